Source: an optimization exercise on an open RTL-to-GDS flow (aim: small area and a short achievable clock period). Production flows keep margins and buffers that such runs may drop. The RTL was checked by simulation tests, not by an equivalence proof against the original design. Order is by start time. A run may have started before the one above it ended, and the first run may already hold edits. Not every run is shown, and edits may drop behaviour that the tests do not exercise. Power figures rest on the tool's default switching activity, not on a simulated workload.

==> constraint.sdc <==
create_clock -name core_clock -period 7.0 [get_ports {PCLK}]
set_input_delay 1.4000 -clock core_clock [delete_from_list [all_inputs] [get_ports {PCLK}]]
set_output_delay 1.4000 -clock core_clock [all_outputs]
set_load 0.01 [all_outputs]
==> design.v <==
module apb_mux_top #(
    parameter NUM_APB_MASTERS = 16,
    parameter APB_ADDR_WIDTH  = 32,
    parameter APB_DATA_WIDTH  = 32,
    parameter APB_STRB_WIDTH  = APB_DATA_WIDTH/4
)(
    input                       PRESETn,
    input                       PCLK,
    input      [NUM_APB_MASTERS-1:0]                  PSEL_s,
    input      [NUM_APB_MASTERS*APB_ADDR_WIDTH-1:0]   PADDR_s,
    input      [NUM_APB_MASTERS-1:0]                  PWRITE_s,
    input      [NUM_APB_MASTERS*APB_DATA_WIDTH-1:0]   PWDATA_s,
    input      [NUM_APB_MASTERS-1:0]                  PENABLE_s,
    input      [NUM_APB_MASTERS*APB_STRB_WIDTH-1:0]   PSTRB_s,
    input      [NUM_APB_MASTERS*3-1:0]                PPROT_s,
    output reg [NUM_APB_MASTERS*APB_DATA_WIDTH-1:0]   PRDATA_s,
    output reg [NUM_APB_MASTERS-1:0]                  PREADY_s,
    output reg [NUM_APB_MASTERS-1:0]                  PSLVERR_s,
    output reg                      PSEL_m,
    output reg [APB_ADDR_WIDTH-1:0] PADDR_m,
    output reg                      PWRITE_m,
    output reg [APB_DATA_WIDTH-1:0] PWDATA_m,
    output reg                      PENABLE_m,
    output reg [APB_STRB_WIDTH-1:0] PSTRB_m,      
    output reg [2:0]                PPROT_m,      
    input      [APB_DATA_WIDTH-1:0] PRDATA_m,
    input                           PREADY_m,
    input                           PSLVERR_m
);
    localparam PTR_WIDTH = $clog2(NUM_APB_MASTERS);
    logic [PTR_WIDTH-1:0]              ptr;             
    logic [NUM_APB_MASTERS-1:0]        current_master; 
    logic [NUM_APB_MASTERS-1:0]        gnt;            
    logic [NUM_APB_MASTERS-1:0]        shift_req;
    logic [NUM_APB_MASTERS-1:0]        shift_gnt;
    logic [2*NUM_APB_MASTERS-1:0]      double_req, double_gnt;
    logic found;
    logic [NUM_APB_MASTERS-1:0] PSEL_packed;
    always_comb begin
        for (int i = 0; i < NUM_APB_MASTERS; i++) begin
            PSEL_packed[i] = PSEL_s[i];
        end
        double_req = {PSEL_packed, PSEL_packed} >> ptr;
        shift_req  = double_req[NUM_APB_MASTERS-1:0];
        shift_gnt = '0;
        found = 1'b0;
        for (int i = 0; i < NUM_APB_MASTERS; i++) begin
            if (shift_req[i] && !found) begin
                shift_gnt[i] = 1'b1;
                found = 1'b1;
            end else begin
                shift_gnt[i] = 1'b0;
            end
        end
        double_gnt = {shift_gnt, shift_gnt} << ptr;
        gnt        = double_gnt[2*NUM_APB_MASTERS-1:NUM_APB_MASTERS];
    end
    always_ff @(posedge PCLK or negedge PRESETn) begin
        if (!PRESETn)
            ptr <= '0;
        else if (|gnt) begin
            for (int i = 0; i < NUM_APB_MASTERS; i++) begin
                if (gnt[i]) begin
                    ptr <= (i == NUM_APB_MASTERS-1) ? '0 : i + 1;
                end
            end
        end
    end
    typedef enum logic [1:0] {
        IDLE   = 2'b00,
        SETUP  = 2'b01,
        ACCESS = 2'b10
    } state_t;
    state_t current_state, next_state;
    always_comb begin
        next_state = current_state;
        case (current_state)
            IDLE: begin
                if (|gnt)
                    next_state = SETUP;
            end
            SETUP: begin
                next_state = ACCESS;
            end
            ACCESS: begin
                if (PREADY_m)
                    next_state = IDLE;
            end
        endcase
    end
    always_ff @(posedge PCLK or negedge PRESETn) begin
        if (!PRESETn) begin
            current_state  <= IDLE;
            current_master <= '0;
        end else begin
            current_state <= next_state;
            if (current_state == IDLE && next_state == SETUP)
                current_master <= gnt;
            else if (current_state == ACCESS && PREADY_m)
                current_master <= '0;
        end
    end
    always_comb begin
        PSEL_m    = 1'b0;
        PADDR_m   = '0;
        PWRITE_m  = 1'b0;
        PWDATA_m  = '0;
        PENABLE_m = 1'b0;
        PSTRB_m   = 1'b0;
        PPROT_m   = 1'b0;
        if (current_state != IDLE) begin
            for (int i = 0; i < NUM_APB_MASTERS; i++) begin
                if (current_master[i]) begin
                    PSEL_m    = PSEL_s[i];
                    PADDR_m   = PADDR_s[i*APB_ADDR_WIDTH +: APB_ADDR_WIDTH];
                    PWRITE_m  = PWRITE_s[i];
                    PWDATA_m  = PWDATA_s[i*APB_DATA_WIDTH +: APB_DATA_WIDTH];
                    PENABLE_m = (current_state == ACCESS) ? PENABLE_s[i] : 1'b0;
                    PSTRB_m   = PSTRB_s[i*APB_STRB_WIDTH +: APB_STRB_WIDTH];
                    PPROT_m   = PPROT_s[i*3 +: 3];
                end
            end
        end
    end
    generate
        for (genvar i = 0; i < NUM_APB_MASTERS; i++) begin : master_resp_gen
            always_comb begin
                PRDATA_s[i*APB_DATA_WIDTH +: APB_DATA_WIDTH] = '0;
                PREADY_s[i]  = 1'b0;
                PSLVERR_s[i] = 1'b0;
                if (current_master[i] && current_state == ACCESS) begin
                    PRDATA_s[i*APB_DATA_WIDTH +: APB_DATA_WIDTH] = PRDATA_m;
                    PREADY_s[i]  = PREADY_m;
                    PSLVERR_s[i] = PSLVERR_m;
                end
            end
        end
    endgenerate
endmodule
==> run.sh <==
#!/bin/bash
# synth_recipe.tcl (not shown) runs the flow's synth.tcl, then flattens the netlist and writes it again
# the make line also repeats each setting of config.mk as NAME=value (left out here)
make -C /OpenROAD-flow-scripts/flow DESIGN_CONFIG=/design/flow/config.mk WORK_HOME=/design/flow/orfs CLKGATE_MAP_FILE= SYNTH_SCRIPT=/design/flow/synth_recipe.tcl finish
==> config.mk <==
export PLATFORM = sky130hd
export DESIGN_NAME = apb_mux_top
export DESIGN_NICKNAME = apb_mux_top
export VERILOG_FILES = /design/flow/design.v
export SDC_FILE = /design/flow/constraint.sdc
export NUM_CORES = 4
export LEC_CHECK = 0
export CAP_MARGIN = 20
export CORE_AREA = 10 10 550 550
export DIE_AREA = 0 0 560 560
export SLEW_MARGIN = 20
==> results.txt, run 1 <==
- Status: finished clean
- Maxcap violations: 0
- Fin Setup TNS: 0 ns
- Portion of netlist area occupied by mux cells: 5.98%
- Die ar.: 0.314 mm²
- CP required: 5.60 ns
- Post-route ant nets: 0
- RSZ-0062 raised after global routing: false
- CP Class: in -> out
- Post-Synth Adder-Cell Area: 0%
- Leading cell type in the layout, fill and taps excluded: clkdlybuf4s50_1
- Startpoint Class: input port
- Most frequent cells in the layout: 1882 x clkdlybuf4s50_1, 546 x and3_1, 264 x nor2_1
- #FFs+latches synth: 22
- Layout cells sized above 1: 8.56%
- Slew HR: 24.9%
- Sw Pwr: 0.0115 W
- Worst-Margin Slew: 1.11 ns
- Synth Net Count: 4340
- Largest fanout on the critical path: 1
- Syn Area/Cell: 6.26 µm²
- Largest family of logic cells by synthesized area: compound AO/OA/AOI/OAI gates
- Comb pwr share: 95.5%
- Gp weighted congestion: 0.992
- Crit path DAT: 5.38 ns
- Routed len/inst: 35.7 µm
- Reg2Reg Setup Slack: 1.60 ns
- Die W: 560 µm
- Hold wc startpoint: current_state[1]$_DFF_PN0_
- Kind of end point of the critical path: primary output
- Final min period: 6.78 ns
- Max stage delay on crit path: 0.83 ns
- Number of global-route vias before repair: 34900
- Worst reg2reg path endpoint: current_master[1]$_DFFE_PN0P_
- Hold buffer count at cts: 0
- FF-to-FF Start: ptr[1]$_DFFE_PN0P_
- Syn Inst Count: 3056
- Reg power frac: 3.7%
- Vias per std cell: 4.09
- Port buffer count: 1905
- # IOs: 1906
- Clk root buf: clkbuf_16
- DRC violation count after routing: 0
- Via count: 35500
- Warnings from Yosys: 1
- Total CTS buffers: 3
- Tcrit/Tclk final: 96.9%
- Dominant synthesized flop cell: dfrtp_1
- Pwr dens: 428 mW/mm²
- Hold Path Class: reg -> reg
- CTS tree: built
- Max-slew violation count: 0
- HPWL after detailed placement: 264 mm
- Syn Std Cell Area: 0.0191 mm²
- Number of DRC markers in iteration 0: 4099
- Clock Latency Late Sink: 0.26 ns
- Clock power frac: 0.8%
- Layout Skew: 0.00603 ns
- Final Util: 15.2%
- Fillers: 33400
- Final setup fails: 0
- Synth cell types: 75
- Synth Area in XOR/XNOR: 0%
- Initial core utilization: 6.58%
- Synth Area in Compound Gates: 44.2%
- Pin count of the biggest net entering global routing: 229
- Nets: 6017
- First-pass GRT wire length: 387 mm
- Sequence of cells on the critical path: clkdlybuf4s50_1 > a221oi_1 > o311ai_0 > o211a_1 > a211oi_1 > nor3_1 > a211oi_1 > o31ai_1 > buf_4 > a221oi_1 > o31a_1 > nor3_1 > clkdlybuf4s50_1
- H-tree lvl count: 1
- Router iterations before antenna repair: 6
- Worst VDD drop: 452 µV
- Total track usage: 18.4%
- Die Y: 560 µm
- Rows: 198
- Hold Path Sink: current_state[1]$_DFF_PN0_
- Sw Ratio: 60.9%
- Reg2reg path depth: 12
- CTS clk-pin slew, worst paths: 0.06 ns
- CTS Sinks: 22
- Remaining Overflow, GRT: 0
- Final Hold Vio Count: 0
- CTS Buffer Depth: 2
- Hold path depth: 1
- P&R area growth vs syn: 131%
- Initial antenna violation count: 117
- Fraction of registers with async set/reset: 100%
- Pint: 0.00740 W
- Fmax: 147 MHz
- Simple-gate share of the synthesized area: 35.7%
- Post-synth EDFFs: 0
- Critical path's slowest cell: nor3_1
- Final wirelength: 310 mm
- Core region area: 0.291 mm²
- Total power: 0.0189 W
- Sequential share of the synthesized area: 2.88%
- Lkg Pwr: 16.6 nW
## logic make-up (layout without fill, tap and decap cells)
logic type	Yosys count	in the layout
DFF	22	22
AOI/OAI and AO/OA	1108	1108
muxes	82	82
buffers and inverters	559	2235
other	0	52
and+or+nand+nor	1285	1285
## cell type report
| type | instances | area, µm² | area share [%] |
|---|---|---|---|
| Sequential cell | 22 | 607 | 1.37 |
| Clock buffer | 3 | 75.1 | 0.170 |
| Timing Repair Buffer | 2139 | 21200 | 48.1 |
| Antenna cell | 52 | 130 | 0.295 |
| Multi-Input combinational cell | 2475 | 16800 | 38.1 |
| Clock inverter | 1 | 30.0 | 0.0680 |
| Inverter | 92 | 368 | 0.833 |
| Tap cell | 3900 | 4880 | 11.0 |
## synthesized netlist by cell type, types with 4 or more instances
library cell	number	share of area, %
a22o_1	4	0.18
and4_1	4	0.18
mux2i_1	35	1.8
or2_2	7	0.23
o21ai_0	35	0.92
buf_1	7	0.14
o21ai_1	10	0.26
o311ai_0	82	3.8
a21oi_1	169	4.4
nor2_1	266	5.2
nand2_1	155	3.0
o22a_1	6	0.27
buf_2	7	0.18
nand2b_1	12	0.39
nor4_1	7	0.23
o31a_1	80	3.7
o211ai_1	16	0.63
o21a_1	7	0.27
o211a_1	75	3.9
o22ai_1	87	2.8
inv_1	86	1.7
and2_1	9	0.29
o31ai_1	79	3.1
mux2_2	22	1.3
mux4_2	23	2.7
dfrtp_1	22	2.9
a211oi_1	155	6.1
a221oi_1	234	11
a22oi_1	5	0.20
nand3_1	16	0.42
and3_1	546	18
a31oi_1	13	0.43
a21o_1	7	0.27
nor3_1	161	4.2
buf_6	6	0.35
nor2b_1	84	2.7
o2111ai_1	6	0.27
clkbuf_1	444	8.7
o32ai_1	4	0.18
## power groups by stage
| stage | sequential (W) | clock, W | combinational (W) |
|---|---|---|---|
| 2_1_floorplan | 0.000198 | 0 | 0.00772 |
| 3_3_place_gp | 0.000727 | 0 | 0.0188 |
| 3_5_place_dp | 0.000725 | 0 | 0.0187 |
| 4_1_cts | 0.000722 | 0.000161 | 0.0188 |
| 5_1_grt | 0.000725 | 0.000168 | 0.0193 |
| 6_report | 0.000694 | 0.000160 | 0.0180 |
## metrics by stage
step | area, µm² | hold WS (ns) | instances | setup slack [ns]
6_report | 44200 | 0.618 | 8684 | 0.220
5_1_grt | 44100 | 0.645 | 8663 | 0.102
4_1_cts | 44000 | 0.616 | 8632 | 0.0976
3_5_place_dp | 43900 | 0.601 | 8628 | -0.251
3_3_place_gp | 43900 | 0.582 | 8627 | -0.286
2_1_floorplan | 19100 | 0.484 | 3056 | 2.06
## sequential cells by signal (all words and copies together) (netlist names)
register,count
current_master,16
current_state,2
ptr,4
## metal layers
layer	global-route usage [%]	vias to the layer above	wire length, µm
met5	0	-	227
met4	7.31	36	14000
met3	4.52	422	25100
met2	33.0	2443	156000
met1	20.6	17300	115000
li1	-	15300	-
## how the worst max path moves through the flow
stage	from	to	cells past startpoint	slack [ns]
after floorplan	PSEL_s[2]	ptr[0]$_DFFE_PN0P_	12	2.06
after global placement	PWDATA_s[31]	PWDATA_m[31]	14	-0.29
after detailed placement	PWDATA_s[63]	PWDATA_m[31]	14	-0.25
after CTS	PWDATA_s[63]	PWDATA_m[31]	14	0.1
after global routing	PWDATA_s[31]	PWDATA_m[31]	14	0.10
final	PADDR_s[32]	PADDR_m[0]	13	0.22
## what timing repair did
action,4_1_cts,5_1_grt
gates resized for setup,2,0
endpoints found under the setup margin,2,0
setup buffers,0,0
## critical path: cells and delay by family
kind / cells / cell delay (ns)
AND/OR/NAND/NOR: 2 / 0.95
AO/OA/AOI/OAI: 8 / 1.69
buffers and inverters: 3 / 1.35
==> inputs of run 2 (changes only) <==
==> design.v (replaced) <==
module apb_mux_top #(
    parameter NUM_APB_MASTERS = 16,
    parameter APB_ADDR_WIDTH  = 32,
    parameter APB_DATA_WIDTH  = 32,
    parameter APB_STRB_WIDTH  = APB_DATA_WIDTH/4
)(
    input                       PRESETn,
    input                       PCLK,
    input      [NUM_APB_MASTERS-1:0]                  PSEL_s,
    input      [NUM_APB_MASTERS*APB_ADDR_WIDTH-1:0]   PADDR_s,
    input      [NUM_APB_MASTERS-1:0]                  PWRITE_s,
    input      [NUM_APB_MASTERS*APB_DATA_WIDTH-1:0]   PWDATA_s,
    input      [NUM_APB_MASTERS-1:0]                  PENABLE_s,
    input      [NUM_APB_MASTERS*APB_STRB_WIDTH-1:0]   PSTRB_s,
    input      [NUM_APB_MASTERS*3-1:0]                PPROT_s,
    output reg [NUM_APB_MASTERS*APB_DATA_WIDTH-1:0]   PRDATA_s,
    output reg [NUM_APB_MASTERS-1:0]                  PREADY_s,
    output reg [NUM_APB_MASTERS-1:0]                  PSLVERR_s,
    output reg                      PSEL_m,
    output reg [APB_ADDR_WIDTH-1:0] PADDR_m,
    output reg                      PWRITE_m,
    output reg [APB_DATA_WIDTH-1:0] PWDATA_m,
    output reg                      PENABLE_m,
    output reg [APB_STRB_WIDTH-1:0] PSTRB_m,
    output reg [2:0]                PPROT_m,
    input      [APB_DATA_WIDTH-1:0] PRDATA_m,
    input                           PREADY_m,
    input                           PSLVERR_m
);
    localparam N  = NUM_APB_MASTERS;
    localparam PW = $clog2(N);
    localparam BW = 1 + APB_ADDR_WIDTH + 1 + APB_DATA_WIDTH + APB_STRB_WIDTH + 3 + 1;
    logic [PW-1:0] ptr;
    logic          busy, acc;
    logic [N-1:0]  sel;
    logic [N-1:0]   mask, hi;
    logic [2*N-1:0] cat, pre;
    logic [N-1:0]   gnt, nxt;
    logic           any;
    always_comb begin
        for (int i = 0; i < N; i++)
            mask[i] = (i >= ptr);
        hi  = PSEL_s & mask;
        cat = {PSEL_s, hi};
        pre[0] = 1'b0;
        for (int i = 1; i < 2*N; i++)
            pre[i] = pre[i-1] | cat[i-1];
        for (int i = 0; i < N; i++)
            gnt[i] = (cat[i] & ~pre[i]) | (cat[N+i] & ~pre[N+i]);
        any = |PSEL_s;
        nxt = {gnt[N-2:0], gnt[N-1]};
    end
    logic [PW-1:0] ptr_n;
    always_comb begin
        ptr_n = '0;
        for (int i = 0; i < N; i++)
            if (nxt[i]) ptr_n = ptr_n | i[PW-1:0];
    end
    always_ff @(posedge PCLK or negedge PRESETn) begin
        if (!PRESETn)
            ptr <= '0;
        else if (any)
            ptr <= ptr_n;
    end
    wire done = acc & PREADY_m;
    always_ff @(posedge PCLK or negedge PRESETn) begin
        if (!PRESETn) begin
            busy <= 1'b0;
            acc  <= 1'b0;
            sel  <= '0;
        end else begin
            if (!busy) begin
                busy <= any;
                sel  <= gnt;
            end else if (!acc) begin
                acc  <= 1'b1;
            end else if (PREADY_m) begin
                busy <= 1'b0;
                acc  <= 1'b0;
                sel  <= '0;
            end
        end
    end
    logic [BW-1:0] bundle [N];
    logic [BW-1:0] req_m;
    always_comb begin
        for (int i = 0; i < N; i++)
            bundle[i] = {PSEL_s[i],
                         PADDR_s[i*APB_ADDR_WIDTH +: APB_ADDR_WIDTH],
                         PWRITE_s[i],
                         PWDATA_s[i*APB_DATA_WIDTH +: APB_DATA_WIDTH],
                         PSTRB_s[i*APB_STRB_WIDTH +: APB_STRB_WIDTH],
                         PPROT_s[i*3 +: 3],
                         PENABLE_s[i]};
        req_m = '0;
        for (int i = 0; i < N; i++)
            req_m = req_m | (bundle[i] & {BW{sel[i]}});
        {PSEL_m, PADDR_m, PWRITE_m, PWDATA_m, PSTRB_m, PPROT_m} = req_m[BW-1:1];
        PENABLE_m = req_m[0] & acc;
    end
    always_comb begin
        for (int i = 0; i < N; i++) begin
            PRDATA_s[i*APB_DATA_WIDTH +: APB_DATA_WIDTH] = PRDATA_m & {APB_DATA_WIDTH{sel[i] & acc}};
            PREADY_s[i]  = PREADY_m  & sel[i] & acc;
            PSLVERR_s[i] = PSLVERR_m & sel[i] & acc;
        end
    end
endmodule
==> flow/run.sh (new file) <==
#!/bin/bash
# Standard ORFS layout, with plain buf_1 cells as the input/output port buffers.
set -euo pipefail
export BUFFER_PORTS_ARGS="-buffer_cell sky130_fd_sc_hd__buf_1"
bash standard.sh finish > standard_flow.log 2>&1
==> standard.sh (new file) <==
#!/bin/bash
# synth_recipe.tcl (not shown) runs the flow's synth.tcl, then flattens the netlist and writes it again
# the make line also repeats each setting of config.mk as NAME=value (left out here)
make -C /OpenROAD-flow-scripts/flow DESIGN_CONFIG=/design/flow/config.mk WORK_HOME=/design/flow/orfs CLKGATE_MAP_FILE= SYNTH_SCRIPT=/design/flow/synth_recipe.tcl "${@:-finish}"
removed: run.sh
==> run 2 against run 1 <==
Against the previous run:
- setup slack better by 1.2 ns
- maximum frequency is 23% higher
- clock skew shrank 0.0029 ns
- non-clock buffer count down 122
- critical path depth fell by 7
- the layout now fails its checks (antenna rules)
- total power down 63%
- critical endpoint is now PWDATA_m[6]
- cell count down 12%
- sequential share of layout area increased by 1.1 points
- routed wire length is 16% higher
- register-to-register slack better by 2.6 ns
- die area did not move
==> results.txt, run 2 <==
- Syn Area/Cell: 6.97 µm² (was 6.26 µm²)
- Max-slew violation count: 0 (unchanged)
- Post-place setup slack: 1.94 ns (was -0.251 ns)
- Met1 track demand over resource: 21.8% (was 20.6%)
- #FFs+latches synth: 22 (unchanged)
- Area of the multi-input gates: 0.0104 mm² (was 0.0168 mm²)
- Number of DRC markers in iteration 0: 4714 (was 4099)
- Hold Path Sink: sel[8]$_DFFE_PN0P_ (was current_state[1]$_DFF_PN0_)
- P&R area growth vs syn: 108% (was 131%)
- Hold wc startpoint: busy$_DFF_PN0_ (was current_state[1]$_DFF_PN0_)
- Kind of end point of the critical path: primary output (unchanged)
- Biggest regs: sel: 16 flops, ptr: 4 flops (was current_master: 16 flops, ptr: 4 flops, current_state: 2 flops)
- WP buf/inv: 3 (unchanged)
- Final Hold Vio Count: 0 (unchanged)
- Post-synth top area cell: and3_1 (unchanged)
- Register area: 614 µm² (was 607 µm²)
- Sequential share of the synthesized area: 4.55% (was 2.88%)
- Startpoint Class: flip-flop (was input port)
- CP required: 5.60 ns (about the same)
- Most frequent cells in the layout: 1881 x buf_1, 546 x and3_1, 312 x a22o_1 (was 1882 x clkdlybuf4s50_1, 546 x and3_1, 264 x nor2_1)
- FF-to-FF Start: ptr[3]$_DFFE_PN0P_ (was ptr[1]$_DFFE_PN0P_)
- Post-route ant nets: 1 (was 0)
- Core region area: 0.291 mm² (unchanged)
- Failed Checks: antenna rules
- Gp weighted congestion: 1.07 (was 0.992)
- Remaining Overflow, GRT: 0 (unchanged)
- Die Y: 560 µm (unchanged)
- Worst reg2reg path endpoint: ptr[0]$_DFFE_PN0P_ (was current_master[1]$_DFFE_PN0P_)
- Fraction of registers with async set/reset: 100% (unchanged)
- CTS resizes: 0 (was 2)
- Dominant synthesized flop cell: dfrtp_1 (unchanged)
- Reg2reg path depth: 7 (was 12)
- Leading cell type in the layout, fill and taps excluded: buf_1 (was clkdlybuf4s50_1)
- Nets: 4730 (was 6017)
- Die W: 560 µm (unchanged)
- Pin count of the biggest net entering global routing: 244 (was 229)
- Ranking of synthesized cells by area: and3_1 28%, a22o_1 23%, a221oi_1 22%, clkbuf_1 8.7%, dfrtp_1 4.6% (was and3_1 18%, a221oi_1 11%, clkbuf_1 8.7%, a211oi_1 6.1%, nor2_1 5.2%)
- Largest register FFs: 16 (unchanged)
- Tcrit/Tclk final: 79.0% (was 96.9%)
- Top post-synthesis cells by count: 546 x and3_1, 312 x a22o_1, 309 x a221oi_1 (was 546 x and3_1, 444 x clkbuf_1, 266 x nor2_1)
- Final min period: 5.53 ns (was 6.78 ns)
- Fillers: 34600 (was 33400)
- Hold buffer count at cts: 0 (unchanged)
- First-pass GRT wire length: 416 mm (was 387 mm)
- CTS clk-pin slew, worst paths: 0.06 ns (about the same)
- Met3 layer usage reported by global route: 9.98% (was 4.52%)
- HPWL after detailed placement: 322 mm (was 264 mm)
- Die ar.: 0.314 mm² (unchanged)
- Status: finished with violations (was finished clean)
- Final setup fails: 0 (unchanged)
- Total CTS buffers: 3 (unchanged)
- Pwr dens: 277 mW/mm² (was 428 mW/mm²)
- Warnings from Yosys: 2 (was 1)
- Total track usage: 21.4% (was 18.4%)
- Maxcap violations: 0 (unchanged)
- Fin Setup TNS: 0 ns (unchanged)
- Largest Register: sel (was current_master)
- Crit path DAT: 4.13 ns (was 5.38 ns)
- Post-CTS setup buffers: 0 (unchanged)
- Worst VDD drop: 349 µV (was 452 µV)
- Critical path's top delay family: compound AO/OA/AOI/OAI gates (unchanged)
- Rows: 198 (unchanged)
- Max stage delay on crit path: 0.97 ns (was 0.83 ns)
- CP Class: reg -> out (was in -> out)
- # IOs: 1906 (unchanged)
- Met2 Resource Use GR: 38.2% (was 33.0%)
- Gr busiest metal: met2 (unchanged)
- Setup ws final: 1.47 ns (was 0.220 ns)
- Syn Std Cell Area: 0.0121 mm² (was 0.0191 mm²)
- Crit path top cell by count: buf_4
- Largest fanout on the critical path: 26 (was 1)
- Synth cell types: 61 (was 75)
- Slew HR: 14.3% (was 24.9%)
- CTS Sinks: 22 (unchanged)
- Cell with the most instances after synthesis: and3_1 (unchanged)
- Clock Latency Late Sink: 0.27 ns (was 0.26 ns)
- Hold path depth: 1 (unchanged)
- Number of global-route vias before repair: 26400 (was 34900)
- Clk root buf: clkbuf_16 (unchanged)
- Critical path's slowest cell: a221oi_1 (was nor3_1)
- CTS tree: built (unchanged)
- Initial core utilization: 4.16% (was 6.58%)
- Final wirelength: 361 mm (was 310 mm)
- Fmax: 181 MHz (was 147 MHz)
- Routed len/inst: 47.1 µm (was 35.7 µm)
- Syn Inst Count: 1736 (was 3056)
- Via count: 29700 (was 35500)
- Port buffer count: 1905 (unchanged)
- Post-synth EDFFs: 0 (unchanged)
- DRC violation count after routing: 0 (unchanged)
- Layout Skew: 0.00318 ns (was 0.00603 ns)
- Synth Net Count: 3020 (was 4340)
- Sequence of cells on the critical path: buf_4 > buf_4 > a22o_1 > a221oi_1 > nand4_1 > buf_1 (was clkdlybuf4s50_1 > a221oi_1 > o311ai_0 > o211a_1 > a211oi_1 > nor3_1 > a211oi_1 > o31ai_1 > buf_4 > a221oi_1 > o31a_1 > nor3_1 > clkdlybuf4s50_1)
- Reg2Reg Setup Slack: 4.19 ns (was 1.60 ns)
- Worst-Margin Slew: 1.29 ns (was 1.11 ns)
- Initial antenna violation count: 468 (was 117)
- CTS Buffer Depth: 2 (unchanged)
- RSZ-0062 raised after global routing: false (unchanged)
- Hold Path Class: reg -> reg (unchanged)
- Lkg Pwr: 8.55 nW (was 16.6 nW)
- H-tree lvl count: 1 (unchanged)
- Layout cells sized above 1: 5.46% (was 8.56%)
- Top-area cell type share of the netlist area: 28.2% (was 17.9%)
- Vias per std cell: 3.87 (was 4.09)
- Router iterations before antenna repair: 6 (unchanged)
## run 2: metal layers
metal	routed length [µm]	share of wire, %
met5	699	0.19
met4	17100	4.7
met3	43700	12
met2	178000	49
met1	122000	34
## run 2: worst max path at each step
stage | startpoint | endpoint | slack [ns] | depth (start not counted)
2_1_floorplan | PENABLE_s[1] | PENABLE_m | 3.49 | 4
3_3_place_gp | PWDATA_s[369] | PWDATA_m[17] | 1.77 | 5
3_5_place_dp | PWDATA_s[166] | PWDATA_m[6] | 1.94 | 5
4_1_cts | sel[9]$_DFFE_PN0P_ | PWDATA_m[6] | 1.75 | 6
5_1_grt | sel[9]$_DFFE_PN0P_ | PWDATA_m[6] | 1.71 | 6
6_report | sel[9]$_DFFE_PN0P_ | PWDATA_m[6] | 1.47 | 6
## run 2: cell type report
type,count,share of cell area (%)
timing repair buffer,2017,32.9
clock inverter,1,0.120
sequential,22,2.45
tap,3900,19.4
multi-input combinational,1398,41.5
clock buffer,3,0.299
inverter,4,0.0598
antenna,329,3.28
## run 2: logic make-up after synthesis
family,synth area share (%)
simple gates,36.4
mux,0.0828
compound gates,49.0
buf+inv,9.97
flops,4.55
## run 2: worst reg2reg max path: stages, from the launching register on
cell and delay [ns]:
dfrtp_1 0.78, nor3_1 0.19, o21ai_1 0.31, nand4_4 0.26, nor4_1 0.54, a21boi_0 0.25, and4_4 0.25, a31oi_1 0.15
## run 2: per-stage QoR
step,utilization [%],instances,cell area (µm²),hold slack (ns),total power [W]
after global placement,8.32,7338,24200,0.751,0.00678
after CTS,8.36,7345,24300,0.780,0.00695
after detailed placement,8.33,7341,24200,0.765,0.00677
final,8.65,7674,25100,0.769,0.00695
after floorplan,-,1736,12100,0.573,0.00283
after global routing,8.51,7512,24700,0.824,0.00722
## run 2: power breakdown
group	switching, W	total (W)	internal (W)
registers	0.000435	0.000604	0.000169
clock network	0.0000528	0.000167	0.000114
logic	0.00445	0.00618	0.00173
total	0.00494	0.00695	0.00201
==> inputs of run 3 (changes only) <==
--- a/config.mk
+++ b/config.mk
@@ -7,5 +7,5 @@
 export LEC_CHECK = 0
 export CAP_MARGIN = 20
-export CORE_AREA = 10 10 550 550
-export DIE_AREA = 0 0 560 560
+export CORE_AREA = 10 10 370 370
+export DIE_AREA = 0 0 380 380
 export SLEW_MARGIN = 20
==> run 3 against run 2 <==
Against the previous run:
- the flow now stops in 3_2_place_iop
- area after synthesis is the same
- synthesized cell count did not move
==> results.txt, run 3 <==
- Rows: 132 (was 198)
- Synth Net Count: 3020 (unchanged)
- Error Message: [ERROR PPL-0024] Number of IO pins (1906) exceeds maximum number of available positions (1374). Increase the die perimeter from 1520.00um to 2592.16um.
- Warnings from Yosys: 2 (unchanged)
- Initial core utilization: 9.37% (was 4.16%)
- Post-synth top area cell: and3_1 (unchanged)
- Syn Inst Count: 1736 (unchanged)
- Dominant synthesized flop cell: dfrtp_1 (unchanged)
- Status: aborted with a tool error (was finished with violations)
- Die W: 380 µm (was 560 µm)
- Sequential share of the synthesized area: 4.55% (unchanged)
- Synth cell types: 61 (unchanged)
- Fraction of registers with async set/reset: 100% (unchanged)
- Post-synth EDFFs: 0 (unchanged)
- Halt Stage: 3_2_place_iop
- Syn Std Cell Area: 0.0121 mm² (unchanged)
- #FFs+latches synth: 22 (unchanged)
- Syn Area/Cell: 6.97 µm² (unchanged)
- Cell with the most instances after synthesis: and3_1 (unchanged)
- Die Y: 380 µm (was 560 µm)
- Top post-synthesis cells by count: 546 x and3_1, 312 x a22o_1, 309 x a221oi_1 (unchanged)
- Top-area cell type share of the netlist area: 28.2% (unchanged)
- Ranking of synthesized cells by area: and3_1 28%, a22o_1 23%, a221oi_1 22%, clkbuf_1 8.7%, dfrtp_1 4.6% (unchanged)
[run 3: cell counts after synthesis]
No cell type changed its count.
[run 3: cell families after synthesis]
family	after synthesis	synth area share (%)
compound gates	687	49.0
flops	22	4.55
buf+inv	316	9.97
simple gates	710	36.4
mux	1	0.0828
==> inputs of run 4 (changes only) <==
==> flow/run.sh (replaced) <==
#!/bin/bash
# Standard ORFS layout, with plain buf_1 cells as the input/output port buffers
# and I/O pins packed one routing track apart so the die can be small.
set -euo pipefail
export BUFFER_PORTS_ARGS="-buffer_cell sky130_fd_sc_hd__buf_1"
export PLACE_PINS_ARGS="-min_distance 1 -min_distance_in_tracks"
bash standard.sh finish > standard_flow.log 2>&1
--- a/config.mk
+++ b/config.mk
@@ -7,5 +7,6 @@
 export LEC_CHECK = 0
 export CAP_MARGIN = 20
-export CORE_AREA = 10 10 370 370
-export DIE_AREA = 0 0 380 380
+export CORE_AREA = 10 10 320 320
+export DIE_AREA = 0 0 330 330
+export SETUP_SLACK_MARGIN = 2.5
 export SLEW_MARGIN = 20
==> run 4 against run 3 <==
Against the previous run:
- the flow stops in 5_1_grt
- area after synthesis did not move
- synthesized cell count did not move
==> results.txt, run 4 <==
- Error Message: [ERROR GRT-0116] Global routing finished with congestion. Check the congestion regions in the DRC Viewer. (was [ERROR PPL-0024] Number of IO pins (1906) exceeds maximum number of available positions (1374). Increase the die perimeter from 1520.00um to 2592.16um.)
- Post-place setup slack: 2.43 ns
- Synth Net Count: 3020 (unchanged)
- Dominant synthesized flop cell: dfrtp_1 (unchanged)
- Number of global-route vias before repair: 28100
- Status: aborted with a tool error (unchanged)
- Remaining Overflow, GRT: 5
- Syn Area/Cell: 6.97 µm² (unchanged)
- HPWL after detailed placement: 173 mm
- # IOs: 1906
- Top-area cell type share of the netlist area: 28.2% (unchanged)
- Synth cell types: 61 (unchanged)
- Sequential share of the synthesized area: 4.55% (unchanged)
- Port buffer count: 1905
- Post-synth top area cell: and3_1 (unchanged)
- H-tree lvl count: 1
- Fraction of registers with async set/reset: 100% (unchanged)
- CTS Sinks: 22
- Die W: 330 µm (was 380 µm)
- Gp weighted congestion: 1.24
- Syn Std Cell Area: 0.0121 mm² (unchanged)
- Cell with the most instances after synthesis: and3_1 (unchanged)
- Initial core utilization: 12.7% (was 9.37%)
- CTS Buffer Depth: 2
- Halt Stage: 5_1_grt (was 3_2_place_iop)
- Top post-synthesis cells by count: 546 x and3_1, 312 x a22o_1, 309 x a221oi_1 (unchanged)
- #FFs+latches synth: 22 (unchanged)
- Syn Inst Count: 1736 (unchanged)
- Area post-placement: 0.0201 mm²
- Post-synth EDFFs: 0 (unchanged)
- Total CTS buffers: 3
- Rows: 113 (was 132)
- Total track usage: 39.5%
- First-pass GRT wire length: 287 mm
- Die Y: 330 µm (was 380 µm)
- Warnings from Yosys: 2 (unchanged)
- Placed insts: 4639
- Ranking of synthesized cells by area: and3_1 28%, a22o_1 23%, a221oi_1 22%, clkbuf_1 8.7%, dfrtp_1 4.6% (unchanged)
- Clk root buf: clkbuf_16
- Pin count of the biggest net entering global routing: 293
- Post-CTS setup buffers: 0
[run 4: cell counts after synthesis]
No cell type changed its count.
[run 4: cell families after synthesis]
group                  share of synthesized area [%]
AO/OA/AOI/OAI                                   49.0
buffers and inverters                           9.97
flip-flops                                      4.55
multiplexers                                  0.0828
AND/OR/NAND/NOR                                 36.4
[run 4: worst max path at each step]
stage	from	endpoint	slack (ns)	cells after the start
2_1_floorplan	PENABLE_s[1]	PENABLE_m	3.49	4
3_3_place_gp	PADDR_s[100]	PADDR_m[4]	2.45	5
3_5_place_dp	PADDR_s[31]	PADDR_m[31]	2.43	6
4_1_cts	PADDR_s[100]	PADDR_m[4]	2.52	5
[run 4: per-stage QoR]
stage | hold slack (ns) | utilization [%]
2_1_floorplan | 0.573 | -
3_3_place_gp | 0.747 | 21.2
3_5_place_dp | 0.756 | 21.2
4_1_cts | 0.771 | 21.3
[run 4: layer usage]
| metal | overflow | GRT usage (%) |
|---|---|---|
| met4 | 1 | 34.3 |
| met1 | 0 | 41.1 |
| met5 | 0 | 7.54 |
| met3 | 0 | 25.2 |
| met2 | 4 | 53.9 |
[run 4: repair_timing]
item,CTS
hold buffers,0
setup endpoints to repair,3
resized for setup,3
cloned,0
[run 4: power groups by stage]
stage / sequential (W) / clock, W / combinational [W]
after global placement: 0.000569 / 0 / 0.00468
after CTS: 0.000565 / 0.000159 / 0.00470
after detailed placement: 0.000569 / 0 / 0.00468
after floorplan: 0.000182 / 0 / 0.00265
==> inputs of run 5 (changes only) <==
==> flow/run.sh (replaced) <==
#!/bin/bash
# Standard ORFS layout, with plain buf_1 cells as the input/output port buffers.
set -euo pipefail
export BUFFER_PORTS_ARGS="-buffer_cell sky130_fd_sc_hd__buf_1"
bash standard.sh finish > standard_flow.log 2>&1
--- a/config.mk
+++ b/config.mk
@@ -7,6 +7,6 @@
 export LEC_CHECK = 0
 export CAP_MARGIN = 20
-export CORE_AREA = 10 10 320 320
-export DIE_AREA = 0 0 330 330
+export CORE_AREA = 10 10 550 550
+export DIE_AREA = 0 0 560 560
 export SETUP_SLACK_MARGIN = 2.5
 export SLEW_MARGIN = 20
==> run 5 against run 4 <==
Against the previous run:
- the run now finishes clean
- area after synthesis unchanged
- synthesized cell count unchanged
==> results.txt, run 5 <==
- Worst hold margin: 0.770 ns
- CTS Buffer Depth: 2 (unchanged)
- Fraction of registers with async set/reset: 100% (unchanged)
- Clock Latency Late Sink: 0.26 ns
- Die ar.: 0.314 mm²
- Final Hold Vio Count: 0
- DRC violation count after routing: 0
- Clk root buf: clkbuf_16 (unchanged)
- Layout cells sized above 1: 6.11%
- #FFs+latches synth: 22 (unchanged)
- CTS clk-pin slew, worst paths: 0.06 ns
- Finished layout cell area: 0.0253 mm²
- CTS tree: built
- Number of DRC markers in iteration 0: 4668
- Syn Area/Cell: 6.97 µm² (unchanged)
- Fmax: 216 MHz
- Largest Register: sel
- Hold Path Class: reg -> reg
- Total CTS buffers: 3 (unchanged)
- H-tree lvl count: 1 (unchanged)
- Final min period: 4.63 ns
- Register area: 614 µm²
- Sequence of cells on the critical path: buf_1 > a22o_1 > a221oi_4 > nand4_1 > buf_2
- Post-synth EDFFs: 0 (unchanged)
- First-pass GRT wire length: 417 mm
- Largest fanout on the critical path: 1
- Port buffer count: 1905 (unchanged)
- Rows: 198 (was 113)
- Initial antenna violation count: 462
- Warnings from Yosys: 2 (unchanged)
- Remaining Overflow, GRT: 0
- Cell with the most instances after synthesis: and3_1 (unchanged)
- Area of the multi-input gates: 0.0105 mm²
- Worst-Margin Slew: 1.30 ns
- Synth Net Count: 3020 (unchanged)
- Tcrit/Tclk final: 66.1%
- Post-route ant nets: 0
- Max stage delay on crit path: 0.66 ns
- Fillers: 34600
- Biggest regs: sel: 16 flops, ptr: 4 flops
- Final Instance Count excl. Fillers: 7685
- Router iterations before antenna repair: 6
- Top-area cell type share of the netlist area: 28.2% (unchanged)
- Final setup fails: 0
- Via count: 30000
- Most frequent cells in the layout: 1875 x buf_1, 546 x and3_1, 311 x a22o_1
- Crit path DAT: 3.23 ns
- # IOs: 1906 (unchanged)
- Status: finished clean (was aborted with a tool error)
- Final Util: 8.72%
- Critical path's top delay family: compound AO/OA/AOI/OAI gates
- Total track usage: 21.5%
- Vias per std cell: 3.91
- Core region area: 0.291 mm²
- Largest register FFs: 16
- CTS Sinks: 22 (unchanged)
- Dominant synthesized flop cell: dfrtp_1 (unchanged)
- Top post-synthesis cells by count: 546 x and3_1, 312 x a22o_1, 309 x a221oi_1 (unchanged)
- CP required: 5.60 ns
- CP Class: in -> out
- Die Y: 560 µm (was 330 µm)
- HPWL after detailed placement: 322 mm (was 173 mm)
- Synth cell types: 61 (unchanged)
- Placed insts: 7341 (was 4639)
- Max-slew violation count: 0
- Die W: 560 µm (was 330 µm)
- Post-synth top area cell: and3_1 (unchanged)
- Startpoint Class: input port
- Layout Skew: 0.00223 ns
- Number of global-route vias before repair: 26400
- Syn Inst Count: 1736 (unchanged)
- Kind of end point of the critical path: primary output
- Pin count of the biggest net entering global routing: 244
- Routed len/inst: 47.2 µm
- Critical path's slowest cell: a221oi_4
- Area post-placement: 0.0242 mm² (was 0.0201 mm²)
- Ranking of synthesized cells by area: and3_1 28%, a22o_1 23%, a221oi_1 22%, clkbuf_1 8.7%, dfrtp_1 4.6% (unchanged)
- Maxcap violations: 0
- Hold buffer count at cts: 0 (unchanged)
- Slew HR: 13.6%
- Fin Setup TNS: 0 ns
- Gp weighted congestion: 1.07 (was 1.24)
- Syn Std Cell Area: 0.0121 mm² (unchanged)
- Pwr dens: 277 mW/mm²
- Leading cell type in the layout, fill and taps excluded: buf_1
- Sequential share of the synthesized area: 4.55% (unchanged)
- RSZ-0062 raised after global routing: true
- Initial core utilization: 4.16% (was 12.7%)
- Final wirelength: 363 mm
- Lkg Pwr: 8.65 nW
- Worst VDD drop: 350 µV
- WP buf/inv: 2
- P&R area growth vs syn: 110%
- Nets: 4737
run 5: cell counts after synthesis:
Identical to the previous run, type by type.
run 5: area by class of cell:
cell class / instances / area share, %
multi-input cells: 1398 / 41.6
flip-flops and latches: 22 / 2.42
inverters: 4 / 0.0592
well taps: 3900 / 19.3
clock buffers: 3 / 0.296
diodes: 333 / 3.29
repair buffers: 2024 / 32.9
clock inverters: 1 / 0.118
run 5: worst paths after layout:
| check | start | endpoint | cells after the start | slack [ns] |
|---|---|---|---|---|
| max | PSTRB_s[25] | PSTRB_m[1] | 5 | 2.37 |
| min | busy$_DFF_PN0_ | sel[8]$_DFFE_PN0P_ | 1 | 0.77 |
| max reg2reg | ptr[3]$_DFFE_PN0P_ | ptr[2]$_DFFE_PN0P_ | 7 | 4.20 |
| min in group asynchronous | PRESETn | sel[3]$_DFFE_PN0P_ | 2 | 1.11 |
| min reg2reg | busy$_DFF_PN0_ | sel[8]$_DFFE_PN0P_ | 1 | 0.77 |
| max in group asynchronous | PRESETn | sel[13]$_DFFE_PN0P_ | 2 | 5.60 |
run 5: through the flow:
step                      total power [W]  setup slack, ns
after floorplan                   0.00283             3.49
final                             0.00702             2.37
after CTS                         0.00704             2.38
after global placement            0.00678             1.77
after global routing              0.00732             2.41
after detailed placement          0.00677             1.94
run 5: where the power goes:
group          total (W)  switching [W]  internal [W]
Clock           0.000167      0.0000527      0.000114
Combinational    0.00632        0.00454       0.00178
Sequential      0.000528       0.000358      0.000170
Total            0.00702        0.00495       0.00206
run 5: layer usage:
layer | track usage, % | up-vias | share of wire (%)
met1 | 21.9 | 14300 | 33
li1 | - | 11200 | -
met4 | 7.87 | 124 | 4.2
met3 | 9.99 | 950 | 12
met2 | 38.2 | 3445 | 50
met5 | 0 | - | 0.22
run 5: repair_timing:
item                                    CTS  global route
resized for setup                        23             6
endpoints found under the setup margin   13             5
buffers inserted                          7             0
cloned                                    0             0
pin swaps                                 4             1
run 5: cells by family after synthesis:
logic type | synth area share (%)
DFF | 4.55
AOI/OAI and AO/OA | 49.0
muxes | 0.0828
and+or+nand+nor | 36.4
buffers and inverters | 9.97
==> inputs of run 6 (changes only) <==
--- a/design.v
+++ b/design.v
@@ -33,5 +33,5 @@
     logic [PW-1:0] ptr;
     logic          busy, acc;
-    logic [N-1:0]  sel;
+    logic [N-1:0]  sel, asel;
     logic [N-1:0]   mask, hi;
     logic [2*N-1:0] cat, pre;
@@ -69,4 +69,5 @@
             acc  <= 1'b0;
             sel  <= '0;
+            asel <= '0;
         end else begin
             if (!busy) begin
@@ -75,8 +76,10 @@
             end else if (!acc) begin
                 acc  <= 1'b1;
+                asel <= sel;
             end else if (PREADY_m) begin
                 busy <= 1'b0;
                 acc  <= 1'b0;
                 sel  <= '0;
+                asel <= '0;
             end
         end
@@ -95,13 +98,12 @@
         req_m = '0;
         for (int i = 0; i < N; i++)
-            req_m = req_m | (bundle[i] & {BW{sel[i]}});
-        {PSEL_m, PADDR_m, PWRITE_m, PWDATA_m, PSTRB_m, PPROT_m} = req_m[BW-1:1];
-        PENABLE_m = req_m[0] & acc;
+            req_m = req_m | (bundle[i] & {{(BW-1){sel[i]}}, asel[i]});
+        {PSEL_m, PADDR_m, PWRITE_m, PWDATA_m, PSTRB_m, PPROT_m, PENABLE_m} = req_m;
     end
     always_comb begin
         for (int i = 0; i < N; i++) begin
-            PRDATA_s[i*APB_DATA_WIDTH +: APB_DATA_WIDTH] = PRDATA_m & {APB_DATA_WIDTH{sel[i] & acc}};
-            PREADY_s[i]  = PREADY_m  & sel[i] & acc;
-            PSLVERR_s[i] = PSLVERR_m & sel[i] & acc;
+            PRDATA_s[i*APB_DATA_WIDTH +: APB_DATA_WIDTH] = PRDATA_m & {APB_DATA_WIDTH{asel[i]}};
+            PREADY_s[i]  = PREADY_m  & asel[i];
+            PSLVERR_s[i] = PSLVERR_m & asel[i];
         end
     end
==> flow/run.sh (replaced) <==
#!/bin/bash
# Standard ORFS layout with three changes:
#  - plain buf_1 cells as the input/output port buffers,
#  - I/O pins packed one routing track apart so the die can be small,
#  - I/O pins grouped per multiplexed bit (flow/pins.tcl, from gen/pins.py),
#    so each bit's mux/demux sits beside its own pins; the clock and
#    reset pins are placed apart from the rest.
set -euo pipefail
export BUFFER_PORTS_ARGS="-buffer_cell sky130_fd_sc_hd__buf_1"
export PLACE_PINS_ARGS="-min_distance 1 -min_distance_in_tracks -exclude left:180-210"
export PRE_IO_PLACEMENT_TCL="$PWD/flow/pins.tcl"
bash standard.sh finish > standard_flow.log 2>&1
==> flow/pins.tcl (new file) <==
# generated by gen/pins.py
set_io_pin_constraint -group -order -pin_names {PSEL_s[0] PSEL_s[1] PSEL_s[2] PSEL_s[3] PSEL_s[4] PSEL_s[5] PSEL_s[6] PSEL_s[7] PSEL_m PSEL_s[8] PSEL_s[9] PSEL_s[10] PSEL_s[11] PSEL_s[12] PSEL_s[13] PSEL_s[14] PSEL_s[15]}
set_io_pin_constraint -group -order -pin_names {PADDR_s[0] PADDR_s[32] PADDR_s[64] PADDR_s[96] PADDR_s[128] PADDR_s[160] PADDR_s[192] PADDR_s[224] PADDR_m[0] PADDR_s[256] PADDR_s[288] PADDR_s[320] PADDR_s[352] PADDR_s[384] PADDR_s[416] PADDR_s[448] PADDR_s[480]}
set_io_pin_constraint -group -order -pin_names {PADDR_s[1] PADDR_s[33] PADDR_s[65] PADDR_s[97] PADDR_s[129] PADDR_s[161] PADDR_s[193] PADDR_s[225] PADDR_m[1] PADDR_s[257] PADDR_s[289] PADDR_s[321] PADDR_s[353] PADDR_s[385] PADDR_s[417] PADDR_s[449] PADDR_s[481]}
set_io_pin_constraint -group -order -pin_names {PADDR_s[2] PADDR_s[34] PADDR_s[66] PADDR_s[98] PADDR_s[130] PADDR_s[162] PADDR_s[194] PADDR_s[226] PADDR_m[2] PADDR_s[258] PADDR_s[290] PADDR_s[322] PADDR_s[354] PADDR_s[386] PADDR_s[418] PADDR_s[450] PADDR_s[482]}
set_io_pin_constraint -group -order -pin_names {PADDR_s[3] PADDR_s[35] PADDR_s[67] PADDR_s[99] PADDR_s[131] PADDR_s[163] PADDR_s[195] PADDR_s[227] PADDR_m[3] PADDR_s[259] PADDR_s[291] PADDR_s[323] PADDR_s[355] PADDR_s[387] PADDR_s[419] PADDR_s[451] PADDR_s[483]}
set_io_pin_constraint -group -order -pin_names {PADDR_s[4] PADDR_s[36] PADDR_s[68] PADDR_s[100] PADDR_s[132] PADDR_s[164] PADDR_s[196] PADDR_s[228] PADDR_m[4] PADDR_s[260] PADDR_s[292] PADDR_s[324] PADDR_s[356] PADDR_s[388] PADDR_s[420] PADDR_s[452] PADDR_s[484]}
set_io_pin_constraint -group -order -pin_names {PADDR_s[5] PADDR_s[37] PADDR_s[69] PADDR_s[101] PADDR_s[133] PADDR_s[165] PADDR_s[197] PADDR_s[229] PADDR_m[5] PADDR_s[261] PADDR_s[293] PADDR_s[325] PADDR_s[357] PADDR_s[389] PADDR_s[421] PADDR_s[453] PADDR_s[485]}
set_io_pin_constraint -group -order -pin_names {PADDR_s[6] PADDR_s[38] PADDR_s[70] PADDR_s[102] PADDR_s[134] PADDR_s[166] PADDR_s[198] PADDR_s[230] PADDR_m[6] PADDR_s[262] PADDR_s[294] PADDR_s[326] PADDR_s[358] PADDR_s[390] PADDR_s[422] PADDR_s[454] PADDR_s[486]}
set_io_pin_constraint -group -order -pin_names {PADDR_s[7] PADDR_s[39] PADDR_s[71] PADDR_s[103] PADDR_s[135] PADDR_s[167] PADDR_s[199] PADDR_s[231] PADDR_m[7] PADDR_s[263] PADDR_s[295] PADDR_s[327] PADDR_s[359] PADDR_s[391] PADDR_s[423] PADDR_s[455] PADDR_s[487]}
set_io_pin_constraint -group -order -pin_names {PADDR_s[8] PADDR_s[40] PADDR_s[72] PADDR_s[104] PADDR_s[136] PADDR_s[168] PADDR_s[200] PADDR_s[232] PADDR_m[8] PADDR_s[264] PADDR_s[296] PADDR_s[328] PADDR_s[360] PADDR_s[392] PADDR_s[424] PADDR_s[456] PADDR_s[488]}
set_io_pin_constraint -group -order -pin_names {PADDR_s[9] PADDR_s[41] PADDR_s[73] PADDR_s[105] PADDR_s[137] PADDR_s[169] PADDR_s[201] PADDR_s[233] PADDR_m[9] PADDR_s[265] PADDR_s[297] PADDR_s[329] PADDR_s[361] PADDR_s[393] PADDR_s[425] PADDR_s[457] PADDR_s[489]}
set_io_pin_constraint -group -order -pin_names {PADDR_s[10] PADDR_s[42] PADDR_s[74] PADDR_s[106] PADDR_s[138] PADDR_s[170] PADDR_s[202] PADDR_s[234] PADDR_m[10] PADDR_s[266] PADDR_s[298] PADDR_s[330] PADDR_s[362] PADDR_s[394] PADDR_s[426] PADDR_s[458] PADDR_s[490]}
set_io_pin_constraint -group -order -pin_names {PADDR_s[11] PADDR_s[43] PADDR_s[75] PADDR_s[107] PADDR_s[139] PADDR_s[171] PADDR_s[203] PADDR_s[235] PADDR_m[11] PADDR_s[267] PADDR_s[299] PADDR_s[331] PADDR_s[363] PADDR_s[395] PADDR_s[427] PADDR_s[459] PADDR_s[491]}
set_io_pin_constraint -group -order -pin_names {PADDR_s[12] PADDR_s[44] PADDR_s[76] PADDR_s[108] PADDR_s[140] PADDR_s[172] PADDR_s[204] PADDR_s[236] PADDR_m[12] PADDR_s[268] PADDR_s[300] PADDR_s[332] PADDR_s[364] PADDR_s[396] PADDR_s[428] PADDR_s[460] PADDR_s[492]}
set_io_pin_constraint -group -order -pin_names {PADDR_s[13] PADDR_s[45] PADDR_s[77] PADDR_s[109] PADDR_s[141] PADDR_s[173] PADDR_s[205] PADDR_s[237] PADDR_m[13] PADDR_s[269] PADDR_s[301] PADDR_s[333] PADDR_s[365] PADDR_s[397] PADDR_s[429] PADDR_s[461] PADDR_s[493]}
set_io_pin_constraint -group -order -pin_names {PADDR_s[14] PADDR_s[46] PADDR_s[78] PADDR_s[110] PADDR_s[142] PADDR_s[174] PADDR_s[206] PADDR_s[238] PADDR_m[14] PADDR_s[270] PADDR_s[302] PADDR_s[334] PADDR_s[366] PADDR_s[398] PADDR_s[430] PADDR_s[462] PADDR_s[494]}
set_io_pin_constraint -group -order -pin_names {PADDR_s[15] PADDR_s[47] PADDR_s[79] PADDR_s[111] PADDR_s[143] PADDR_s[175] PADDR_s[207] PADDR_s[239] PADDR_m[15] PADDR_s[271] PADDR_s[303] PADDR_s[335] PADDR_s[367] PADDR_s[399] PADDR_s[431] PADDR_s[463] PADDR_s[495]}
set_io_pin_constraint -group -order -pin_names {PADDR_s[16] PADDR_s[48] PADDR_s[80] PADDR_s[112] PADDR_s[144] PADDR_s[176] PADDR_s[208] PADDR_s[240] PADDR_m[16] PADDR_s[272] PADDR_s[304] PADDR_s[336] PADDR_s[368] PADDR_s[400] PADDR_s[432] PADDR_s[464] PADDR_s[496]}
set_io_pin_constraint -group -order -pin_names {PADDR_s[17] PADDR_s[49] PADDR_s[81] PADDR_s[113] PADDR_s[145] PADDR_s[177] PADDR_s[209] PADDR_s[241] PADDR_m[17] PADDR_s[273] PADDR_s[305] PADDR_s[337] PADDR_s[369] PADDR_s[401] PADDR_s[433] PADDR_s[465] PADDR_s[497]}
set_io_pin_constraint -group -order -pin_names {PADDR_s[18] PADDR_s[50] PADDR_s[82] PADDR_s[114] PADDR_s[146] PADDR_s[178] PADDR_s[210] PADDR_s[242] PADDR_m[18] PADDR_s[274] PADDR_s[306] PADDR_s[338] PADDR_s[370] PADDR_s[402] PADDR_s[434] PADDR_s[466] PADDR_s[498]}
set_io_pin_constraint -group -order -pin_names {PADDR_s[19] PADDR_s[51] PADDR_s[83] PADDR_s[115] PADDR_s[147] PADDR_s[179] PADDR_s[211] PADDR_s[243] PADDR_m[19] PADDR_s[275] PADDR_s[307] PADDR_s[339] PADDR_s[371] PADDR_s[403] PADDR_s[435] PADDR_s[467] PADDR_s[499]}
set_io_pin_constraint -group -order -pin_names {PADDR_s[20] PADDR_s[52] PADDR_s[84] PADDR_s[116] PADDR_s[148] PADDR_s[180] PADDR_s[212] PADDR_s[244] PADDR_m[20] PADDR_s[276] PADDR_s[308] PADDR_s[340] PADDR_s[372] PADDR_s[404] PADDR_s[436] PADDR_s[468] PADDR_s[500]}
set_io_pin_constraint -group -order -pin_names {PADDR_s[21] PADDR_s[53] PADDR_s[85] PADDR_s[117] PADDR_s[149] PADDR_s[181] PADDR_s[213] PADDR_s[245] PADDR_m[21] PADDR_s[277] PADDR_s[309] PADDR_s[341] PADDR_s[373] PADDR_s[405] PADDR_s[437] PADDR_s[469] PADDR_s[501]}
set_io_pin_constraint -group -order -pin_names {PADDR_s[22] PADDR_s[54] PADDR_s[86] PADDR_s[118] PADDR_s[150] PADDR_s[182] PADDR_s[214] PADDR_s[246] PADDR_m[22] PADDR_s[278] PADDR_s[310] PADDR_s[342] PADDR_s[374] PADDR_s[406] PADDR_s[438] PADDR_s[470] PADDR_s[502]}
set_io_pin_constraint -group -order -pin_names {PADDR_s[23] PADDR_s[55] PADDR_s[87] PADDR_s[119] PADDR_s[151] PADDR_s[183] PADDR_s[215] PADDR_s[247] PADDR_m[23] PADDR_s[279] PADDR_s[311] PADDR_s[343] PADDR_s[375] PADDR_s[407] PADDR_s[439] PADDR_s[471] PADDR_s[503]}
set_io_pin_constraint -group -order -pin_names {PADDR_s[24] PADDR_s[56] PADDR_s[88] PADDR_s[120] PADDR_s[152] PADDR_s[184] PADDR_s[216] PADDR_s[248] PADDR_m[24] PADDR_s[280] PADDR_s[312] PADDR_s[344] PADDR_s[376] PADDR_s[408] PADDR_s[440] PADDR_s[472] PADDR_s[504]}
set_io_pin_constraint -group -order -pin_names {PADDR_s[25] PADDR_s[57] PADDR_s[89] PADDR_s[121] PADDR_s[153] PADDR_s[185] PADDR_s[217] PADDR_s[249] PADDR_m[25] PADDR_s[281] PADDR_s[313] PADDR_s[345] PADDR_s[377] PADDR_s[409] PADDR_s[441] PADDR_s[473] PADDR_s[505]}
set_io_pin_constraint -group -order -pin_names {PADDR_s[26] PADDR_s[58] PADDR_s[90] PADDR_s[122] PADDR_s[154] PADDR_s[186] PADDR_s[218] PADDR_s[250] PADDR_m[26] PADDR_s[282] PADDR_s[314] PADDR_s[346] PADDR_s[378] PADDR_s[410] PADDR_s[442] PADDR_s[474] PADDR_s[506]}
set_io_pin_constraint -group -order -pin_names {PADDR_s[27] PADDR_s[59] PADDR_s[91] PADDR_s[123] PADDR_s[155] PADDR_s[187] PADDR_s[219] PADDR_s[251] PADDR_m[27] PADDR_s[283] PADDR_s[315] PADDR_s[347] PADDR_s[379] PADDR_s[411] PADDR_s[443] PADDR_s[475] PADDR_s[507]}
set_io_pin_constraint -group -order -pin_names {PADDR_s[28] PADDR_s[60] PADDR_s[92] PADDR_s[124] PADDR_s[156] PADDR_s[188] PADDR_s[220] PADDR_s[252] PADDR_m[28] PADDR_s[284] PADDR_s[316] PADDR_s[348] PADDR_s[380] PADDR_s[412] PADDR_s[444] PADDR_s[476] PADDR_s[508]}
set_io_pin_constraint -group -order -pin_names {PADDR_s[29] PADDR_s[61] PADDR_s[93] PADDR_s[125] PADDR_s[157] PADDR_s[189] PADDR_s[221] PADDR_s[253] PADDR_m[29] PADDR_s[285] PADDR_s[317] PADDR_s[349] PADDR_s[381] PADDR_s[413] PADDR_s[445] PADDR_s[477] PADDR_s[509]}
set_io_pin_constraint -group -order -pin_names {PADDR_s[30] PADDR_s[62] PADDR_s[94] PADDR_s[126] PADDR_s[158] PADDR_s[190] PADDR_s[222] PADDR_s[254] PADDR_m[30] PADDR_s[286] PADDR_s[318] PADDR_s[350] PADDR_s[382] PADDR_s[414] PADDR_s[446] PADDR_s[478] PADDR_s[510]}
set_io_pin_constraint -group -order -pin_names {PADDR_s[31] PADDR_s[63] PADDR_s[95] PADDR_s[127] PADDR_s[159] PADDR_s[191] PADDR_s[223] PADDR_s[255] PADDR_m[31] PADDR_s[287] PADDR_s[319] PADDR_s[351] PADDR_s[383] PADDR_s[415] PADDR_s[447] PADDR_s[479] PADDR_s[511]}
set_io_pin_constraint -group -order -pin_names {PWRITE_s[0] PWRITE_s[1] PWRITE_s[2] PWRITE_s[3] PWRITE_s[4] PWRITE_s[5] PWRITE_s[6] PWRITE_s[7] PWRITE_m PWRITE_s[8] PWRITE_s[9] PWRITE_s[10] PWRITE_s[11] PWRITE_s[12] PWRITE_s[13] PWRITE_s[14] PWRITE_s[15]}
set_io_pin_constraint -group -order -pin_names {PWDATA_s[0] PWDATA_s[32] PWDATA_s[64] PWDATA_s[96] PWDATA_s[128] PWDATA_s[160] PWDATA_s[192] PWDATA_s[224] PWDATA_m[0] PWDATA_s[256] PWDATA_s[288] PWDATA_s[320] PWDATA_s[352] PWDATA_s[384] PWDATA_s[416] PWDATA_s[448] PWDATA_s[480]}
set_io_pin_constraint -group -order -pin_names {PWDATA_s[1] PWDATA_s[33] PWDATA_s[65] PWDATA_s[97] PWDATA_s[129] PWDATA_s[161] PWDATA_s[193] PWDATA_s[225] PWDATA_m[1] PWDATA_s[257] PWDATA_s[289] PWDATA_s[321] PWDATA_s[353] PWDATA_s[385] PWDATA_s[417] PWDATA_s[449] PWDATA_s[481]}
set_io_pin_constraint -group -order -pin_names {PWDATA_s[2] PWDATA_s[34] PWDATA_s[66] PWDATA_s[98] PWDATA_s[130] PWDATA_s[162] PWDATA_s[194] PWDATA_s[226] PWDATA_m[2] PWDATA_s[258] PWDATA_s[290] PWDATA_s[322] PWDATA_s[354] PWDATA_s[386] PWDATA_s[418] PWDATA_s[450] PWDATA_s[482]}
set_io_pin_constraint -group -order -pin_names {PWDATA_s[3] PWDATA_s[35] PWDATA_s[67] PWDATA_s[99] PWDATA_s[131] PWDATA_s[163] PWDATA_s[195] PWDATA_s[227] PWDATA_m[3] PWDATA_s[259] PWDATA_s[291] PWDATA_s[323] PWDATA_s[355] PWDATA_s[387] PWDATA_s[419] PWDATA_s[451] PWDATA_s[483]}
set_io_pin_constraint -group -order -pin_names {PWDATA_s[4] PWDATA_s[36] PWDATA_s[68] PWDATA_s[100] PWDATA_s[132] PWDATA_s[164] PWDATA_s[196] PWDATA_s[228] PWDATA_m[4] PWDATA_s[260] PWDATA_s[292] PWDATA_s[324] PWDATA_s[356] PWDATA_s[388] PWDATA_s[420] PWDATA_s[452] PWDATA_s[484]}
set_io_pin_constraint -group -order -pin_names {PWDATA_s[5] PWDATA_s[37] PWDATA_s[69] PWDATA_s[101] PWDATA_s[133] PWDATA_s[165] PWDATA_s[197] PWDATA_s[229] PWDATA_m[5] PWDATA_s[261] PWDATA_s[293] PWDATA_s[325] PWDATA_s[357] PWDATA_s[389] PWDATA_s[421] PWDATA_s[453] PWDATA_s[485]}
set_io_pin_constraint -group -order -pin_names {PWDATA_s[6] PWDATA_s[38] PWDATA_s[70] PWDATA_s[102] PWDATA_s[134] PWDATA_s[166] PWDATA_s[198] PWDATA_s[230] PWDATA_m[6] PWDATA_s[262] PWDATA_s[294] PWDATA_s[326] PWDATA_s[358] PWDATA_s[390] PWDATA_s[422] PWDATA_s[454] PWDATA_s[486]}
set_io_pin_constraint -group -order -pin_names {PWDATA_s[7] PWDATA_s[39] PWDATA_s[71] PWDATA_s[103] PWDATA_s[135] PWDATA_s[167] PWDATA_s[199] PWDATA_s[231] PWDATA_m[7] PWDATA_s[263] PWDATA_s[295] PWDATA_s[327] PWDATA_s[359] PWDATA_s[391] PWDATA_s[423] PWDATA_s[455] PWDATA_s[487]}
set_io_pin_constraint -group -order -pin_names {PWDATA_s[8] PWDATA_s[40] PWDATA_s[72] PWDATA_s[104] PWDATA_s[136] PWDATA_s[168] PWDATA_s[200] PWDATA_s[232] PWDATA_m[8] PWDATA_s[264] PWDATA_s[296] PWDATA_s[328] PWDATA_s[360] PWDATA_s[392] PWDATA_s[424] PWDATA_s[456] PWDATA_s[488]}
set_io_pin_constraint -group -order -pin_names {PWDATA_s[9] PWDATA_s[41] PWDATA_s[73] PWDATA_s[105] PWDATA_s[137] PWDATA_s[169] PWDATA_s[201] PWDATA_s[233] PWDATA_m[9] PWDATA_s[265] PWDATA_s[297] PWDATA_s[329] PWDATA_s[361] PWDATA_s[393] PWDATA_s[425] PWDATA_s[457] PWDATA_s[489]}
set_io_pin_constraint -group -order -pin_names {PWDATA_s[10] PWDATA_s[42] PWDATA_s[74] PWDATA_s[106] PWDATA_s[138] PWDATA_s[170] PWDATA_s[202] PWDATA_s[234] PWDATA_m[10] PWDATA_s[266] PWDATA_s[298] PWDATA_s[330] PWDATA_s[362] PWDATA_s[394] PWDATA_s[426] PWDATA_s[458] PWDATA_s[490]}
set_io_pin_constraint -group -order -pin_names {PWDATA_s[11] PWDATA_s[43] PWDATA_s[75] PWDATA_s[107] PWDATA_s[139] PWDATA_s[171] PWDATA_s[203] PWDATA_s[235] PWDATA_m[11] PWDATA_s[267] PWDATA_s[299] PWDATA_s[331] PWDATA_s[363] PWDATA_s[395] PWDATA_s[427] PWDATA_s[459] PWDATA_s[491]}
set_io_pin_constraint -group -order -pin_names {PWDATA_s[12] PWDATA_s[44] PWDATA_s[76] PWDATA_s[108] PWDATA_s[140] PWDATA_s[172] PWDATA_s[204] PWDATA_s[236] PWDATA_m[12] PWDATA_s[268] PWDATA_s[300] PWDATA_s[332] PWDATA_s[364] PWDATA_s[396] PWDATA_s[428] PWDATA_s[460] PWDATA_s[492]}
set_io_pin_constraint -group -order -pin_names {PWDATA_s[13] PWDATA_s[45] PWDATA_s[77] PWDATA_s[109] PWDATA_s[141] PWDATA_s[173] PWDATA_s[205] PWDATA_s[237] PWDATA_m[13] PWDATA_s[269] PWDATA_s[301] PWDATA_s[333] PWDATA_s[365] PWDATA_s[397] PWDATA_s[429] PWDATA_s[461] PWDATA_s[493]}
set_io_pin_constraint -group -order -pin_names {PWDATA_s[14] PWDATA_s[46] PWDATA_s[78] PWDATA_s[110] PWDATA_s[142] PWDATA_s[174] PWDATA_s[206] PWDATA_s[238] PWDATA_m[14] PWDATA_s[270] PWDATA_s[302] PWDATA_s[334] PWDATA_s[366] PWDATA_s[398] PWDATA_s[430] PWDATA_s[462] PWDATA_s[494]}
set_io_pin_constraint -group -order -pin_names {PWDATA_s[15] PWDATA_s[47] PWDATA_s[79] PWDATA_s[111] PWDATA_s[143] PWDATA_s[175] PWDATA_s[207] PWDATA_s[239] PWDATA_m[15] PWDATA_s[271] PWDATA_s[303] PWDATA_s[335] PWDATA_s[367] PWDATA_s[399] PWDATA_s[431] PWDATA_s[463] PWDATA_s[495]}
set_io_pin_constraint -group -order -pin_names {PWDATA_s[16] PWDATA_s[48] PWDATA_s[80] PWDATA_s[112] PWDATA_s[144] PWDATA_s[176] PWDATA_s[208] PWDATA_s[240] PWDATA_m[16] PWDATA_s[272] PWDATA_s[304] PWDATA_s[336] PWDATA_s[368] PWDATA_s[400] PWDATA_s[432] PWDATA_s[464] PWDATA_s[496]}
set_io_pin_constraint -group -order -pin_names {PWDATA_s[17] PWDATA_s[49] PWDATA_s[81] PWDATA_s[113] PWDATA_s[145] PWDATA_s[177] PWDATA_s[209] PWDATA_s[241] PWDATA_m[17] PWDATA_s[273] PWDATA_s[305] PWDATA_s[337] PWDATA_s[369] PWDATA_s[401] PWDATA_s[433] PWDATA_s[465] PWDATA_s[497]}
set_io_pin_constraint -group -order -pin_names {PWDATA_s[18] PWDATA_s[50] PWDATA_s[82] PWDATA_s[114] PWDATA_s[146] PWDATA_s[178] PWDATA_s[210] PWDATA_s[242] PWDATA_m[18] PWDATA_s[274] PWDATA_s[306] PWDATA_s[338] PWDATA_s[370] PWDATA_s[402] PWDATA_s[434] PWDATA_s[466] PWDATA_s[498]}
set_io_pin_constraint -group -order -pin_names {PWDATA_s[19] PWDATA_s[51] PWDATA_s[83] PWDATA_s[115] PWDATA_s[147] PWDATA_s[179] PWDATA_s[211] PWDATA_s[243] PWDATA_m[19] PWDATA_s[275] PWDATA_s[307] PWDATA_s[339] PWDATA_s[371] PWDATA_s[403] PWDATA_s[435] PWDATA_s[467] PWDATA_s[499]}
set_io_pin_constraint -group -order -pin_names {PWDATA_s[20] PWDATA_s[52] PWDATA_s[84] PWDATA_s[116] PWDATA_s[148] PWDATA_s[180] PWDATA_s[212] PWDATA_s[244] PWDATA_m[20] PWDATA_s[276] PWDATA_s[308] PWDATA_s[340] PWDATA_s[372] PWDATA_s[404] PWDATA_s[436] PWDATA_s[468] PWDATA_s[500]}
set_io_pin_constraint -group -order -pin_names {PWDATA_s[21] PWDATA_s[53] PWDATA_s[85] PWDATA_s[117] PWDATA_s[149] PWDATA_s[181] PWDATA_s[213] PWDATA_s[245] PWDATA_m[21] PWDATA_s[277] PWDATA_s[309] PWDATA_s[341] PWDATA_s[373] PWDATA_s[405] PWDATA_s[437] PWDATA_s[469] PWDATA_s[501]}
set_io_pin_constraint -group -order -pin_names {PWDATA_s[22] PWDATA_s[54] PWDATA_s[86] PWDATA_s[118] PWDATA_s[150] PWDATA_s[182] PWDATA_s[214] PWDATA_s[246] PWDATA_m[22] PWDATA_s[278] PWDATA_s[310] PWDATA_s[342] PWDATA_s[374] PWDATA_s[406] PWDATA_s[438] PWDATA_s[470] PWDATA_s[502]}
set_io_pin_constraint -group -order -pin_names {PWDATA_s[23] PWDATA_s[55] PWDATA_s[87] PWDATA_s[119] PWDATA_s[151] PWDATA_s[183] PWDATA_s[215] PWDATA_s[247] PWDATA_m[23] PWDATA_s[279] PWDATA_s[311] PWDATA_s[343] PWDATA_s[375] PWDATA_s[407] PWDATA_s[439] PWDATA_s[471] PWDATA_s[503]}
set_io_pin_constraint -group -order -pin_names {PWDATA_s[24] PWDATA_s[56] PWDATA_s[88] PWDATA_s[120] PWDATA_s[152] PWDATA_s[184] PWDATA_s[216] PWDATA_s[248] PWDATA_m[24] PWDATA_s[280] PWDATA_s[312] PWDATA_s[344] PWDATA_s[376] PWDATA_s[408] PWDATA_s[440] PWDATA_s[472] PWDATA_s[504]}
set_io_pin_constraint -group -order -pin_names {PWDATA_s[25] PWDATA_s[57] PWDATA_s[89] PWDATA_s[121] PWDATA_s[153] PWDATA_s[185] PWDATA_s[217] PWDATA_s[249] PWDATA_m[25] PWDATA_s[281] PWDATA_s[313] PWDATA_s[345] PWDATA_s[377] PWDATA_s[409] PWDATA_s[441] PWDATA_s[473] PWDATA_s[505]}
set_io_pin_constraint -group -order -pin_names {PWDATA_s[26] PWDATA_s[58] PWDATA_s[90] PWDATA_s[122] PWDATA_s[154] PWDATA_s[186] PWDATA_s[218] PWDATA_s[250] PWDATA_m[26] PWDATA_s[282] PWDATA_s[314] PWDATA_s[346] PWDATA_s[378] PWDATA_s[410] PWDATA_s[442] PWDATA_s[474] PWDATA_s[506]}
set_io_pin_constraint -group -order -pin_names {PWDATA_s[27] PWDATA_s[59] PWDATA_s[91] PWDATA_s[123] PWDATA_s[155] PWDATA_s[187] PWDATA_s[219] PWDATA_s[251] PWDATA_m[27] PWDATA_s[283] PWDATA_s[315] PWDATA_s[347] PWDATA_s[379] PWDATA_s[411] PWDATA_s[443] PWDATA_s[475] PWDATA_s[507]}
set_io_pin_constraint -group -order -pin_names {PWDATA_s[28] PWDATA_s[60] PWDATA_s[92] PWDATA_s[124] PWDATA_s[156] PWDATA_s[188] PWDATA_s[220] PWDATA_s[252] PWDATA_m[28] PWDATA_s[284] PWDATA_s[316] PWDATA_s[348] PWDATA_s[380] PWDATA_s[412] PWDATA_s[444] PWDATA_s[476] PWDATA_s[508]}
set_io_pin_constraint -group -order -pin_names {PWDATA_s[29] PWDATA_s[61] PWDATA_s[93] PWDATA_s[125] PWDATA_s[157] PWDATA_s[189] PWDATA_s[221] PWDATA_s[253] PWDATA_m[29] PWDATA_s[285] PWDATA_s[317] PWDATA_s[349] PWDATA_s[381] PWDATA_s[413] PWDATA_s[445] PWDATA_s[477] PWDATA_s[509]}
set_io_pin_constraint -group -order -pin_names {PWDATA_s[30] PWDATA_s[62] PWDATA_s[94] PWDATA_s[126] PWDATA_s[158] PWDATA_s[190] PWDATA_s[222] PWDATA_s[254] PWDATA_m[30] PWDATA_s[286] PWDATA_s[318] PWDATA_s[350] PWDATA_s[382] PWDATA_s[414] PWDATA_s[446] PWDATA_s[478] PWDATA_s[510]}
set_io_pin_constraint -group -order -pin_names {PWDATA_s[31] PWDATA_s[63] PWDATA_s[95] PWDATA_s[127] PWDATA_s[159] PWDATA_s[191] PWDATA_s[223] PWDATA_s[255] PWDATA_m[31] PWDATA_s[287] PWDATA_s[319] PWDATA_s[351] PWDATA_s[383] PWDATA_s[415] PWDATA_s[447] PWDATA_s[479] PWDATA_s[511]}
set_io_pin_constraint -group -order -pin_names {PENABLE_s[0] PENABLE_s[1] PENABLE_s[2] PENABLE_s[3] PENABLE_s[4] PENABLE_s[5] PENABLE_s[6] PENABLE_s[7] PENABLE_m PENABLE_s[8] PENABLE_s[9] PENABLE_s[10] PENABLE_s[11] PENABLE_s[12] PENABLE_s[13] PENABLE_s[14] PENABLE_s[15]}
set_io_pin_constraint -group -order -pin_names {PSTRB_s[0] PSTRB_s[8] PSTRB_s[16] PSTRB_s[24] PSTRB_s[32] PSTRB_s[40] PSTRB_s[48] PSTRB_s[56] PSTRB_m[0] PSTRB_s[64] PSTRB_s[72] PSTRB_s[80] PSTRB_s[88] PSTRB_s[96] PSTRB_s[104] PSTRB_s[112] PSTRB_s[120]}
set_io_pin_constraint -group -order -pin_names {PSTRB_s[1] PSTRB_s[9] PSTRB_s[17] PSTRB_s[25] PSTRB_s[33] PSTRB_s[41] PSTRB_s[49] PSTRB_s[57] PSTRB_m[1] PSTRB_s[65] PSTRB_s[73] PSTRB_s[81] PSTRB_s[89] PSTRB_s[97] PSTRB_s[105] PSTRB_s[113] PSTRB_s[121]}
set_io_pin_constraint -group -order -pin_names {PSTRB_s[2] PSTRB_s[10] PSTRB_s[18] PSTRB_s[26] PSTRB_s[34] PSTRB_s[42] PSTRB_s[50] PSTRB_s[58] PSTRB_m[2] PSTRB_s[66] PSTRB_s[74] PSTRB_s[82] PSTRB_s[90] PSTRB_s[98] PSTRB_s[106] PSTRB_s[114] PSTRB_s[122]}
set_io_pin_constraint -group -order -pin_names {PSTRB_s[3] PSTRB_s[11] PSTRB_s[19] PSTRB_s[27] PSTRB_s[35] PSTRB_s[43] PSTRB_s[51] PSTRB_s[59] PSTRB_m[3] PSTRB_s[67] PSTRB_s[75] PSTRB_s[83] PSTRB_s[91] PSTRB_s[99] PSTRB_s[107] PSTRB_s[115] PSTRB_s[123]}
set_io_pin_constraint -group -order -pin_names {PSTRB_s[4] PSTRB_s[12] PSTRB_s[20] PSTRB_s[28] PSTRB_s[36] PSTRB_s[44] PSTRB_s[52] PSTRB_s[60] PSTRB_m[4] PSTRB_s[68] PSTRB_s[76] PSTRB_s[84] PSTRB_s[92] PSTRB_s[100] PSTRB_s[108] PSTRB_s[116] PSTRB_s[124]}
set_io_pin_constraint -group -order -pin_names {PSTRB_s[5] PSTRB_s[13] PSTRB_s[21] PSTRB_s[29] PSTRB_s[37] PSTRB_s[45] PSTRB_s[53] PSTRB_s[61] PSTRB_m[5] PSTRB_s[69] PSTRB_s[77] PSTRB_s[85] PSTRB_s[93] PSTRB_s[101] PSTRB_s[109] PSTRB_s[117] PSTRB_s[125]}
set_io_pin_constraint -group -order -pin_names {PSTRB_s[6] PSTRB_s[14] PSTRB_s[22] PSTRB_s[30] PSTRB_s[38] PSTRB_s[46] PSTRB_s[54] PSTRB_s[62] PSTRB_m[6] PSTRB_s[70] PSTRB_s[78] PSTRB_s[86] PSTRB_s[94] PSTRB_s[102] PSTRB_s[110] PSTRB_s[118] PSTRB_s[126]}
set_io_pin_constraint -group -order -pin_names {PSTRB_s[7] PSTRB_s[15] PSTRB_s[23] PSTRB_s[31] PSTRB_s[39] PSTRB_s[47] PSTRB_s[55] PSTRB_s[63] PSTRB_m[7] PSTRB_s[71] PSTRB_s[79] PSTRB_s[87] PSTRB_s[95] PSTRB_s[103] PSTRB_s[111] PSTRB_s[119] PSTRB_s[127]}
set_io_pin_constraint -group -order -pin_names {PPROT_s[0] PPROT_s[3] PPROT_s[6] PPROT_s[9] PPROT_s[12] PPROT_s[15] PPROT_s[18] PPROT_s[21] PPROT_m[0] PPROT_s[24] PPROT_s[27] PPROT_s[30] PPROT_s[33] PPROT_s[36] PPROT_s[39] PPROT_s[42] PPROT_s[45]}
set_io_pin_constraint -group -order -pin_names {PPROT_s[1] PPROT_s[4] PPROT_s[7] PPROT_s[10] PPROT_s[13] PPROT_s[16] PPROT_s[19] PPROT_s[22] PPROT_m[1] PPROT_s[25] PPROT_s[28] PPROT_s[31] PPROT_s[34] PPROT_s[37] PPROT_s[40] PPROT_s[43] PPROT_s[46]}
set_io_pin_constraint -group -order -pin_names {PPROT_s[2] PPROT_s[5] PPROT_s[8] PPROT_s[11] PPROT_s[14] PPROT_s[17] PPROT_s[20] PPROT_s[23] PPROT_m[2] PPROT_s[26] PPROT_s[29] PPROT_s[32] PPROT_s[35] PPROT_s[38] PPROT_s[41] PPROT_s[44] PPROT_s[47]}
set_io_pin_constraint -group -order -pin_names {PRDATA_s[0] PRDATA_s[32] PRDATA_s[64] PRDATA_s[96] PRDATA_s[128] PRDATA_s[160] PRDATA_s[192] PRDATA_s[224] PRDATA_m[0] PRDATA_s[256] PRDATA_s[288] PRDATA_s[320] PRDATA_s[352] PRDATA_s[384] PRDATA_s[416] PRDATA_s[448] PRDATA_s[480]}
set_io_pin_constraint -group -order -pin_names {PRDATA_s[1] PRDATA_s[33] PRDATA_s[65] PRDATA_s[97] PRDATA_s[129] PRDATA_s[161] PRDATA_s[193] PRDATA_s[225] PRDATA_m[1] PRDATA_s[257] PRDATA_s[289] PRDATA_s[321] PRDATA_s[353] PRDATA_s[385] PRDATA_s[417] PRDATA_s[449] PRDATA_s[481]}
set_io_pin_constraint -group -order -pin_names {PRDATA_s[2] PRDATA_s[34] PRDATA_s[66] PRDATA_s[98] PRDATA_s[130] PRDATA_s[162] PRDATA_s[194] PRDATA_s[226] PRDATA_m[2] PRDATA_s[258] PRDATA_s[290] PRDATA_s[322] PRDATA_s[354] PRDATA_s[386] PRDATA_s[418] PRDATA_s[450] PRDATA_s[482]}
set_io_pin_constraint -group -order -pin_names {PRDATA_s[3] PRDATA_s[35] PRDATA_s[67] PRDATA_s[99] PRDATA_s[131] PRDATA_s[163] PRDATA_s[195] PRDATA_s[227] PRDATA_m[3] PRDATA_s[259] PRDATA_s[291] PRDATA_s[323] PRDATA_s[355] PRDATA_s[387] PRDATA_s[419] PRDATA_s[451] PRDATA_s[483]}
set_io_pin_constraint -group -order -pin_names {PRDATA_s[4] PRDATA_s[36] PRDATA_s[68] PRDATA_s[100] PRDATA_s[132] PRDATA_s[164] PRDATA_s[196] PRDATA_s[228] PRDATA_m[4] PRDATA_s[260] PRDATA_s[292] PRDATA_s[324] PRDATA_s[356] PRDATA_s[388] PRDATA_s[420] PRDATA_s[452] PRDATA_s[484]}
set_io_pin_constraint -group -order -pin_names {PRDATA_s[5] PRDATA_s[37] PRDATA_s[69] PRDATA_s[101] PRDATA_s[133] PRDATA_s[165] PRDATA_s[197] PRDATA_s[229] PRDATA_m[5] PRDATA_s[261] PRDATA_s[293] PRDATA_s[325] PRDATA_s[357] PRDATA_s[389] PRDATA_s[421] PRDATA_s[453] PRDATA_s[485]}
set_io_pin_constraint -group -order -pin_names {PRDATA_s[6] PRDATA_s[38] PRDATA_s[70] PRDATA_s[102] PRDATA_s[134] PRDATA_s[166] PRDATA_s[198] PRDATA_s[230] PRDATA_m[6] PRDATA_s[262] PRDATA_s[294] PRDATA_s[326] PRDATA_s[358] PRDATA_s[390] PRDATA_s[422] PRDATA_s[454] PRDATA_s[486]}
set_io_pin_constraint -group -order -pin_names {PRDATA_s[7] PRDATA_s[39] PRDATA_s[71] PRDATA_s[103] PRDATA_s[135] PRDATA_s[167] PRDATA_s[199] PRDATA_s[231] PRDATA_m[7] PRDATA_s[263] PRDATA_s[295] PRDATA_s[327] PRDATA_s[359] PRDATA_s[391] PRDATA_s[423] PRDATA_s[455] PRDATA_s[487]}
set_io_pin_constraint -group -order -pin_names {PRDATA_s[8] PRDATA_s[40] PRDATA_s[72] PRDATA_s[104] PRDATA_s[136] PRDATA_s[168] PRDATA_s[200] PRDATA_s[232] PRDATA_m[8] PRDATA_s[264] PRDATA_s[296] PRDATA_s[328] PRDATA_s[360] PRDATA_s[392] PRDATA_s[424] PRDATA_s[456] PRDATA_s[488]}
set_io_pin_constraint -group -order -pin_names {PRDATA_s[9] PRDATA_s[41] PRDATA_s[73] PRDATA_s[105] PRDATA_s[137] PRDATA_s[169] PRDATA_s[201] PRDATA_s[233] PRDATA_m[9] PRDATA_s[265] PRDATA_s[297] PRDATA_s[329] PRDATA_s[361] PRDATA_s[393] PRDATA_s[425] PRDATA_s[457] PRDATA_s[489]}
set_io_pin_constraint -group -order -pin_names {PRDATA_s[10] PRDATA_s[42] PRDATA_s[74] PRDATA_s[106] PRDATA_s[138] PRDATA_s[170] PRDATA_s[202] PRDATA_s[234] PRDATA_m[10] PRDATA_s[266] PRDATA_s[298] PRDATA_s[330] PRDATA_s[362] PRDATA_s[394] PRDATA_s[426] PRDATA_s[458] PRDATA_s[490]}
set_io_pin_constraint -group -order -pin_names {PRDATA_s[11] PRDATA_s[43] PRDATA_s[75] PRDATA_s[107] PRDATA_s[139] PRDATA_s[171] PRDATA_s[203] PRDATA_s[235] PRDATA_m[11] PRDATA_s[267] PRDATA_s[299] PRDATA_s[331] PRDATA_s[363] PRDATA_s[395] PRDATA_s[427] PRDATA_s[459] PRDATA_s[491]}
set_io_pin_constraint -group -order -pin_names {PRDATA_s[12] PRDATA_s[44] PRDATA_s[76] PRDATA_s[108] PRDATA_s[140] PRDATA_s[172] PRDATA_s[204] PRDATA_s[236] PRDATA_m[12] PRDATA_s[268] PRDATA_s[300] PRDATA_s[332] PRDATA_s[364] PRDATA_s[396] PRDATA_s[428] PRDATA_s[460] PRDATA_s[492]}
set_io_pin_constraint -group -order -pin_names {PRDATA_s[13] PRDATA_s[45] PRDATA_s[77] PRDATA_s[109] PRDATA_s[141] PRDATA_s[173] PRDATA_s[205] PRDATA_s[237] PRDATA_m[13] PRDATA_s[269] PRDATA_s[301] PRDATA_s[333] PRDATA_s[365] PRDATA_s[397] PRDATA_s[429] PRDATA_s[461] PRDATA_s[493]}
set_io_pin_constraint -group -order -pin_names {PRDATA_s[14] PRDATA_s[46] PRDATA_s[78] PRDATA_s[110] PRDATA_s[142] PRDATA_s[174] PRDATA_s[206] PRDATA_s[238] PRDATA_m[14] PRDATA_s[270] PRDATA_s[302] PRDATA_s[334] PRDATA_s[366] PRDATA_s[398] PRDATA_s[430] PRDATA_s[462] PRDATA_s[494]}
set_io_pin_constraint -group -order -pin_names {PRDATA_s[15] PRDATA_s[47] PRDATA_s[79] PRDATA_s[111] PRDATA_s[143] PRDATA_s[175] PRDATA_s[207] PRDATA_s[239] PRDATA_m[15] PRDATA_s[271] PRDATA_s[303] PRDATA_s[335] PRDATA_s[367] PRDATA_s[399] PRDATA_s[431] PRDATA_s[463] PRDATA_s[495]}
set_io_pin_constraint -group -order -pin_names {PRDATA_s[16] PRDATA_s[48] PRDATA_s[80] PRDATA_s[112] PRDATA_s[144] PRDATA_s[176] PRDATA_s[208] PRDATA_s[240] PRDATA_m[16] PRDATA_s[272] PRDATA_s[304] PRDATA_s[336] PRDATA_s[368] PRDATA_s[400] PRDATA_s[432] PRDATA_s[464] PRDATA_s[496]}
set_io_pin_constraint -group -order -pin_names {PRDATA_s[17] PRDATA_s[49] PRDATA_s[81] PRDATA_s[113] PRDATA_s[145] PRDATA_s[177] PRDATA_s[209] PRDATA_s[241] PRDATA_m[17] PRDATA_s[273] PRDATA_s[305] PRDATA_s[337] PRDATA_s[369] PRDATA_s[401] PRDATA_s[433] PRDATA_s[465] PRDATA_s[497]}
set_io_pin_constraint -group -order -pin_names {PRDATA_s[18] PRDATA_s[50] PRDATA_s[82] PRDATA_s[114] PRDATA_s[146] PRDATA_s[178] PRDATA_s[210] PRDATA_s[242] PRDATA_m[18] PRDATA_s[274] PRDATA_s[306] PRDATA_s[338] PRDATA_s[370] PRDATA_s[402] PRDATA_s[434] PRDATA_s[466] PRDATA_s[498]}
set_io_pin_constraint -group -order -pin_names {PRDATA_s[19] PRDATA_s[51] PRDATA_s[83] PRDATA_s[115] PRDATA_s[147] PRDATA_s[179] PRDATA_s[211] PRDATA_s[243] PRDATA_m[19] PRDATA_s[275] PRDATA_s[307] PRDATA_s[339] PRDATA_s[371] PRDATA_s[403] PRDATA_s[435] PRDATA_s[467] PRDATA_s[499]}
set_io_pin_constraint -group -order -pin_names {PRDATA_s[20] PRDATA_s[52] PRDATA_s[84] PRDATA_s[116] PRDATA_s[148] PRDATA_s[180] PRDATA_s[212] PRDATA_s[244] PRDATA_m[20] PRDATA_s[276] PRDATA_s[308] PRDATA_s[340] PRDATA_s[372] PRDATA_s[404] PRDATA_s[436] PRDATA_s[468] PRDATA_s[500]}
set_io_pin_constraint -group -order -pin_names {PRDATA_s[21] PRDATA_s[53] PRDATA_s[85] PRDATA_s[117] PRDATA_s[149] PRDATA_s[181] PRDATA_s[213] PRDATA_s[245] PRDATA_m[21] PRDATA_s[277] PRDATA_s[309] PRDATA_s[341] PRDATA_s[373] PRDATA_s[405] PRDATA_s[437] PRDATA_s[469] PRDATA_s[501]}
set_io_pin_constraint -group -order -pin_names {PRDATA_s[22] PRDATA_s[54] PRDATA_s[86] PRDATA_s[118] PRDATA_s[150] PRDATA_s[182] PRDATA_s[214] PRDATA_s[246] PRDATA_m[22] PRDATA_s[278] PRDATA_s[310] PRDATA_s[342] PRDATA_s[374] PRDATA_s[406] PRDATA_s[438] PRDATA_s[470] PRDATA_s[502]}
set_io_pin_constraint -group -order -pin_names {PRDATA_s[23] PRDATA_s[55] PRDATA_s[87] PRDATA_s[119] PRDATA_s[151] PRDATA_s[183] PRDATA_s[215] PRDATA_s[247] PRDATA_m[23] PRDATA_s[279] PRDATA_s[311] PRDATA_s[343] PRDATA_s[375] PRDATA_s[407] PRDATA_s[439] PRDATA_s[471] PRDATA_s[503]}
set_io_pin_constraint -group -order -pin_names {PRDATA_s[24] PRDATA_s[56] PRDATA_s[88] PRDATA_s[120] PRDATA_s[152] PRDATA_s[184] PRDATA_s[216] PRDATA_s[248] PRDATA_m[24] PRDATA_s[280] PRDATA_s[312] PRDATA_s[344] PRDATA_s[376] PRDATA_s[408] PRDATA_s[440] PRDATA_s[472] PRDATA_s[504]}
set_io_pin_constraint -group -order -pin_names {PRDATA_s[25] PRDATA_s[57] PRDATA_s[89] PRDATA_s[121] PRDATA_s[153] PRDATA_s[185] PRDATA_s[217] PRDATA_s[249] PRDATA_m[25] PRDATA_s[281] PRDATA_s[313] PRDATA_s[345] PRDATA_s[377] PRDATA_s[409] PRDATA_s[441] PRDATA_s[473] PRDATA_s[505]}
set_io_pin_constraint -group -order -pin_names {PRDATA_s[26] PRDATA_s[58] PRDATA_s[90] PRDATA_s[122] PRDATA_s[154] PRDATA_s[186] PRDATA_s[218] PRDATA_s[250] PRDATA_m[26] PRDATA_s[282] PRDATA_s[314] PRDATA_s[346] PRDATA_s[378] PRDATA_s[410] PRDATA_s[442] PRDATA_s[474] PRDATA_s[506]}
set_io_pin_constraint -group -order -pin_names {PRDATA_s[27] PRDATA_s[59] PRDATA_s[91] PRDATA_s[123] PRDATA_s[155] PRDATA_s[187] PRDATA_s[219] PRDATA_s[251] PRDATA_m[27] PRDATA_s[283] PRDATA_s[315] PRDATA_s[347] PRDATA_s[379] PRDATA_s[411] PRDATA_s[443] PRDATA_s[475] PRDATA_s[507]}
set_io_pin_constraint -group -order -pin_names {PRDATA_s[28] PRDATA_s[60] PRDATA_s[92] PRDATA_s[124] PRDATA_s[156] PRDATA_s[188] PRDATA_s[220] PRDATA_s[252] PRDATA_m[28] PRDATA_s[284] PRDATA_s[316] PRDATA_s[348] PRDATA_s[380] PRDATA_s[412] PRDATA_s[444] PRDATA_s[476] PRDATA_s[508]}
set_io_pin_constraint -group -order -pin_names {PRDATA_s[29] PRDATA_s[61] PRDATA_s[93] PRDATA_s[125] PRDATA_s[157] PRDATA_s[189] PRDATA_s[221] PRDATA_s[253] PRDATA_m[29] PRDATA_s[285] PRDATA_s[317] PRDATA_s[349] PRDATA_s[381] PRDATA_s[413] PRDATA_s[445] PRDATA_s[477] PRDATA_s[509]}
set_io_pin_constraint -group -order -pin_names {PRDATA_s[30] PRDATA_s[62] PRDATA_s[94] PRDATA_s[126] PRDATA_s[158] PRDATA_s[190] PRDATA_s[222] PRDATA_s[254] PRDATA_m[30] PRDATA_s[286] PRDATA_s[318] PRDATA_s[350] PRDATA_s[382] PRDATA_s[414] PRDATA_s[446] PRDATA_s[478] PRDATA_s[510]}
set_io_pin_constraint -group -order -pin_names {PRDATA_s[31] PRDATA_s[63] PRDATA_s[95] PRDATA_s[127] PRDATA_s[159] PRDATA_s[191] PRDATA_s[223] PRDATA_s[255] PRDATA_m[31] PRDATA_s[287] PRDATA_s[319] PRDATA_s[351] PRDATA_s[383] PRDATA_s[415] PRDATA_s[447] PRDATA_s[479] PRDATA_s[511]}
set_io_pin_constraint -group -order -pin_names {PREADY_s[0] PREADY_s[1] PREADY_s[2] PREADY_s[3] PREADY_s[4] PREADY_s[5] PREADY_s[6] PREADY_s[7] PREADY_m PREADY_s[8] PREADY_s[9] PREADY_s[10] PREADY_s[11] PREADY_s[12] PREADY_s[13] PREADY_s[14] PREADY_s[15]}
set_io_pin_constraint -group -order -pin_names {PSLVERR_s[0] PSLVERR_s[1] PSLVERR_s[2] PSLVERR_s[3] PSLVERR_s[4] PSLVERR_s[5] PSLVERR_s[6] PSLVERR_s[7] PSLVERR_m PSLVERR_s[8] PSLVERR_s[9] PSLVERR_s[10] PSLVERR_s[11] PSLVERR_s[12] PSLVERR_s[13] PSLVERR_s[14] PSLVERR_s[15]}
place_pin -pin_name PCLK -layer met3 -location {0.4 200} -pin_size {0.8 0.3} -force_to_die_boundary
place_pin -pin_name PRESETn -layer met3 -location {0.4 190} -pin_size {0.8 0.3} -force_to_die_boundary
--- a/config.mk
+++ b/config.mk
@@ -7,6 +7,6 @@
 export LEC_CHECK = 0
 export CAP_MARGIN = 20
-export CORE_AREA = 10 10 550 550
-export DIE_AREA = 0 0 560 560
-export SETUP_SLACK_MARGIN = 2.5
+export CORE_AREA = 10 10 390 390
+export DIE_AREA = 0 0 400 400
+export SETUP_SLACK_MARGIN = 3.2
 export SLEW_MARGIN = 20
==> run 6 against run 5 <==
Against the previous run:
- area after synthesis grew 1.6%
- synthesized cell count shrank 1.8%
- the flow now stops in 3_2_place_iop
==> results.txt, run 6 <==
- Top post-synthesis cells by count: 546 x and2_1, 329 x a22o_1, 314 x a221oi_1 (was 546 x and3_1, 312 x a22o_1, 309 x a221oi_1)
- Synth cell types: 46 (was 61)
- Synth Net Count: 2988 (was 3020)
- Post-synth EDFFs: 0 (unchanged)
- Cell with the most instances after synthesis: and2_1 (was and3_1)
- Syn Inst Count: 1704 (was 1736)
- Sequential share of the synthesized area: 7.74% (was 4.55%)
- Top-area cell type share of the netlist area: 27.8% (was 28.2%)
- Warnings from Yosys: 2 (unchanged)
- Halt Stage: 3_2_place_iop
- Error Message: [ERROR PPL-0086] Pin group of size 17 was not assigned.
- Post-synth top area cell: and2_1 (was and3_1)
- Syn Std Cell Area: 0.0123 mm² (was 0.0121 mm²)
- Fraction of registers with async set/reset: 100% (unchanged)
- Syn Area/Cell: 7.21 µm² (was 6.97 µm²)
- Die Y: 400 µm (was 560 µm)
- Status: aborted with a tool error (was finished clean)
- Initial core utilization: 8.57% (was 4.16%)
- #FFs+latches synth: 38 (was 22)
- Dominant synthesized flop cell: dfrtp_1 (unchanged)
- Ranking of synthesized cells by area: and2_1 28%, a22o_1 23%, a221oi_1 22%, dfrtp_1 7.7%, clkbuf_1 6.6% (was and3_1 28%, a22o_1 23%, a221oi_1 22%, clkbuf_1 8.7%, dfrtp_1 4.6%)
- Rows: 139 (was 198)
- Die W: 400 µm (was 560 µm)
## run 6: changes by cell type after synthesis, moves of 5 or more
cell / before / now
a221oi_1: 309 / 314
a22o_1: 312 / 329
a22oi_1: 6 / 0
a32o_1: 6 / 1
and2_1: 2 / 546
and3_1: 546 / 1
buf_1: 27 / 19
clkbuf_1: 281 / 217
dfrtp_1: 22 / 38
inv_1: 2 / 8
nand2_1: 20 / 37
o21ai_0: 16 / 21
## run 6: kinds of logic after synthesis
logic type | Yosys count | share of synthesized area [%]
and+or+nand+nor | 712 | 35.3
buffers and inverters | 248 | 7.66
DFF | 38 | 7.74
AOI/OAI and AO/OA | 706 | 49.3
==> inputs of run 7 (changes only) <==
--- a/config.mk
+++ b/config.mk
@@ -7,6 +7,8 @@
 export LEC_CHECK = 0
 export CAP_MARGIN = 20
+export CELL_PAD_IN_SITES_DETAIL_PLACEMENT = 1
+export CELL_PAD_IN_SITES_GLOBAL_PLACEMENT = 2
 export CORE_AREA = 10 10 390 390
 export DIE_AREA = 0 0 400 400
-export SETUP_SLACK_MARGIN = 3.2
+export SETUP_SLACK_MARGIN = 3.6
 export SLEW_MARGIN = 20
==> run 7 against run 6 <==
Against the previous run:
- the run again fails in 3_2_place_iop
- synthesized cell count is the same
- area after synthesis did not move
==> results.txt, run 7 <==
- Dominant synthesized flop cell: dfrtp_1 (unchanged)
- Synth Net Count: 2988 (unchanged)
- Halt Stage: 3_2_place_iop (unchanged)
- Top post-synthesis cells by count: 546 x and2_1, 329 x a22o_1, 314 x a221oi_1 (unchanged)
- #FFs+latches synth: 38 (unchanged)
- Post-synth top area cell: and2_1 (unchanged)
- Syn Std Cell Area: 0.0123 mm² (unchanged)
- Syn Area/Cell: 7.21 µm² (unchanged)
- Status: aborted with a tool error (unchanged)
- Synth cell types: 46 (unchanged)
- Rows: 139 (unchanged)
- Die Y: 400 µm (unchanged)
- Post-synth EDFFs: 0 (unchanged)
- Sequential share of the synthesized area: 7.74% (unchanged)
- Error Message: [ERROR PPL-0086] Pin group of size 17 was not assigned. (unchanged)
- Initial core utilization: 8.57% (unchanged)
- Syn Inst Count: 1704 (unchanged)
- Ranking of synthesized cells by area: and2_1 28%, a22o_1 23%, a221oi_1 22%, dfrtp_1 7.7%, clkbuf_1 6.6% (unchanged)
- Fraction of registers with async set/reset: 100% (unchanged)
- Warnings from Yosys: 2 (unchanged)
- Top-area cell type share of the netlist area: 27.8% (unchanged)
- Die W: 400 µm (unchanged)
- Cell with the most instances after synthesis: and2_1 (unchanged)
==> run 7: cells by family after synthesis <==
kind of cell / synth area share [%]
AO/OA/AOI/OAI: 49.3
buffers and inverters: 7.66
flip-flops: 7.74
AND/OR/NAND/NOR: 35.3
==> inputs of run 8 (changes only) <==
==> flow/run.sh (replaced) <==
#!/bin/bash
# Standard ORFS layout with three changes:
#  - plain buf_1 cells as the input/output port buffers,
#  - I/O pins packed one routing track apart so the die can be small,
#  - I/O pins grouped per multiplexed bit (flow/pins.tcl, from gen/pins.py),
#    so each bit's mux/demux sits beside its own pins; the clock pin
#    is placed apart from the rest.
set -euo pipefail
export BUFFER_PORTS_ARGS="-buffer_cell sky130_fd_sc_hd__buf_1"
export PLACE_PINS_ARGS="-min_distance 1 -min_distance_in_tracks -exclude left:195-205"
export PRE_IO_PLACEMENT_TCL="$PWD/flow/pins.tcl"
bash standard.sh finish > standard_flow.log 2>&1
--- a/flow/pins.tcl
+++ b/flow/pins.tcl
@@ -113,3 +113,2 @@
 set_io_pin_constraint -group -order -pin_names {PSLVERR_s[0] PSLVERR_s[1] PSLVERR_s[2] PSLVERR_s[3] PSLVERR_s[4] PSLVERR_s[5] PSLVERR_s[6] PSLVERR_s[7] PSLVERR_m PSLVERR_s[8] PSLVERR_s[9] PSLVERR_s[10] PSLVERR_s[11] PSLVERR_s[12] PSLVERR_s[13] PSLVERR_s[14] PSLVERR_s[15]}
 place_pin -pin_name PCLK -layer met3 -location {0.4 200} -pin_size {0.8 0.3} -force_to_die_boundary
-place_pin -pin_name PRESETn -layer met3 -location {0.4 190} -pin_size {0.8 0.3} -force_to_die_boundary
--- a/config.mk
+++ b/config.mk
@@ -7,8 +7,6 @@
 export LEC_CHECK = 0
 export CAP_MARGIN = 20
-export CELL_PAD_IN_SITES_DETAIL_PLACEMENT = 1
-export CELL_PAD_IN_SITES_GLOBAL_PLACEMENT = 2
 export CORE_AREA = 10 10 390 390
 export DIE_AREA = 0 0 400 400
-export SETUP_SLACK_MARGIN = 3.6
+export SETUP_SLACK_MARGIN = 3.2
 export SLEW_MARGIN = 20
==> run 8 against run 7 <==
Against the previous run:
- now clean on timing, DRC and antenna
- synthesized cell count is the same
- area after synthesis unchanged
==> results.txt, run 8 <==
- Syn Area/Cell: 7.21 µm² (unchanged)
- Hold wc startpoint: acc$_DFFE_PN0P_
- Clock Latency Late Sink: 0.29 ns
- Hold Path Class: reg -> reg
- CTS tree: built
- Largest fanout on the critical path: 50
- Post-synth EDFFs: 0 (unchanged)
- Pin count of the biggest net entering global routing: 67
- Die Y: 400 µm (unchanged)
- Syn Inst Count: 1704 (unchanged)
- Via count: 25200
- Synth cell types: 46 (unchanged)
- Vias per std cell: 4.72
- Pwr dens: 228 mW/mm²
- Worst reg2reg path endpoint: ptr[2]$_DFFE_PN0P_
- Router iterations before antenna repair: 7
- Fmax: 266 MHz
- CP required: 5.60 ns
- Top post-synthesis cells by count: 546 x and2_1, 329 x a22o_1, 314 x a221oi_1 (unchanged)
- Final Instance Count excl. Fillers: 5340
- Cell with the most instances after synthesis: and2_1 (unchanged)
- Top-area cell type share of the netlist area: 27.8% (unchanged)
- Kind of end point of the critical path: primary output
- Sequential share of the synthesized area: 7.74% (unchanged)
- Final Hold Vio Count: 0
- Lkg Pwr: 6.86 nW
- Post-route ant nets: 0
- Layout cells sized above 1: 2.71%
- Comb pwr share: 83.7%
- RSZ-0062 raised after global routing: false
- Fraction of registers with async set/reset: 100% (unchanged)
- Clk root buf: clkbuf_16
- # IOs: 1905
- Number of DRC markers in iteration 0: 3688
- Reg2reg path depth: 7
- Reg2Reg Setup Slack: 3.96 ns
- HPWL after detailed placement: 88.6 mm
- Initial antenna violation count: 16
- Area post-placement: 0.0212 mm²
- Clock power frac: 4.7%
- CTS Sinks: 38
- Pint: 0.00200 W
- First-pass GRT wire length: 159 mm
- Nets: 4714
- Worst Setup EP: PADDR_m[10]
- Total CTS buffers: 5
- Final setup fails: 0
- Synth Net Count: 2988 (unchanged)
- Ranking of synthesized cells by area: and2_1 28%, a22o_1 23%, a221oi_1 22%, dfrtp_1 7.7%, clkbuf_1 6.6% (unchanged)
- Gp weighted congestion: 0.971
- Final wirelength: 124 mm
- Number of global-route vias before repair: 25200
- Dominant synthesized flop cell: dfrtp_1 (unchanged)
- FF-to-FF Start: ptr[1]$_DFFE_PN0P_
- Die W: 400 µm (unchanged)
- Biggest regs: asel: 16 flops, sel: 16 flops, ptr: 4 flops
- CTS Buffer Depth: 2
- Crit path DAT: 2.35 ns
- Max-slew violation count: 0
- Maxcap violations: 0
- Initial core utilization: 8.57% (unchanged)
- Tcrit/Tclk final: 53.6%
- Final min period: 3.75 ns
- Worst-Margin Slew: 0.994 ns
- Layout Skew: 0.00601 ns
- Port buffer count: 1905
- #FFs+latches synth: 38 (unchanged)
- Remaining Overflow, GRT: 0
- P&R area growth vs syn: 77.4%
- Warnings from Yosys: 2 (unchanged)
- Rows: 139 (unchanged)
- Die ar.: 0.160 mm²
- Finished layout cell area: 0.0218 mm²
- Core region area: 0.143 mm²
- Post-synth top area cell: and2_1 (unchanged)
- Most frequent cells in the layout: 1902 x buf_1, 546 x and2_1, 329 x a22o_1
- Sw Ratio: 59.7%
- Startpoint Class: flip-flop
- Leading cell type in the layout, fill and taps excluded: buf_1
- Worst VDD drop: 143 µV
- DRC violation count after routing: 0
- Routed len/inst: 23.2 µm
- CP Class: reg -> out
- Syn Std Cell Area: 0.0123 mm² (unchanged)
- Critical Path Source: sel[2]$_DFFE_PN0P_
- H-tree lvl count: 2
- Reg power frac: 11.6%
- Placed insts: 5307
- Total track usage: 12.9%
- Fin Setup TNS: 0 ns
- CTS clk-pin slew, worst paths: 0.06 ns
- Status: finished clean (was aborted with a tool error)
- Slew HR: 33.5%
- Sw Pwr: 0.00297 W
## run 8: cell counts after synthesis
Identical to the previous run, type by type.
## run 8: logic make-up (layout without fill, tap and decap cells)
logic type,Yosys count,count (layout),share of synthesized area [%]
and+or+nand+nor,712,712,35.3
DFF,38,38,7.74
buffers and inverters,248,1975,7.66
other,0,6,0
AOI/OAI and AO/OA,706,706,49.3
## run 8: timing repair
item | in CTS | in global routing
setup endpoints to repair | 54 | 43
hold buffers | 0 | 0
resized for setup | 14 | 15
buffers inserted | 3 | 16
## run 8: worst min-delay path by stage
stage	cells past startpoint	slack, ns	to
final	1	0.54	acc$_DFFE_PN0P_
after detailed placement	1	0.52	acc$_DFFE_PN0P_
after global routing	1	0.55	acc$_DFFE_PN0P_
after floorplan	1	0.50	acc$_DFFE_PN0P_
after CTS	1	0.54	acc$_DFFE_PN0P_
after global placement	1	0.51	acc$_DFFE_PN0P_
## run 8: final cells by class
cell class / instances / area [µm²]
sequential: 38 / 1010
clock inverter: 2 / 12.5
tap: 1903 / 2380
multi-input combinational: 1418 / 10400
timing repair buffer: 1959 / 7800
antenna: 6 / 15.0
clock buffer: 6 / 139
fill: 16400 / 122000
inverter: 8 / 30.0
## run 8: routing by layer
layer  share of wire [%]  track usage (%)  wire, µm  vias up
met4                 9.6             11.3     11900        2
met5               0.010                0        13        -
li1                    -                -         -    10300
met3                  13             5.18     16500      956
met1                  32             13.2     39400    11200
met2                  45             20.4     56100     2792
## run 8: critical path: stages, from the launching register on
cell      delay (ns)
dfrtp_4         0.67
buf_6           0.29
a22o_1          0.33
a221oi_1        0.27
nand4_1         0.13
buf_1           0.16
## run 8: power by group through the flow
stage / sequential, W / clock, W / combinational (W)
3_3_place_gp: 0.000647 / 0 / 0.00375
4_1_cts: 0.000619 / 0.000239 / 0.00389
3_5_place_dp: 0.000641 / 0 / 0.00378
5_1_grt: 0.000587 / 0.000251 / 0.00445
6_report: 0.000575 / 0.000236 / 0.00416
2_1_floorplan: 0.000311 / 0 / 0.00240
## run 8: stage by stage
stage | util [%] | hold slack, ns | worst slack (ns) | power, W
after CTS | 15.0 | 0.536 | 3.20 | 0.00474
after floorplan | - | 0.498 | 3.43 | 0.00271
after global placement | 14.8 | 0.510 | 3.07 | 0.00440
final | 15.2 | 0.537 | 3.25 | 0.00497
after detailed placement | 14.8 | 0.524 | 3.21 | 0.00442
after global routing | 15.2 | 0.546 | 3.21 | 0.00529
==> inputs of run 9 (changes only) <==
--- a/design.v
+++ b/design.v
@@ -14,14 +14,14 @@
     input      [NUM_APB_MASTERS*APB_STRB_WIDTH-1:0]   PSTRB_s,
     input      [NUM_APB_MASTERS*3-1:0]                PPROT_s,
-    output reg [NUM_APB_MASTERS*APB_DATA_WIDTH-1:0]   PRDATA_s,
-    output reg [NUM_APB_MASTERS-1:0]                  PREADY_s,
-    output reg [NUM_APB_MASTERS-1:0]                  PSLVERR_s,
-    output reg                      PSEL_m,
-    output reg [APB_ADDR_WIDTH-1:0] PADDR_m,
-    output reg                      PWRITE_m,
-    output reg [APB_DATA_WIDTH-1:0] PWDATA_m,
-    output reg                      PENABLE_m,
-    output reg [APB_STRB_WIDTH-1:0] PSTRB_m,
-    output reg [2:0]                PPROT_m,
+    output [NUM_APB_MASTERS*APB_DATA_WIDTH-1:0]   PRDATA_s,
+    output [NUM_APB_MASTERS-1:0]                  PREADY_s,
+    output [NUM_APB_MASTERS-1:0]                  PSLVERR_s,
+    output                      PSEL_m,
+    output [APB_ADDR_WIDTH-1:0] PADDR_m,
+    output                      PWRITE_m,
+    output [APB_DATA_WIDTH-1:0] PWDATA_m,
+    output                      PENABLE_m,
+    output [APB_STRB_WIDTH-1:0] PSTRB_m,
+    output [2:0]                PPROT_m,
     input      [APB_DATA_WIDTH-1:0] PRDATA_m,
     input                           PREADY_m,
@@ -33,5 +33,5 @@
     logic [PW-1:0] ptr;
     logic          busy, acc;
-    logic [N-1:0]  sel, asel;
+    logic [N-1:0]  sel;
     logic [N-1:0]   mask, hi;
     logic [2*N-1:0] cat, pre;
@@ -69,5 +69,4 @@
             acc  <= 1'b0;
             sel  <= '0;
-            asel <= '0;
         end else begin
             if (!busy) begin
@@ -76,17 +75,18 @@
             end else if (!acc) begin
                 acc  <= 1'b1;
-                asel <= sel;
             end else if (PREADY_m) begin
                 busy <= 1'b0;
                 acc  <= 1'b0;
                 sel  <= '0;
-                asel <= '0;
             end
         end
     end
     logic [BW-1:0] bundle [N];
-    logic [BW-1:0] req_m;
+    logic [BW-1:0] bsel   [N];
+    logic [BW-1:0] t0, t1, t2, t3, t4, t5, u, req_m;
+    logic [N-1:0]  asel;     
+    assign asel = sel & {N{acc}};
     always_comb begin
-        for (int i = 0; i < N; i++)
+        for (int i = 0; i < N; i++) begin
             bundle[i] = {PSEL_s[i],
                          PADDR_s[i*APB_ADDR_WIDTH +: APB_ADDR_WIDTH],
@@ -96,15 +96,57 @@
                          PPROT_s[i*3 +: 3],
                          PENABLE_s[i]};
-        req_m = '0;
-        for (int i = 0; i < N; i++)
-            req_m = req_m | (bundle[i] & {{(BW-1){sel[i]}}, asel[i]});
-        {PSEL_m, PADDR_m, PWRITE_m, PWDATA_m, PSTRB_m, PPROT_m, PENABLE_m} = req_m;
-    end
-    always_comb begin
-        for (int i = 0; i < N; i++) begin
-            PRDATA_s[i*APB_DATA_WIDTH +: APB_DATA_WIDTH] = PRDATA_m & {APB_DATA_WIDTH{asel[i]}};
-            PREADY_s[i]  = PREADY_m  & asel[i];
-            PSLVERR_s[i] = PSLVERR_m & asel[i];
+            bsel[i]   = {{(BW-1){sel[i]}}, asel[i]};
         end
     end
+    apb_mux_aoi222 #(BW) m0 (.a0(bundle[0]),  .s0(bsel[0]),  .a1(bundle[1]),  .s1(bsel[1]),  .a2(bundle[2]),  .s2(bsel[2]),  .y(t0));
+    apb_mux_aoi222 #(BW) m1 (.a0(bundle[3]),  .s0(bsel[3]),  .a1(bundle[4]),  .s1(bsel[4]),  .a2(bundle[5]),  .s2(bsel[5]),  .y(t1));
+    apb_mux_aoi222 #(BW) m2 (.a0(bundle[6]),  .s0(bsel[6]),  .a1(bundle[7]),  .s1(bsel[7]),  .a2(bundle[8]),  .s2(bsel[8]),  .y(t2));
+    apb_mux_aoi222 #(BW) m3 (.a0(bundle[9]),  .s0(bsel[9]),  .a1(bundle[10]), .s1(bsel[10]), .a2(bundle[11]), .s2(bsel[11]), .y(t3));
+    apb_mux_aoi222 #(BW) m4 (.a0(bundle[12]), .s0(bsel[12]), .a1(bundle[13]), .s1(bsel[13]), .a2(bundle[14]), .s2(bsel[14]), .y(t4));
+    apb_mux_nand2  #(BW) m5 (.a(bundle[15]), .b(bsel[15]), .y(t5));
+    apb_mux_and3   #(BW) m6 (.a(t0), .b(t1), .c(t2), .y(u));
+    apb_mux_nand4  #(BW) m7 (.a(u), .b(t3), .c(t4), .d(t5), .y(req_m));
+    assign {PSEL_m, PADDR_m, PWRITE_m, PWDATA_m, PSTRB_m, PPROT_m, PENABLE_m} = req_m;
+    localparam RW = APB_DATA_WIDTH + 2;
+    logic [RW-1:0] rsp_n;
+    logic [N-1:0]  asel_n;
+    logic [RW-1:0] rsp_s [N];
+    assign rsp_n  = ~{PRDATA_m, PREADY_m, PSLVERR_m};
+    assign asel_n = ~asel;
+    generate
+        for (genvar i = 0; i < N; i++) begin : g_rsp
+            apb_mux_nor2 #(RW) d (.a(rsp_n), .b({RW{asel_n[i]}}), .y(rsp_s[i]));
+            assign {PRDATA_s[i*APB_DATA_WIDTH +: APB_DATA_WIDTH], PREADY_s[i], PSLVERR_s[i]} = rsp_s[i];
+        end
+    endgenerate
 endmodule
+module apb_mux_aoi222 #(parameter W = 1) (
+    input  [W-1:0] a0, s0, a1, s1, a2, s2,
+    output [W-1:0] y
+);
+    assign y = ~((a0 & s0) | (a1 & s1) | (a2 & s2));
+endmodule
+module apb_mux_nand2 #(parameter W = 1) (
+    input  [W-1:0] a, b,
+    output [W-1:0] y
+);
+    assign y = ~(a & b);
+endmodule
+module apb_mux_and3 #(parameter W = 1) (
+    input  [W-1:0] a, b, c,
+    output [W-1:0] y
+);
+    assign y = a & b & c;
+endmodule
+module apb_mux_nand4 #(parameter W = 1) (
+    input  [W-1:0] a, b, c, d,
+    output [W-1:0] y
+);
+    assign y = ~(a & b & c & d);
+endmodule
+module apb_mux_nor2 #(parameter W = 1) (
+    input  [W-1:0] a, b,
+    output [W-1:0] y
+);
+    assign y = ~(a | b);
+endmodule
--- a/config.mk
+++ b/config.mk
@@ -7,6 +7,9 @@
 export LEC_CHECK = 0
 export CAP_MARGIN = 20
+export CELL_PAD_IN_SITES_DETAIL_PLACEMENT = 1
+export CELL_PAD_IN_SITES_GLOBAL_PLACEMENT = 2
 export CORE_AREA = 10 10 390 390
 export DIE_AREA = 0 0 400 400
 export SETUP_SLACK_MARGIN = 3.2
 export SLEW_MARGIN = 20
+export SYNTH_HIERARCHICAL = 1
==> run 9 against run 8 <==
Against the previous run:
- still clean on timing, DRC and antenna
- clock power decreased by 29%
- total power decreased by 3.1%
- global-route usage increased by 3.8 points
- non-clock buffer count decreased by 10
- routed wire length increased by 25%
- via count decreased by 4.1%
- sequential share of layout area decreased by 1.5 points
- die area unchanged
- worst hold slack improved by 0.27 ns
- design area decreased by 10%
- cell count increased by 0.56%
- setup slack got worse by 0.065 ns
- critical endpoint is now PWDATA_m[15]
- largest cell class unchanged
- largest power group unchanged
==> results.txt, run 9 <==
- Hold Path Class: reg -> reg (unchanged)
- Core region area: 0.143 mm² (unchanged)
- Max-slew violation count: 0 (unchanged)
- CTS Buffer Depth: 2 (unchanged)
- Die W: 400 µm (unchanged)
- Hold wc startpoint: busy$_DFF_PN0_ (was acc$_DFFE_PN0P_)
- Post-place setup slack: 3.11 ns (was 3.21 ns)
- Ranking of synthesized cells by area: a222oi_1 43%, nor2_1 23%, dfrtp_1 6.1%, nand4_1 5.7%, and3_1 5.5% (was and2_1 28%, a22o_1 23%, a221oi_1 22%, dfrtp_1 7.7%, clkbuf_1 6.6%)
- Via count: 24200 (was 25200)
- Final setup fails: 0 (unchanged)
- Fillers: 18500 (was 16400)
- #FFs+latches synth: 22 (was 38)
- H-tree lvl count: 1 (was 2)
- Synth cell types: 51 (was 46)
- CTS Sinks: 22 (was 38)
- Kind of end point of the critical path: primary output (unchanged)
- Pwr dens: 246 mW/mm² (was 228 mW/mm²)
- Total power: 0.00482 W (was 0.00497 W)
- Die Y: 400 µm (unchanged)
- Met2 Resource Use GR: 28.7% (was 20.4%)
- Dominant synthesized flop cell: dfrtp_1 (unchanged)
- Worst VDD drop: 132 µV (was 143 µV)
- Met1 track demand over resource: 15.0% (was 13.2%)
- Final Hold Vio Count: 0 (unchanged)
- Most frequent cells in the layout: 1894 x buf_1, 559 x nor2_1, 390 x a222oi_1 (was 1902 x buf_1, 546 x and2_1, 329 x a22o_1)
- Fraction of registers with async set/reset: 100% (unchanged)
- Reg2Reg Setup Slack: 4.06 ns (was 3.96 ns)
- Post-synth top area cell: a222oi_1 (was and2_1)
- Fmax: 262 MHz (was 266 MHz)
- Port buffer count: 1905 (unchanged)
- Worst reg2reg path endpoint: ptr[0]$_DFFE_PN0P_ (was ptr[2]$_DFFE_PN0P_)
- Reg2reg path depth: 7 (unchanged)
- Hold Path Sink: sel[6]$_DFFE_PN0P_ (was acc$_DFFE_PN0P_)
- Final min period: 3.82 ns (was 3.75 ns)
- Layout cells sized above 1: 3.10% (was 2.71%)
- Stages on worst setup path: 5 (unchanged)
- Syn Inst Count: 1414 (was 1704)
- CTS clk-pin slew, worst paths: 0.06 ns (about the same)
- HPWL after detailed placement: 120 mm (was 88.6 mm)
- Post-synth EDFFs: 0 (unchanged)
- Slew HR: 49.8% (was 33.5%)
- Initial antenna violation count: 103 (was 16)
- RSZ-0062 raised after global routing: true (was false)
- Status: finished clean (unchanged)
- First-pass GRT wire length: 195 mm (was 159 mm)
- Number of DRC markers in iteration 0: 3299 (was 3688)
- Lkg Pwr: 5.59 nW (was 6.86 nW)
- Die ar.: 0.160 mm² (unchanged)
- Syn Area/Cell: 6.36 µm² (was 7.21 µm²)
- Nets: 4644 (was 4714)
- Maxcap violations: 0 (unchanged)
- Cell with the most instances after synthesis: nor2_1 (was and2_1)
- CTS tree: built (unchanged)
- Crit path DAT: 2.42 ns (was 2.35 ns)
- Largest fanout on the critical path: 1 (was 50)
- Number of global-route vias before repair: 25300 (was 25200)
- Largest Register: sel
- Final Util: 13.6% (was 15.2%)
- Total track usage: 16.7% (was 12.9%)
- Sequence of cells on the critical path: buf_1 > a222oi_1 > and3_1 > nand4_1 > clkbuf_2 (was buf_6 > a22o_1 > a221oi_1 > nand4_1 > buf_1)
- Remaining Overflow, GRT: 0 (unchanged)
- Largest register FFs: 16
- Clock Latency Late Sink: 0.26 ns (was 0.29 ns)
- Sequential share of the synthesized area: 6.12% (was 7.74%)
- Rows: 139 (unchanged)
- Biggest regs: sel: 16 flops, ptr: 4 flops (was asel: 16 flops, sel: 16 flops, ptr: 4 flops)
- Gp weighted congestion: 1.02 (was 0.971)
- Pin count of the biggest net entering global routing: 57 (was 67)
- FF-to-FF Start: ptr[3]$_DFFE_PN0P_ (was ptr[1]$_DFFE_PN0P_)
- Max stage delay on crit path: 0.40 ns (was 0.67 ns)
- Leading cell type in the layout, fill and taps excluded: buf_1 (unchanged)
- Worst-Margin Slew: 0.753 ns (was 0.994 ns)
- Critical path's top delay family: compound AO/OA/AOI/OAI gates (was flip-flops)
- Met3 layer usage reported by global route: 6.19% (was 5.18%)
- Warnings from Yosys: 12 (was 2)
- Synth Net Count: 2698 (was 2988)
- Vias per std cell: 4.51 (was 4.72)
- Final wirelength: 155 mm (was 124 mm)
- Layout Skew: 0.00369 ns (was 0.00601 ns)
- Critical path's slowest cell: a222oi_1 (was dfrtp_4)
- Tcrit/Tclk final: 54.5% (was 53.6%)
- Top-area cell type share of the netlist area: 43.4% (was 27.8%)
- Total CTS buffers: 3 (was 5)
- Router iterations before antenna repair: 13 (was 7)
- Post-route ant nets: 0 (unchanged)
- WP buf/inv: 2 (unchanged)
- # IOs: 1905 (unchanged)
- DRC violation count after routing: 0 (unchanged)
- Clk root buf: clkbuf_16 (unchanged)
- CP required: 5.60 ns (about the same)
- Startpoint Class: input port (was flip-flop)
- CP Class: in -> out (was reg -> out)
- P&R area growth vs syn: 118% (was 77.4%)
- Top post-synthesis cells by count: 559 x nor2_1, 390 x a222oi_1, 117 x nand2_1 (was 546 x and2_1, 329 x a22o_1, 314 x a221oi_1)
- Setup ws final: 3.18 ns (was 3.25 ns)
- Fin Setup TNS: 0 ns (unchanged)
- Initial core utilization: 6.27% (was 8.57%)
- Routed len/inst: 28.8 µm (was 23.2 µm)
- Gr busiest metal: met2 (unchanged)
- Hold path depth: 1 (unchanged)
- Syn Std Cell Area: 0.00899 mm² (was 0.0123 mm²)
run 9: cell types whose count changed in the layout (fill, tap and decap cells not counted), sizes merged, moves of 18 or more:
cell,before,now
diode,6,108
a222oi,0,390
nor2,11,560
buf,1958,1940
a221oi,314,0
and3,1,79
and2,546,2
a22o,329,3
nand2,37,117
inv,8,56
run 9: per-stage QoR:
stage / hold slack, ns / std cells / cell area, µm²
global route: 0.869 / 5364 / 19600
floorplan: 0.504 / 1414 / 9010
global placement: 0.795 / 5247 / 18800
CTS: 0.816 / 5255 / 19100
finish: 0.809 / 5370 / 19600
detailed placement: 0.799 / 5247 / 18800
run 9: where the power goes:
part	switching [W]	leakage [nW]	internal [W]
clock	0.0000529	0.0518	0.000114
sequential	0.000298	0.261	0.000169
combinational	0.00269	5.28	0.00150
total	0.00304	5.59	0.00178
run 9: cell families (layout without fill, tap and decap cells):
family                 count (synthesis)  after routing  share of synthesized area (%)
AO/OA/AOI/OAI                        447            447                           48.2
buffers and inverters                 65           2010                           2.96
flip-flops                            22             22                           6.12
other                                  0            108                              0
AND/OR/NAND/NOR                      880            880                           42.7
run 9: final cells by class:
cell class	count	area, µm²	area share [%]
Clock buffer	3	75.1	0.383
Clock inverter	1	30.0	0.153
Multi-Input combinational cell	1327	8260	42.2
Antenna cell	108	270	1.38
Sequential cell	22	614	3.14
Timing Repair Buffer	1949	7730	39.5
Tap cell	1903	2380	12.2
Inverter	57	218	1.11
run 9: per-layer routing:
metal / vias up / wire length (µm)
met1: 11300 / 46300
met5: - / 123
li1: 10100 / -
met4: 6 / 15400
met3: 713 / 16900
met2: 2008 / 76100
run 9: what timing repair did:
item                                    in CTS  in global routing
endpoints found under the setup margin     157                 38
pin swaps                                    1                 14
endpoints found under the hold margin        0                  0
hold buffers                                 0                  0
resized for setup                           32                 22
buffers inserted                             4                  7
run 9: how the worst max path moves through the flow:
stage,startpoint,end,slack [ns]
after floorplan,sel[8]$_DFFE_PN0P_,PENABLE_m,3.43
after global placement,sel[1]$_DFFE_PN0P_,PWDATA_m[15],3.11
after detailed placement,sel[1]$_DFFE_PN0P_,PWDATA_m[15],3.11
after CTS,sel[4]$_DFFE_PN0P_,PWDATA_m[15],3.17
after global routing,PWDATA_s[118],PWDATA_m[22],3.16
final,PWDATA_s[143],PWDATA_m[15],3.18
==> inputs of run 10 (changes only) <==
--- a/config.mk
+++ b/config.mk
@@ -7,6 +7,4 @@
 export LEC_CHECK = 0
 export CAP_MARGIN = 20
-export CELL_PAD_IN_SITES_DETAIL_PLACEMENT = 1
-export CELL_PAD_IN_SITES_GLOBAL_PLACEMENT = 2
 export CORE_AREA = 10 10 390 390
 export DIE_AREA = 0 0 400 400
==> run 10 against run 9 <==
Against the previous run:
- utilization barely moved
- total power fell by 5.3%
- maximum frequency fell by 1.7%
- worst hold slack got worse by 0.058 ns
- cell count fell by 1.8%
- count of clock-buffer cells in the layout did not move
- setup slack got worse by 0.067 ns
- synthesized cell count did not move
- area after synthesis did not move
- clock skew rose by 0.0046 ns
- combinational power fell by 5.7%
- sequential share of layout area barely moved
- largest cell class unchanged
==> results.txt, run 10 <==
- Gp weighted congestion: 0.974 (was 1.02)
- Die ar.: 0.160 mm² (unchanged)
- Syn Area/Cell: 6.36 µm² (unchanged)
- Ranking of synthesized cells by area: a222oi_1 43%, nor2_1 23%, dfrtp_1 6.1%, nand4_1 5.7%, and3_1 5.5% (unchanged)
- Reg2Reg Setup Slack: 3.92 ns (was 4.06 ns)
- Post-route ant nets: 0 (unchanged)
- Max-slew violation count: 0 (unchanged)
- CP required: 5.60 ns (about the same)
- Tcrit/Tclk final: 55.5% (was 54.5%)
- Slew HR: 44.4% (was 49.8%)
- Layout cells sized above 1: 3.62% (was 3.10%)
- Top post-synthesis cells by count: 559 x nor2_1, 390 x a222oi_1, 117 x nand2_1 (unchanged)
- First-pass GRT wire length: 159 mm (was 195 mm)
- Hold path depth: 1 (unchanged)
- P&R area growth vs syn: 117% (was 118%)
- Most frequent cells in the layout: 1891 x buf_1, 553 x nor2_1, 390 x a222oi_1 (was 1894 x buf_1, 559 x nor2_1, 390 x a222oi_1)
- Hold buffer count at cts: 0 (unchanged)
- Total CTS buffers: 3 (unchanged)
- Synth cell types: 51 (unchanged)
- Hold wc startpoint: busy$_DFF_PN0_ (unchanged)
- Pwr dens: 233 mW/mm² (was 246 mW/mm²)
- Remaining Overflow, GRT: 0 (unchanged)
- Core region area: 0.143 mm² (unchanged)
- Worst VDD drop: 198 µV (was 132 µV)
- Fin Setup TNS: 0 ns (unchanged)
- Syn Inst Count: 1414 (unchanged)
- Critical path's slowest cell: dfrtp_4 (was a222oi_1)
- Crit path DAT: 2.49 ns (was 2.42 ns)
- Biggest regs: sel: 16 flops, ptr: 4 flops (unchanged)
- Post-synth EDFFs: 0 (unchanged)
- Largest register FFs: 16 (unchanged)
- Router iterations before antenna repair: 28 (was 13)
- Fmax: 257 MHz (was 262 MHz)
- Post-place setup slack: 2.74 ns (was 3.11 ns)
- DRC violation count after routing: 0 (unchanged)
- Initial antenna violation count: 7 (was 103)
- Number of global-route vias before repair: 24700 (was 25300)
- Reg2reg path depth: 7 (unchanged)
- Die W: 400 µm (unchanged)
- CTS clk-pin slew, worst paths: 0.06 ns (about the same)
- Post-synth top area cell: a222oi_1 (unchanged)
- Lkg Pwr: 5.68 nW (was 5.59 nW)
- Kind of end point of the critical path: primary output (unchanged)
- Initial core utilization: 6.27% (unchanged)
- Fraction of registers with async set/reset: 100% (unchanged)
- # IOs: 1905 (unchanged)
- Top-area cell type share of the netlist area: 43.4% (unchanged)
- Largest Register: sel (unchanged)
- Finished layout cell area: 0.0196 mm² (about the same)
- Final Instance Count excl. Fillers: 5274 (was 5370)
- CTS Buffer Depth: 2 (unchanged)
- Die Y: 400 µm (unchanged)
- Worst-Margin Slew: 0.833 ns (was 0.753 ns)
- Final setup fails: 0 (unchanged)
- Final min period: 3.89 ns (was 3.82 ns)
- Vias per std cell: 4.61 (was 4.51)
- Area post-placement: 0.0188 mm² (about the same)
- Final wirelength: 122 mm (was 155 mm)
- Sequence of cells on the critical path: buf_4 > a222oi_1 > nand4_1 > buf_1 (was buf_1 > a222oi_1 > and3_1 > nand4_1 > clkbuf_2)
- HPWL after detailed placement: 91.5 mm (was 120 mm)
- Clk root buf: clkbuf_16 (unchanged)
- Port buffer count: 1905 (unchanged)
- Final Hold Vio Count: 0 (unchanged)
- Total track usage: 13.1% (was 16.7%)
- Worst reg2reg path endpoint: ptr[0]$_DFFE_PN0P_ (unchanged)
- Pin count of the biggest net entering global routing: 47 (was 57)
- Largest fanout on the critical path: 46 (was 1)
- #FFs+latches synth: 22 (unchanged)
- Via count: 24300 (was 24200)
- Routed len/inst: 23.2 µm (was 28.8 µm)
- Dominant synthesized flop cell: dfrtp_1 (unchanged)
- Layout Skew: 0.00826 ns (was 0.00369 ns)
- Sequential share of the synthesized area: 6.12% (unchanged)
- Cell with the most instances after synthesis: nor2_1 (unchanged)
- H-tree lvl count: 1 (unchanged)
- Setup ws final: 3.11 ns (was 3.18 ns)
- Area of the multi-input gates: 0.00842 mm² (was 0.00826 mm²)
- FF-to-FF Start: ptr[3]$_DFFE_PN0P_ (unchanged)
- Placed insts: 5244 (was 5247)
- Clock Latency Late Sink: 0.26 ns (about the same)
- Status: finished clean (unchanged)
- CP Class: reg -> out (was in -> out)
- Startpoint Class: flip-flop (was input port)
- Critical path's top delay family: buffers and inverters (was compound AO/OA/AOI/OAI gates)
- Synth Net Count: 2698 (unchanged)
- WP buf/inv: 2 (unchanged)
- Maxcap violations: 0 (unchanged)
- CTS tree: built (unchanged)
- Hold Path Sink: sel[6]$_DFFE_PN0P_ (unchanged)
- Rows: 139 (unchanged)
- Fillers: 16800 (was 18500)
- Nets: 4651 (was 4644)
- CTS Sinks: 22 (unchanged)
- Max stage delay on crit path: 0.81 ns (was 0.40 ns)
- RSZ-0062 raised after global routing: true (unchanged)
- Hold Path Class: reg -> reg (unchanged)
- Syn Std Cell Area: 0.00899 mm² (unchanged)
- Number of DRC markers in iteration 0: 5574 (was 3299)
- Leading cell type in the layout, fill and taps excluded: buf_1 (unchanged)
- Warnings from Yosys: 12 (unchanged)
- Register area: 614 µm² (unchanged)
==> run 10: cell counts after synthesis <==
No cell type changed its count.
==> run 10: through the flow <==
stage	total power, W	utilization [%]	hold slack [ns]
after global routing	0.00483	13.6	0.803
after CTS	0.00441	13.5	0.741
after detailed placement	0.00404	13.1	0.740
final	0.00456	13.6	0.751
after floorplan	0.00234	-	0.504
after global placement	0.00403	13.1	0.731
==> run 10: worst max path at each step <==
stage / startpoint / endpoint / slack [ns] / depth (start not counted)
2_1_floorplan: sel[8]$_DFFE_PN0P_ / PENABLE_m / 3.43 / 5
3_3_place_gp: acc$_DFFE_PN0P_ / PRDATA_s[221] / 2.74 / 3
6_report: sel[12]$_DFFE_PN0P_ / PWDATA_m[29] / 3.11 / 4
5_1_grt: sel[7]$_DFFE_PN0P_ / PENABLE_m / 3.09 / 7
4_1_cts: sel[7]$_DFFE_PN0P_ / PENABLE_m / 3.21 / 7
3_5_place_dp: acc$_DFFE_PN0P_ / PRDATA_s[125] / 2.74 / 3
==> run 10: what timing repair did <==
item,CTS,global route
gates cloned,0,1
setup buffers,13,7
pin swaps,0,4
resized for setup,59,21
endpoints found under the setup margin,397,79
==> run 10: routing by layer <==
metal | GRT usage, % | up-vias | part of all wire (%)
li1 | - | 10100 | -
met1 | 13.7 | 10700 | 32
met2 | 21.1 | 2853 | 46
met3 | 5.34 | 749 | 14
met4 | 9.70 | 4 | 8.0
met5 | 0.393 | - | 0.051
==> run 10: worst register-to-register path: cells and delay by family, from the launching register on <==
family                 cells  cell delay [ns]
AO/OA/AOI/OAI              4             1.25
buffers and inverters      1             0.21
flip-flops                 1             0.66
AND/OR/NAND/NOR            2             0.89
==> run 10: cell type report <==
cell class	instances	area share [%]
Inverter	57	1.13
Clock inverter	1	0.154
Antenna cell	5	0.0640
Timing Repair inverter	1	0.0256
Tap cell	1903	12.2
Timing Repair Buffer	1955	39.9
Multi-Input combinational cell	1327	43.1
Clock buffer	3	0.384
Sequential cell	22	3.14
==> run 10: kinds of logic after synthesis <==
family          Yosys count  synth area share [%]
buf+inv                  65                  2.96
compound gates          447                  48.2
flops                    22                  6.12
simple gates            880                  42.7
==> run 10: power by group <==
| part | leakage (nW) | total (W) | internal, W | switching [W] |
|---|---|---|---|---|
| clock | 0.0511 | 0.000161 | 0.000114 | 0.0000477 |
| sequential | 0.261 | 0.000462 | 0.000169 | 0.000293 |
| combinational | 5.37 | 0.00394 | 0.00151 | 0.00243 |

separate check: timing with driven ports:
Ports are ideal in the flow. The routed layouts listed here were re-timed in OpenROAD.
Step 1 (the two cells are an assumption about what drives the block):
set clk [get_ports {PCLK}]
set_driving_cell -lib_cell sky130_fd_sc_hd__clkbuf_16 $clk
set_driving_cell -lib_cell sky130_fd_sc_hd__buf_2 [delete_from_list [all_inputs] $clk]
Step 2 moves the port delays by t, midway between the first and last clock arrival at a register: inputs arrive t later, outputs are due t later. That takes back most of the time a late clock gives input paths.
Three values: no drivers, after step 1, after step 2; two values: the first two.
run	shift t [ns]	setup WS [ns]	worst setup path after step 2	worst register clock-pin slew, ns
run 1	0.320	0.220 / 0.136 / 0.136	input to output	0.06 / 0.06
run 2	0.299	1.467 / 1.433 / 1.709	input to output	0.06 / 0.06
run 5	0.297	2.371 / 2.184 / 2.184	input to output	0.06 / 0.06
run 8	0.352	3.247 / 3.184 / 3.129	input to register	0.06 / 0.06
run 9	0.302	3.182 / 3.149 / 3.149	input to output	0.07 / 0.07
run 10	0.313	3.115 / 3.058 / 3.112	input to output	0.06 / 0.06
The setup slack of run 5, which loses most, moves by -0.187 ns with the drivers and by -0.187 ns with both steps.
